Source: an optimization exercise on an open RTL-to-GDS flow (aim: small area, a short achievable clock period and few clock cycles). Production flows keep margins and buffers that such runs may drop. At most, simulation tests tie the RTL to the original design; equivalence was not proved. The runs stand in the order in which they began. Some may have run side by side, so a run need not build on the results above it, and the first need not be the original design. Some runs may be left out. An edit can pass the tests and still lose a function that they never use. Function not checked in run 5: the RTL went through the layout flow alone. Power and IR drop assume default switching activity.

**flow/design.v**
```verilog
`timescale 1ns / 1ps
module ADD4_32(
  input [31:0] pc_before,
  output [31:0] pc_new
    );
	assign pc_new = pc_before + 4;
endmodule	
`timescale 1ns / 1ps
module ADDMulti4_32(
    input [31:0] A,
    input [31:0] B,
    output [31:0] out
    );
  assign out = A + (B << 2);
endmodule
`timescale 1ns / 1ps
module EXT(
  input [1:0]op_ext,              
  input [15:0] src_immed,         
  output [31:0] new_immed   			
    );
  assign new_immed[4:0] = (op_ext == 2'b00) ? src_immed[10:6] : src_immed[4:0];
  assign new_immed[15:5] = (op_ext == 2'b00) ? 11'b00000000000 : src_immed[15:5];
	assign new_immed[31:16] = (op_ext == 2'b10) ? (src_immed[15] ? 16'hffff : 16'h0000) : 16'h0000;
endmodule
`timescale 1ns / 1ps
module PCJUMP(
  	input [31:0] PC4,          
    input [25:0] in_addr,    
    output [31:0] out_addr    
    );
  	assign out_addr[31:28] = PC4[31:28];
    assign out_addr[27:2] = in_addr;
    assign out_addr[1:0] = 2'b00;
endmodule
`timescale 1ns / 1ps
module MUX2L_32(
	  input slc,
    input [31:0] in_0,
    input [31:0] in_1,
    output [31:0] out_0
    );
	assign out_0 = slc ? in_1 : in_0;
endmodule
`timescale 1ns / 1ps
module MUX4L_32(
  input [1:0] slc,
  input [31:0] in_0,
  input [31:0] in_1,
  input [31:0] in_2,
  input [31:0] in_3,
  output [31:0] out_0
    );
	assign out_0 = slc[0] ? (slc[1] ? in_3 : in_1) : (slc[1] ? in_2 : in_0);
endmodule
`timescale 1ns / 1ps
module MUX4L_5(
	 input [1:0] slc,
   input [4:0] in_0,
   input [4:0] in_1,
	 input [4:0] in_2,
	 input [4:0] in_3,
   output [4:0] out_0
    );
	assign out_0 = slc[0] ? (slc[1] ? in_3 : in_1) : (slc[1] ? in_2 : in_0);
endmodule
`timescale 1ns / 1ps
module ALU(
  input [3:0] op_ALU,            
  input [31:0] src_A,
  input [31:0] src_B,
    output reg zero,             
  output reg[31:0] result
    );
	always@(*)
	 begin
		case (op_ALU)
			4'b0000 :  result = src_A + src_B;
			4'b0001 :  result = src_A - src_B;
      4'b0010 :  result = ($signed(src_A) < $signed(src_B)) ? 1 : 0;    
			4'b0011 :  result = src_A >> src_B;
			4'b0100 :  result = src_A << src_B;
			4'b0101 :  result = src_A | src_B;
			4'b0110 :  result = src_A & src_B;
			4'b0111 :  result = src_A ^ src_B;
      4'b1000 :  result = src_B;											 
      4'b1001 :  result = src_A + 4;									 
      default: result = 32'd0;
		endcase
		if (result != 0)  zero = 0;
		else  zero = 1;
	 end
endmodule
`timescale 1ns / 1ps
module RF(
		input CLK,
	 	input w_RF,                   
  input [4:0] readReg_addrA,
  input [4:0] readReg_addrB,
  input [4:0] writeReg_addr,
  input [31:0] writeData,
  output [31:0] out_dataA,
  output [31:0] out_dataB
    );
 reg [31:0] register[1:31];  		 
	assign out_dataA = (readReg_addrA == 0) ? 32'd0 : register[readReg_addrA];
	assign out_dataB = (readReg_addrB == 0) ? 32'd0 : register[readReg_addrB];
  always@(posedge CLK)
	 begin
		if (w_RF && writeReg_addr != 0)  register[writeReg_addr] <= writeData;
	 end
endmodule
`timescale 1ns / 1ps
module PC(
    input CLK,
    input reset,
    input w_pc,                   
  input [31:0] in_addr,           
  output reg[31:0] out_addr       
    );
	always@(posedge CLK or posedge reset)
	 begin
		if (reset == 1)
      out_addr <= 0;
		else
		 begin
			if (w_pc)
        out_addr <= in_addr;
			else
        out_addr <= out_addr;
		 end
	 end
endmodule
`timescale 1ns / 1ps
module CU(
     input CLK,
     input reset,
  input [5:0] op_instruction,      
  input [5:0] func_instruction,    
    input zero,                    
    output reg w_pc,               
    output reg slc_ALUB,           
    output reg slc_ALUA,           
    output reg[1:0] slc_RFWriteData,   
    output reg w_RF,               
    output reg w_dataMem,          
  output reg[1:0] op_ext,          
  output reg[1:0] slc_pcSrc,       
  output reg[1:0] slc_RFWriteAddr, 
  output reg[3:0] op_ALU           
    );
    parameter [2:0]
        IF    		= 3'b000,
        ID    		= 3'b001,
        EX_MEM		= 3'b010,
        EX_NO_MEM = 3'b011,
        EX_NO_WB	=	3'b100,
        MEM_NO_WB	= 3'b101,
        MEM_WB   	= 3'b110,
        WB 				= 3'b111;
    parameter [5:0]
      add_func  = 6'b100000,
      sub_func 	= 6'b100001,
      and_func  = 6'b100100,
      or_func  	= 6'b100101,
      movn_func = 6'b001011,
      movz_func = 6'b001010,
      sll_func  = 6'b000000,
      slt_func  = 6'b101010,
      jr_func   = 6'b001000,
      addi_op   = 6'b001100,
      ori_op    = 6'b001101,
      sw_op  		= 6'b101011,
      lw_op     = 6'b100011,
      beq_op    = 6'b000100,
      j_op  		= 6'b000010,
      jal_op 		= 6'b000011;
    reg [2:0] status;
    reg [2:0] next_status;
    always@(posedge CLK or posedge reset)
     begin
        if (reset)
          status <= IF;
        else
          status <= next_status;
     end
    always@(*)
     begin
       next_status = status;
       case (status)
         IF: next_status = ID;
         ID:
           case (op_instruction)
             6'b000000: next_status = (func_instruction == jr_func) ? EX_NO_WB : EX_NO_MEM;
             sw_op, lw_op: next_status = EX_MEM;
             j_op: next_status = EX_NO_WB;
             jal_op, addi_op, beq_op, ori_op: next_status = EX_NO_MEM;
             default: next_status = ID;         
           endcase
         EX_MEM: next_status = (op_instruction == sw_op) ? MEM_NO_WB : MEM_WB;
         EX_NO_WB: next_status = IF;
         EX_NO_MEM: next_status = WB;
         MEM_NO_WB: next_status = IF;
         MEM_WB: next_status = WB;
         WB: next_status = IF;
       endcase
     end
    always@(*)
     begin
       slc_ALUA = 1;
       slc_ALUB = 1;
       op_ALU = 4'b0000;
       op_ext = 2'b10;
       slc_RFWriteData = 2'b00;
       slc_RFWriteAddr = 2'b01;
       case (op_instruction)
         6'b000000:
           begin
             slc_ALUB = 0;
             slc_RFWriteAddr = 2'b10;
             case (func_instruction)
               add_func : op_ALU = 4'b0000;
               sub_func : op_ALU = 4'b0001;
               and_func : op_ALU = 4'b0110;
               or_func  : op_ALU = 4'b0101;
               movn_func, movz_func:
                 begin
                   op_ALU = 4'b1000;
                   slc_RFWriteData = 2'b10;
                 end
               slt_func : op_ALU = 4'b0010;
               sll_func :
                 begin
                   slc_ALUB = 1;
                   op_ext = 2'b00;
                   op_ALU = 4'b0100;
                 end
               default: ;
             endcase
           end
         addi_op : op_ALU = 4'b0000;
         ori_op  :
           begin
             op_ext = 2'b01;
             op_ALU = 4'b0101;
           end
         lw_op   : slc_RFWriteData = 2'b01;
         sw_op   : ;
         beq_op  :
           begin
             slc_ALUB = 0;
             op_ALU = 4'b0001;
           end
         jal_op  :
           begin
             slc_ALUA = 0;
             op_ALU = 4'b1001;
             slc_RFWriteAddr = 2'b00;
           end
         default: ;
       endcase
     end
    always@(*)
     begin
       case (op_instruction)
         6'b000000: slc_pcSrc = (func_instruction == jr_func) ? 2'b10 : 2'b00;
         beq_op   : slc_pcSrc = zero ? 2'b01 : 2'b00;
         j_op, jal_op: slc_pcSrc = 2'b11;
         default  : slc_pcSrc = 2'b00;
       endcase
     end
    always@(*)
     begin
       w_pc = 0;
       w_RF = 0;
       w_dataMem = 0;
       case (status)
         EX_NO_WB: w_pc = 1;
         MEM_NO_WB:
           begin
             w_dataMem = 1;
             w_pc = 1;
           end
         WB:
           begin
             w_pc = 1;
             if (op_instruction == beq_op)
               w_RF = 0;
             else if (op_instruction == 6'b000000 && func_instruction == movn_func)
               w_RF = !zero;      
             else if (op_instruction == 6'b000000 && func_instruction == movz_func)
               w_RF = zero;       
             else
               w_RF = 1;
           end
         default: ;
       endcase
     end
  endmodule
`timescale 1ns / 1ps
module multicycle_CPU(
    input CLK,
    input reset,
    output [31:0] imem_addr,       
    input  [31:0] imem_rdata,      
    output [31:0] dmem_addr,       
    output [31:0] dmem_wdata,      
    output        dmem_we,         
    input  [31:0] dmem_rdata       
    );
  wire[31:0] out_data;  
  wire[31:0] out_ADDMulti4_32;
  wire[31:0] out_pcSrc;
  wire [4:0] out_RFWriteAddr;
  wire[31:0] result, out_RFWriteData;
  wire zero;
  wire w_pc, slc_ALUB, slc_ALUA, w_RF, w_dataMem;
  wire[1:0] op_ext, slc_pcSrc, slc_RFWriteAddr, slc_RFWriteData;
  wire[3:0] op_ALU;
  wire[31:0] pc_new;  
  wire[31:0] out_addr_pc;
  PC PC_case(.CLK(CLK), .reset(reset), .w_pc(w_pc), .in_addr(out_pcSrc),
             .out_addr(out_addr_pc) );
  wire[5:0] op, func;
  wire[4:0] rs, rt, rd, sa;
  assign imem_addr = out_addr_pc;
  assign {op, rs, rt, rd, sa, func} = imem_rdata;
  wire[31:0] out_dataA, out_dataB;
  RF RF_case (.CLK(CLK), .w_RF(w_RF), .readReg_addrA(rs),
              .readReg_addrB(rt),.writeReg_addr(out_RFWriteAddr),.writeData(out_RFWriteData),
              .out_dataA(out_dataA), .out_dataB(out_dataB));
  wire[31:0] new_immed;
  EXT EXT_case (.op_ext(op_ext), .src_immed({rd,sa,func}),
                .new_immed(new_immed));
  wire[31:0] out_addr;
  PCJUMP PCJUMP_case (.PC4(pc_new), .in_addr({rs,rt,rd,sa,func}),
                      .out_addr(out_addr));
  ADD4_32 ADD4_32_case (.pc_before(out_addr_pc),
                        .pc_new(pc_new));
  wire[31:0] out_slc_ALUA, out_slc_ALUB;
  MUX2L_32 MUX2L_32_ALUA (.slc(slc_ALUA), .in_0(pc_new), .in_1(out_dataA),
                          .out_0(out_slc_ALUA));
  MUX2L_32 MUX2L_32_ALUB (.slc(slc_ALUB), .in_0(out_dataB), .in_1(new_immed),
                          .out_0(out_slc_ALUB));
  MUX4L_32 MUX4L_32_RFWriteData (.slc(slc_RFWriteData), .in_0(result), .in_1(out_data),
                                 .in_2(out_dataA), .in_3(result),
                                 .out_0(out_RFWriteData));
  ALU ALU_case (.op_ALU(op_ALU), .src_A(out_slc_ALUA),
                .src_B(out_slc_ALUB),
                .zero(zero), .result(result));
  assign dmem_addr  = result;
  assign dmem_wdata = out_dataB;
  assign dmem_we    = w_dataMem;
  assign out_data   = dmem_rdata;
  ADDMulti4_32 ADDMulti4_32_case (.A(pc_new), .B(new_immed),
                                  .out(out_ADDMulti4_32));
  MUX4L_32 MUX4L_32_pcSrc (.slc(slc_pcSrc), .in_0(pc_new),
                           .in_1(out_ADDMulti4_32),
                           .in_2(out_dataA), .in_3(out_addr),
                           .out_0(out_pcSrc));
  MUX4L_5 MUX4L_5_RFWriteAddr (.slc(slc_RFWriteAddr), .in_0(5'h1F),
                               .in_1(rt), .in_2(rd),
                               .in_3(5'b00000),
                               .out_0(out_RFWriteAddr));
  CU CU_case (.CLK(CLK), .reset(reset), .op_instruction(op),
              .func_instruction(func), .zero(zero),
              .w_pc(w_pc), .slc_ALUB(slc_ALUB), .slc_ALUA(slc_ALUA),
              .slc_RFWriteData(slc_RFWriteData), .w_RF(w_RF),
              .w_dataMem(w_dataMem), .op_ext(op_ext), .slc_pcSrc(slc_pcSrc),
              .slc_RFWriteAddr(slc_RFWriteAddr), .op_ALU(op_ALU));
endmodule
```
**flow/constraint.sdc**
```tcl
create_clock -name core_clock -period 13.0 [get_ports {CLK}]
set_input_delay 2.6000 -clock core_clock [delete_from_list [all_inputs] [get_ports {CLK}]]
set_output_delay 2.6000 -clock core_clock [all_outputs]
set_load 0.01 [all_outputs]
```
**flow/config.mk**
```make
export PLATFORM = sky130hd
export DESIGN_NAME = multicycle_CPU
export DESIGN_NICKNAME = multicycle_CPU
export VERILOG_FILES = /design/flow/design.v
export SDC_FILE = /design/flow/constraint.sdc
export NUM_CORES = 4
export LEC_CHECK = 0
export CAP_MARGIN = 20
export CORE_MARGIN = 2
export CORE_UTILIZATION = 40
export SLEW_MARGIN = 20
```
**flow/run.sh**
```bash
#!/bin/bash
# synth_recipe.tcl (not shown) runs the flow's synth.tcl, then flattens the netlist and writes it again
# the make line also repeats each setting of config.mk as NAME=value (left out here)
make -C /OpenROAD-flow-scripts/flow DESIGN_CONFIG=/design/flow/config.mk WORK_HOME=/design/flow/orfs CLKGATE_MAP_FILE= SYNTH_SCRIPT=/design/flow/synth_recipe.tcl finish
```
==> results_dict.tcl, run 1 <==
set metrics [dict create \
    worstPathArrival_ns 10.10 \
    crit_slowest_cell "or4_1" \
    avgSynthCellArea_um2 13.1 \
    antenna_found_initial 11 \
    final_core_utilization_pct 47.6 \
    grtUsageTotal_pct 34.9 \
    wl_met3_um 30000 \
    synth_top_area_cell "edfxtp_1" \
    cts_setup_buffers 0 \
    placed_cells 6895 \
    drv_slew 0 \
    worst-setup-path-type "in2out" \
    dp_hpwl_um 197000 \
    power_density_mw_per_mm2 142 \
    synth_async_sr_flop_share_pct 3.41 \
    fp-row-count 142 \
    worstMarginPinSlew_ns 1.20 \
    yosysUniqueCellTypes 93 \
    wire_per_inst_um 38.3 \
    cts_root_buf "clkbuf_16" \
    dr.max_layer_used "met5" \
    regToRegSetupSlack_ns 3.09 \
    die_area_mm2 0.154 \
    ys_ff_latch 1027 \
    finalClockSkew_ns 0.0407 \
    crit_required_ns 10.40 \
    crit_buf_inv 4 \
    synth_common_cells "edfxtp_1, mux4_2, mux2i_1" \
    power.total_w 0.0101 \
    hold_viol_final 0 \
    cp-end-kind "output port" \
    synth_edf_count 992 \
    area_growth_pct 18.1 \
    wl_um 272000 \
    grt_pass1_wl_um 373000 \
    clk_pin_slew_worst_paths_ns 0.06 \
    final_cells 7102 \
    relSlewSlack_pct 18.9 \
    cts_made_buffers 107 \
    core-area_mm2 0.150 \
    synth_nets 4808 \
    drcViolationCount 0 \
    rsz0062_at_grt "false" \
    period_needed_ns 12.70 \
    dr_total_vias 47700 \
    finalNetCount 5188 \
    synth_area_mm2 0.0604 \
    synth_cells 4610 \
    crit_family "simple AND/OR/NAND/NOR gates" \
    io_buffer_count 162 \
    overflow 0 \
    die_w_um 393 \
    fmax_ghz 0.0787 \
    crit_chain "clkdlybuf4s50_1 -> or4_1 -> nor4_2 -> nand2_1 -> nand2b_1 -> a22o_1 -> inv_1 -> ha_1 -> nor2b_1 -> a211oi_1 -> o221a_2 -> nor3_1 -> or3_1 -> a311oi_1 -> o31a_1 -> xnor2_1 -> o2111ai_1 -> nor4b_1 -> inv_1 -> clkdlybuf4s50_1" \
    hold_path.class "reg2reg" \
    p_leak_nw 24.8 \
    final_layout_size_suffix_gt1_share_pct 23.4 \
    gp_congestion 1.07 \
    ir_drop_v 0.000108 \
    max_stage_delay_ns 0.80 \
    routed_via_density 6.71 \
    dr.pass1.iters 8 \
    synth_most_common_cell "edfxtp_1" \
    maxCapViolations 0 \
    outcome "timing/DRC/antenna clean" \
    wl_met2_um 121000 \
    grt_pass1_vias 45900 \
    fillCellCount 13200 \
    ant_nets 0 \
    clk_latency_ns 0.75 \
    wl_met1_um 97000 \
    ys.flop_type "edfxtp_1" \
    clock_sinks 1027 \
    synth_top_area_share_pct 49.3 \
    ys_seq_area_share_pct 50.8 \
    hold_buffers 0 \
    hold_ws_ns 0.576 \
    setup_viol 0 \
    start_util_pct 40.3 \
    die_y_um 393 \
    synth_area_leaders "edfxtp_1, mux4_2, mux2i_1" \
    cp-start-kind "input port" \
    period_share_pct 97.7 \
    cts_tree "built" \
    clock_path_buffers 3 \
    cp_max_fo 10 \
    boundaryPins 163 \
    htreeDepth 3 \
    yosys_warnings 4 \
    grt_max_degree 96 \
    drt_iter0_drc 6751 \
]
stage by stage:
step / setup WS (ns) / instance area [um2] / setup TNS, ns
detailed placement: 0.354 / 67900 / 0
floorplan: -0.748 / 60400 / -249.23
global placement: 0.243 / 67900 / 0
finish: 0.296 / 71300 / 0
CTS: 0.290 / 71200 / 0
global route: 0.0127 / 71300 / 0
placed cells by master (no fill, tap or decap), drive strengths merged, types with 81 or more instances in the layout:
cell,count
edfxtp,992
buf,454
mux4,371
mux2i,339
nor2,273
nand2,239
a21oi,235
inv,160
o21ai,155
clkdlybuf4s50,152
ha,131
clkbuf,127
nor3,96
a22oi,87
a221oi,81
cell type report:
class	instances	area (um2)	area share, %
clock buffers	126	2750	3.86
diodes	11	27.5	0.0386
clock inverters	68	598	0.839
inverters	157	589	0.826
flip-flops and latches	1027	30700	43.0
multi-input cells	3090	28100	39.4
repair buffers	607	6090	8.54
well taps	2016	2520	3.54
worst reg2reg max path, stage by stage, from the launching register on:
cell and delay (ns):
dfrtp_1 0.73, ha_1 0.31, nand2_1 0.25, or4_1 0.75
or3_1 0.41, xor2_1 0.94, mux2i_1 0.44, ha_1 0.44
nor3_1 0.27, nand2_1 0.07, or3_1 0.39, a311oi_1 0.42
o31a_1 0.22, xnor2_1 0.14, o2111ai_1 0.12, nor4b_1 0.72
inv_1 0.18, nor2_1 0.13, and4_1 0.69, nand3_1 0.24
xnor2_1 0.19, a211o_1 0.41, buf_12 0.22, nor3_2 0.50
buf_4 0.24, buf_12 0.16
logic make-up (layout without fill, tap and decap cells):
family	count (synthesis)	count (layout)	share of synthesized area (%)
AOI/OAI and AO/OA	1116	1116	13.1
xor gates and xnor gates	78	78	1.13
adders and majority gates	132	132	2.75
buffers and inverters	493	958	3.55
DFF	1027	1027	50.8
muxes	781	781	20.8
other	0	11	0
and+or+nand+nor	983	983	7.93
final timing paths:
kind,from,end,cells past startpoint
max in group asynchronous,reset,PC_case.out_addr[16]$_DFFE_PP0P_,3
max,imem_rdata[29],dmem_addr[28],20
min reg2reg,CU_case.status[2]$_DFF_PP0_,CU_case.status[2]$_DFF_PP0_,1
max reg2reg,PC_case.out_addr[2]$_DFFE_PP0P_,RF_case.register[21][30]$_DFFE_PP_,25
min in group asynchronous,reset,CU_case.status[2]$_DFF_PP0_,3
min,CU_case.status[2]$_DFF_PP0_,CU_case.status[2]$_DFF_PP0_,1
where the power goes:
group | internal (W) | switching, W | total [W]
Sequential | 0.00398 | 0.0000924 | 0.00407
Combinational | 0.000999 | 0.00202 | 0.00302
Clock | 0.00167 | 0.00135 | 0.00301
flip-flops by register name (all words and copies together) (netlist names):
signal	count
RF_case.register	992
CU_case.status	3
PC_case.out_addr	32
metal layers:
layer | vias to the layer above | global-route usage (%)
li1 | 19400 | -
met1 | 24200 | 42.9
met3 | 769 | 8.54
met5 | - | 0
met4 | 12 | 26.4
met2 | 3272 | 53.1
what timing repair did:
action,in CTS,in global routing
resized for setup,0,2
endpoints found under the hold margin,0,0
endpoints found under the setup margin,0,1
Testbench counts, summed over its fixed seeds: cycles 239,311.
==> inputs of run 2 (changes only) <==
--- a/flow/design.v
+++ b/flow/design.v
@@ -308,64 +308,118 @@
     output        dmem_we,         
     input  [31:0] dmem_rdata       
     );
-  wire[31:0] out_data;  
-  wire[31:0] out_ADDMulti4_32;
-  wire[31:0] out_pcSrc;
-  wire [4:0] out_RFWriteAddr;
-  wire[31:0] result, out_RFWriteData;
-  wire zero;
-  wire w_pc, slc_ALUB, slc_ALUA, w_RF, w_dataMem;
-  wire[1:0] op_ext, slc_pcSrc, slc_RFWriteAddr, slc_RFWriteData;
-  wire[3:0] op_ALU;
-  wire[31:0] pc_new;  
-  wire[31:0] out_addr_pc;
-  PC PC_case(.CLK(CLK), .reset(reset), .w_pc(w_pc), .in_addr(out_pcSrc),
-             .out_addr(out_addr_pc) );
-  wire[5:0] op, func;
-  wire[4:0] rs, rt, rd, sa;
-  assign imem_addr = out_addr_pc;
-  assign {op, rs, rt, rd, sa, func} = imem_rdata;
-  wire[31:0] out_dataA, out_dataB;
-  RF RF_case (.CLK(CLK), .w_RF(w_RF), .readReg_addrA(rs),
-              .readReg_addrB(rt),.writeReg_addr(out_RFWriteAddr),.writeData(out_RFWriteData),
-              .out_dataA(out_dataA), .out_dataB(out_dataB));
-  wire[31:0] new_immed;
-  EXT EXT_case (.op_ext(op_ext), .src_immed({rd,sa,func}),
-                .new_immed(new_immed));
-  wire[31:0] out_addr;
-  PCJUMP PCJUMP_case (.PC4(pc_new), .in_addr({rs,rt,rd,sa,func}),
-                      .out_addr(out_addr));
-  ADD4_32 ADD4_32_case (.pc_before(out_addr_pc),
-                        .pc_new(pc_new));
-  wire[31:0] out_slc_ALUA, out_slc_ALUB;
-  MUX2L_32 MUX2L_32_ALUA (.slc(slc_ALUA), .in_0(pc_new), .in_1(out_dataA),
-                          .out_0(out_slc_ALUA));
-  MUX2L_32 MUX2L_32_ALUB (.slc(slc_ALUB), .in_0(out_dataB), .in_1(new_immed),
-                          .out_0(out_slc_ALUB));
-  MUX4L_32 MUX4L_32_RFWriteData (.slc(slc_RFWriteData), .in_0(result), .in_1(out_data),
-                                 .in_2(out_dataA), .in_3(result),
-                                 .out_0(out_RFWriteData));
-  ALU ALU_case (.op_ALU(op_ALU), .src_A(out_slc_ALUA),
-                .src_B(out_slc_ALUB),
-                .zero(zero), .result(result));
-  assign dmem_addr  = result;
-  assign dmem_wdata = out_dataB;
-  assign dmem_we    = w_dataMem;
-  assign out_data   = dmem_rdata;
-  ADDMulti4_32 ADDMulti4_32_case (.A(pc_new), .B(new_immed),
-                                  .out(out_ADDMulti4_32));
-  MUX4L_32 MUX4L_32_pcSrc (.slc(slc_pcSrc), .in_0(pc_new),
-                           .in_1(out_ADDMulti4_32),
-                           .in_2(out_dataA), .in_3(out_addr),
-                           .out_0(out_pcSrc));
-  MUX4L_5 MUX4L_5_RFWriteAddr (.slc(slc_RFWriteAddr), .in_0(5'h1F),
-                               .in_1(rt), .in_2(rd),
-                               .in_3(5'b00000),
-                               .out_0(out_RFWriteAddr));
-  CU CU_case (.CLK(CLK), .reset(reset), .op_instruction(op),
-              .func_instruction(func), .zero(zero),
-              .w_pc(w_pc), .slc_ALUB(slc_ALUB), .slc_ALUA(slc_ALUA),
-              .slc_RFWriteData(slc_RFWriteData), .w_RF(w_RF),
-              .w_dataMem(w_dataMem), .op_ext(op_ext), .slc_pcSrc(slc_pcSrc),
-              .slc_RFWriteAddr(slc_RFWriteAddr), .op_ALU(op_ALU));
+  localparam [5:0]
+    F_ADD = 6'b100000, F_SUB = 6'b100001, F_AND = 6'b100100, F_OR = 6'b100101,
+    F_MOVN = 6'b001011, F_MOVZ = 6'b001010, F_SLL = 6'b000000, F_SLT = 6'b101010,
+    F_JR = 6'b001000,
+    O_ADDI = 6'b001100, O_ORI = 6'b001101, O_SW = 6'b101011, O_LW = 6'b100011,
+    O_BEQ = 6'b000100, O_J = 6'b000010, O_JAL = 6'b000011;
+  reg  [31:0] pc;
+  assign imem_addr = pc;
+  wire [31:0] fi  = imem_rdata;
+  wire [31:0] pc4 = pc + 32'd4;
+  wire        f_jmp = (fi[31:27] == 5'b00001);           
+  wire [31:0] f_jtarget = {pc4[31:28], fi[25:0], 2'b00};
+  reg         xv;         
+  reg  [31:0] ir;
+  reg  [31:0] xpc4;       
+  reg  [31:0] mres;       
+  reg  [31:0] mwd;        
+  reg  [4:0]  mdst;
+  reg         mwe;        
+  reg         mload;
+  reg         mst;
+  wire [5:0] op   = ir[31:26];
+  wire [4:0] rs   = ir[25:21];
+  wire [4:0] rt   = ir[20:16];
+  wire [4:0] rd   = ir[15:11];
+  wire [4:0] sa   = ir[10:6];
+  wire [5:0] func = ir[5:0];
+  wire [15:0] imm = ir[15:0];
+  wire is_r   = (op == 6'd0);
+  wire x_add  = is_r & (func == F_ADD);
+  wire x_sub  = is_r & (func == F_SUB);
+  wire x_and  = is_r & (func == F_AND);
+  wire x_or   = is_r & (func == F_OR);
+  wire x_slt  = is_r & (func == F_SLT);
+  wire x_sll  = is_r & (func == F_SLL);
+  wire x_movn = is_r & (func == F_MOVN);
+  wire x_movz = is_r & (func == F_MOVZ);
+  wire x_jr   = is_r & (func == F_JR);
+  wire x_addi = (op == O_ADDI);
+  wire x_ori  = (op == O_ORI);
+  wire x_lw   = (op == O_LW);
+  wire x_sw   = (op == O_SW);
+  wire x_beq  = (op == O_BEQ);
+  wire x_jal  = (op == O_JAL);
+  reg [31:0] rf [1:31];
+  wire [31:0] rf_a = (rs == 5'd0) ? 32'd0 : rf[rs];
+  wire [31:0] rf_b = (rt == 5'd0) ? 32'd0 : rf[rt];
+  wire fwd_a = mwe & (mdst == rs);
+  wire fwd_b = mwe & (mdst == rt);
+  wire [31:0] va = fwd_a ? mres : rf_a;
+  wire [31:0] vb = fwd_b ? mres : rf_b;
+  wire use_rs = ~(op == O_J | op == O_JAL);
+  wire use_rt = is_r | x_sw | x_beq;
+  wire stall  = xv & mload & ((use_rs & fwd_a) | (use_rt & fwd_b));
+  wire [31:0] imm_ext = {{16{imm[15] & ~x_ori}}, imm};
+  wire [31:0] opb  = is_r ? vb : imm_ext;
+  wire        dosub = x_sub | x_slt;
+  wire [31:0] sum  = va + (dosub ? ~opb : opb) + {31'd0, dosub};
+  wire        lt   = (va[31] ^ vb[31]) ? va[31] : sum[31];
+  wire [31:0] badd = xpc4 + (x_jal ? 32'd4 : {{14{imm[15]}}, imm, 2'b00});
+  wire        b_zero = (vb == 32'd0);
+  wire        eq   = (va == vb);
+  reg [31:0] res;
+  always @(*) begin
+    if (x_and)                res = va & vb;
+    else if (x_or | x_ori)    res = va | opb;
+    else if (x_slt)           res = {31'd0, lt};
+    else if (x_sll)           res = va << sa;
+    else if (x_movn | x_movz) res = va;
+    else if (x_jal)           res = badd;
+    else                      res = sum;
+  end
+  wire x_wr = x_add | x_sub | x_and | x_or | x_slt | x_sll |
+              (x_movn & ~b_zero) | (x_movz & b_zero) |
+              x_addi | x_ori | x_lw | x_jal;
+  wire [4:0] x_dst = x_jal ? 5'd31 : (is_r ? rd : rt);
+  wire go       = xv & ~stall;
+  wire redirect = go & ((x_beq & eq) | x_jr);
+  wire [31:0] x_target = x_jr ? va : badd;
+  always @(posedge CLK or posedge reset) begin
+    if (reset) begin
+      pc    <= 32'd0;
+      xv    <= 1'b0;
+      mwe   <= 1'b0;
+      mload <= 1'b0;
+      mst   <= 1'b0;
+    end else begin
+      if (redirect) begin
+        pc <= x_target;
+        xv <= 1'b0;
+      end else if (!stall) begin
+        pc <= f_jmp ? f_jtarget : pc4;
+        xv <= 1'b1;
+      end
+      mwe   <= go & x_wr & (x_dst != 5'd0);
+      mload <= go & x_lw;
+      mst   <= go & x_sw;
+    end
+  end
+  always @(posedge CLK) begin
+    if (!stall) begin
+      ir   <= fi;
+      xpc4 <= pc4;
+    end
+    mres <= res;
+    mwd  <= vb;
+    mdst <= x_dst;
+  end
+  assign dmem_addr  = mres;
+  assign dmem_wdata = mwd;
+  assign dmem_we    = mst;
+  always @(posedge CLK) begin
+    if (mwe) rf[mdst] <= mload ? dmem_rdata : mres;
+  end
 endmodule
==> run 2 against run 1 <==
  * Power grew 4.9%
  * Critical path depth shrank 4
  * Die area grew 1.5%
  * Final area is 2.7% lower
  * Via count shrank 11%
  * Critical endpoint is now pc[29]$_DFFE_PP0P_
==> results_dict.tcl, run 2 <==
set metrics [dict create \
    hold_buffers 0 \
    power_density_mw_per_mm2 153 \
    synth_area_mm2 0.0613 \
    synth_top_area_share_pct 51.7 \
    wl_um 227000 \
    fin_setup_tns_ns 0 \
    synth_most_common_cell "edfxtp_1" \
    final_layout_size_suffix_gt1_share_pct 22.0 \
    hold_path.class "reg2reg" \
    clk_latency_ns 0.78 \
    hold_viol_final 0 \
    relSlewSlack_pct 14.8 \
    placed_cells 6155 \
    grt_pass1_wl_um 316000 \
    overflow 0 \
    io_buffer_count 162 \
    die_area_mm2 0.156 \
    final_cells 6396 \
    avgSynthCellArea_um2 14.9 \
    dr_total_vias 42600 \
    ys.flop_type "edfxtp_1" \
    fp-row-count 143 \
    crit_required_ns 13.67 \
    worstPathArrival_ns 8.42 \
    synth_async_sr_flop_share_pct 3.07 \
    drt_iter0_drc 5886 \
    cp-start-kind "flip-flop" \
    cts_setup_buffers 0 \
    routed_via_density 6.66 \
    cts_tree "built" \
    dpl_cell_area_mm2 0.0653 \
    hp-start "ir[22]$_DFFE_PN_" \
    synth_common_cells "edfxtp_1, mux4_2, nor2_1" \
    yosysUniqueCellTypes 99 \
    cts_root_buf "clkbuf_16" \
    boundaryPins 163 \
    grt_pass1_vias 41400 \
    synth_cells 4114 \
    ir_drop_v 0.000121 \
    period_needed_ns 7.74 \
    synth_nets 4274 \
    synth-simple-area-share_pct 6.30 \
    dp_hpwl_um 143000 \
    period_share_pct 59.6 \
    gp_congestion 1.06 \
    drv_slew 0 \
    p_leak_nw 23.3 \
    synth_area_leaders "edfxtp_1, mux4_2, mux2i_1" \
    setup_ws_ns 5.26 \
    setup_viol 0 \
    top_register "rf" \
    synth_compound_area_share_pct 8.91 \
    htreeDepth 4 \
    finalClockSkew_ns 0.0369 \
    rsz0062_at_grt "false" \
    cp-end-kind "flip-flop" \
    clock_sinks 1171 \
    fmax_ghz 0.129 \
    worstHoldPathCells 2 \
    final_core_utilization_pct 45.6 \
    grtUsageTotal_pct 28.5 \
    final_common_cell "edfxtp_1" \
    synthAdderAreaFrac_pct 1.94 \
    die_w_um 396 \
    synth_edf_count 1056 \
    worst_r2r_endpoint "pc[29]$_DFFE_PP0P_" \
    worstMarginPinSlew_ns 1.26 \
    outcome "timing/DRC/antenna clean" \
    cp_max_fo 55 \
    mostFrequentLayoutCells "edfxtp_1, mux4_2, nand2_1" \
    dpl_worst_slack_ns 5.55 \
    worst-setup-path-type "reg2reg" \
    largest_reg_flops 992 \
    area_growth_pct 13.2 \
    grt_max_degree 100 \
    synth-xor-area-share_pct 1.74 \
    die_y_um 396 \
    ant_nets 0 \
    ys_ff_latch 1171 \
    dr.pass1.iters 6 \
    final_area_mm2 0.0694 \
    finalNetCount 4421 \
    regToRegSetupSlack_ns 5.26 \
    core-area_mm2 0.152 \
    synth_top_family_by_area "multiplexers" \
    wire_per_inst_um 35.4 \
    clock_path_buffers 3 \
    clk_pin_slew_worst_paths_ns 0.06 \
    post_cts_resized 0 \
    drcViolationCount 0 \
    ys_seq_area_share_pct 55.8 \
    start_util_pct 40.3 \
    cts_made_buffers 133 \
    antenna_found_initial 13 \
    synth_top_area_cell "edfxtp_1" \
    maxCapViolations 0 \
    yosys_warnings 1 \
    synthMuxAreaShare_pct 22.4 \
    reg2reg_depth 16 \
]
-- run 2: metal layers --
metal	vias to the layer above	part of all wire, %	track usage [%]
li1	17100	-	-
met1	22100	38	37.9
met2	2832	46	43.8
met3	577	11	6.58
met4	10	6.0	14.8
met5	-	0.037	0
-- run 2: worst max path at each step --
stage | endpoint | slack (ns) | cells past startpoint
6_report | pc[29]$_DFFE_PP0P_ | 5.26 | 16
3_5_place_dp | pc[29]$_DFFE_PP0P_ | 5.55 | 16
2_1_floorplan | mres[26]$_DFF_P_ | 7.64 | 22
3_3_place_gp | pc[29]$_DFFE_PP0P_ | 5.48 | 16
5_1_grt | pc[29]$_DFFE_PP0P_ | 5.08 | 16
4_1_cts | pc[29]$_DFFE_PP0P_ | 5.54 | 16
-- run 2: critical path, stage by stage, from the launching register on --
cell and delay [ns]:
dfxtp_4 0.72, buf_4 0.74, nand2_1 0.79, o221ai_1 0.71, a2111oi_0 0.27, a21oi_1 0.79, inv_1 0.19, ha_1 0.38
nor4b_1 0.52, nand4_1 0.15, o31ai_1 0.34, nor2b_2 0.21, buf_4 0.35, inv_1 0.55, nand2_1 0.53, o22ai_1 0.14
a31oi_1 0.17
-- run 2: report_power, final --
part	internal (W)	switching (W)	total [W]
Sequential	0.00457	0.000308	0.00488
Clock	0.00205	0.00157	0.00362
Combinational	0.000771	0.00133	0.00210
-- run 2: stage by stage --
step	power (W)	hold WS, ns
after floorplan	0.00600	0.447
after global placement	0.00698	0.528
after detailed placement	0.00699	0.534
after CTS	0.0106	0.550
after global routing	0.0109	0.586
final	0.0106	0.549
-- run 2: cells by family after synthesis --
group                      after synthesis
muxes                                  732
DFF                                   1171
AOI/OAI and AO/OA                      809
and+or+nand+nor                        838
buffers and inverters                  348
adders and majority gates               94
xor gates and xnor gates               122
-- run 2: area by class of cell --
cell class	instances	area, um2
antenna	4	10.0
clock buffer	175	3670
clock inverter	61	447
fill	13400	82700
inverter	61	230
multi-input combinational	2595	25600
sequential	1171	34200
tap	2030	2540
timing repair buffer	299	2700
Testbench counts for the RTL of run 2, summed over its fixed seeds: cycles 65,633.
==> inputs of run 3 (changes only) <==
--- a/flow/config.mk
+++ b/flow/config.mk
@@ -5,7 +5,9 @@
 export SDC_FILE = /design/flow/constraint.sdc
 export NUM_CORES = 4
 export LEC_CHECK = 0
+export ABC_CLOCK_PERIOD_IN_PS = 4000
 export CAP_MARGIN = 20
 export CORE_MARGIN = 2
-export CORE_UTILIZATION = 40
+export CORE_UTILIZATION = 65
+export SETUP_SLACK_MARGIN = 5
 export SLEW_MARGIN = 20
==> run 3 against run 2 <==
  * Still clean on timing, DRC and antenna
  * Combinational power is 5% higher
  * First-iteration DRC count is 58% higher
  * Final area is 1.8% lower
  * Cell count is 12% lower
  * Synthesized area stayed put
  * Non-clock buffer count stayed put
  * Via count is 10% higher
  * Core utilization is 27 points higher
  * Worst setup slack better by 0.019 ns
  * Clock-buffer cell count is 27 lower
  * Global-route usage is 23 points higher
  * Fmax is 0.25% higher
  * Critical path type unchanged
  * Largest power group unchanged
==> results_dict.tcl, run 3 <==
set metrics [dict create \
    outcome "timing/DRC/antenna clean" \
    power_density_mw_per_mm2 154 \
    use_met3_pct 21.9 \
    fin_setup_tns_ns 0 \
    period_needed_ns 7.72 \
    synth_top_area_cell "edfxtp_1" \
    mostFrequentLayoutCells "edfxtp_1, mux4_2, nand2_1" \
    top_register "rf" \
    cts_tree "built" \
    rsz0062_at_grt "false" \
    wl_um 250000 \
    dr.pass1.iters 12 \
    setup_ws_ns 5.28 \
    cp_max_fo 39 \
    synth_async_sr_flop_share_pct 3.07 \
    hold_path.class "reg2reg" \
    worst_r2r_endpoint "pc[29]$_DFFE_PP0P_" \
    cts_made_buffers 115 \
    setup.worst_path.end "pc[29]$_DFFE_PP0P_" \
    gr-usage-met1_pct 59.9 \
    synth_area_mm2 0.0613 \
    drt_iter0_drc 9312 \
    yosys_warnings 1 \
    final_common_cell "edfxtp_1" \
    area_growth_pct 11.2 \
    drv_slew 0 \
    ir_drop_v 0.000258 \
    relSlewSlack_pct 13.5 \
    wire_per_inst_um 44.6 \
    synth_cells 4114 \
    worstMarginPinSlew_ns 1.29 \
    ant_nets 0 \
    die_y_um 311 \
    top_usage_layer "met2" \
    ys.flop_type "edfxtp_1" \
    dp_hpwl_um 143000 \
    cts_root_buf "clkbuf_16" \
    cp-start-kind "flip-flop" \
    clk_latency_ns 0.75 \
    routed_via_density 8.39 \
    overflow 0 \
    synth_most_common_cell "edfxtp_1" \
    die_w_um 311 \
    gp_congestion 1.07 \
    maxCapViolations 0 \
    antenna_found_initial 22 \
    setup_viol 0 \
    synth_area_leaders "edfxtp_1, mux4_2, mux2i_1" \
    worstPathArrival_ns 8.39 \
    io_buffer_count 162 \
    hold_buffers 0 \
    ys_ff_latch 1171 \
    finalNetCount 4403 \
    final_layout_size_suffix_gt1_share_pct 21.9 \
    clock_sinks 1171 \
    boundaryPins 163 \
    power.total_w 0.0105 \
    drcViolationCount 0 \
    htreeDepth 3 \
    period_share_pct 59.4 \
    core-area_mm2 0.0935 \
    worst-setup-path-type "reg2reg" \
    fp-row-count 112 \
    crit_required_ns 13.67 \
    clock_path_buffers 3 \
    dr_total_vias 47000 \
    ys_seq_area_share_pct 55.8 \
    clk_pin_slew_worst_paths_ns 0.06 \
    reg2reg_depth 17 \
    avgSynthCellArea_um2 14.9 \
    grt_pass1_vias 46300 \
    cp-end-kind "flip-flop" \
    dpl_worst_slack_ns 5.50 \
    hold_viol_final 0 \
    finalClockSkew_ns 0.0414 \
    regToRegSetupSlack_ns 5.28 \
    synth_edf_count 1056 \
    grt_pass1_wl_um 348000 \
    grtUsageTotal_pct 51.5 \
    synth_nets 4274 \
    synth_top_area_share_pct 51.7 \
    largest_reg_flops 992 \
    synth_common_cells "edfxtp_1, mux4_2, nor2_1" \
    start_util_pct 65.6 \
    yosysUniqueCellTypes 99 \
    grt_max_degree 134 \
    fmax_ghz 0.129 \
    p_leak_nw 23.1 \
    die_area_mm2 0.0968 \
    met2_usage_pct 74.1 \
]
[run 3: cell counts after synthesis]
Identical to the previous run, type by type.
[run 3: how the worst min path moves through the flow]
stage                     slack [ns]                end  cells after the start               from
after floorplan                 0.45  xpc4[0]$_DFFE_PN_                      0  pc[0]$_DFFE_PP0P_
after detailed placement        0.52          flip-flop                      2   ir[25]$_DFFE_PN_
after global placement          0.54          flip-flop                      2   ir[25]$_DFFE_PN_
after CTS                       0.54          flip-flop                      2   ir[25]$_DFFE_PN_
final                           0.54          flip-flop                      2   ir[25]$_DFFE_PN_
after global routing            0.57          flip-flop                      2   ir[25]$_DFFE_PN_
[run 3: critical path: stages (launching register included)]
cell and delay, ns:
dfxtp_4 0.71, buf_4 0.62, buf_4 0.77, mux4_2 0.62, o22ai_1 0.19, or3_1 0.24, o221a_2 0.59, inv_1 0.29
ha_1 0.36, nor4_1 0.70, nand4_1 0.27, o31ai_1 0.25, nor2b_2 0.17, buf_4 0.36, inv_1 0.55, nand2_1 0.53
o22ai_1 0.16, a31oi_1 0.17
[run 3: cells by family after synthesis]
logic type	count (synthesis)	share of synthesized area (%)
flops	1171	55.8
simple gates	838	6.30
compound gates	809	8.91
mux	732	22.4
buf+inv	348	2.98
xor+xnor	122	1.74
fa+ha+maj	94	1.94
[run 3: stage by stage]
stage / instance area (um2) / util (%) / hold WS, ns / instances
floorplan: 61300 / - / 0.447 / 4114
global placement: 64300 / 68.8 / 0.535 / 5377
detailed placement: 64300 / 68.8 / 0.522 / 5378
CTS: 68100 / 72.9 / 0.541 / 5598
global route: 68200 / 72.9 / 0.565 / 5601
finish: 68200 / 72.9 / 0.544 / 5608
[run 3: cell type report]
cell class                 instances  area [um2]
fill                            5384       25300
clock buffer                     148        3100
clock inverter                    72         672
sequential                      1171       34200
tap                             1254        1570
multi-input combinational       2595       25600
inverter                          61         230
timing repair buffer             299        2720
antenna                            8        20.0
[run 3: power by group]
part	switching, W	total [W]	leakage (nW)	internal, W
sequential	0.000272	0.00484	10.7	0.00457
clock	0.00156	0.00344	1.83	0.00187
combinational	0.00143	0.00221	10.6	0.000775
[run 3: repair_timing]
item / 4_1_cts / 5_1_grt
resized for setup: 0 / 3
hold endpoints to repair: 0 / 0
setup endpoints to repair: 0 / 13
setup buffers: 0 / 1
[run 3: metal layers]
layer	part of all wire [%]	routed length, um
met1	29	73200
met2	43	107000
met3	17	42200
met4	11	27900
met5	0.074	186
==> inputs of run 4 (changes only) <==
--- a/flow/config.mk
+++ b/flow/config.mk
@@ -8,6 +8,6 @@
 export ABC_CLOCK_PERIOD_IN_PS = 4000
 export CAP_MARGIN = 20
 export CORE_MARGIN = 2
-export CORE_UTILIZATION = 65
+export CORE_UTILIZATION = 40
 export SETUP_SLACK_MARGIN = 5
 export SLEW_MARGIN = 20
==> run 4 against run 3 <==
  * Register-to-register slack lost 0.02 ns
  * Sequential share of layout area shrank 0.90 points
  * Core utilization shrank 27 points
  * Die area grew 62%
  * Hold slack gained 0.0055 ns
  * Sequential power grew 0.8%
  * Combinational power shrank 5%
  * First-iteration DRC count shrank 37%
  * Critical endpoint unchanged
  * Cell count grew 14%
  * Highest routed layer unchanged
  * Routed wire length shrank 9.5%
  * Clock skew shrank 0.0045 ns
  * Clock power grew 5%
==> results_dict.tcl, run 4 <==
set metrics [dict create \
    yosysUniqueCellTypes 99 \
    cp_max_fo 55 \
    synth_most_common_cell "edfxtp_1" \
    synth_area_mm2 0.0613 \
    core-area_mm2 0.152 \
    final_layout_size_suffix_gt1_share_pct 22.0 \
    antenna_found_initial 13 \
    hold_viol_final 0 \
    fp-row-count 143 \
    start_util_pct 40.3 \
    grt_pass1_wl_um 316000 \
    final_cells 6396 \
    synth_edf_count 1056 \
    htreeDepth 4 \
    final_common_cell "edfxtp_1" \
    cp-end-kind "flip-flop" \
    setup_viol 0 \
    post_cts_resized 0 \
    hold_buffers 0 \
    synth_async_sr_flop_share_pct 3.07 \
    cp-start-kind "flip-flop" \
    clk_pin_slew_worst_paths_ns 0.06 \
    drv_slew 0 \
    grt_pass1_vias 41400 \
    clock_path_buffers 3 \
    cts_root_buf "clkbuf_16" \
    pwr-share-clk_pct 34.1 \
    pwr-share-seq_pct 46.0 \
    wl_um 227000 \
    ys.flop_type "edfxtp_1" \
    die_y_um 396 \
    wire_per_inst_um 35.4 \
    top_register "rf" \
    largest_reg_flops 992 \
    internal_power_w 0.00740 \
    fin_setup_tns_ns 0 \
    cts_tree "built" \
    power.total_w 0.0106 \
    clock_sinks 1171 \
    synth_nets 4274 \
    outcome "timing/DRC/antenna clean" \
    die_w_um 396 \
    synth_area_leaders "edfxtp_1, mux4_2, mux2i_1" \
    period_share_pct 59.6 \
    ant_nets 0 \
    finalNetCount 4421 \
    ir_drop_v 0.000121 \
    relSlewSlack_pct 14.8 \
    switchingPower_w 0.00320 \
    synth_top_area_share_pct 51.7 \
    yosys_warnings 1 \
    mostFrequentLayoutCells "edfxtp_1, mux4_2, nand2_1" \
    boundaryPins 163 \
    ys_seq_area_share_pct 55.8 \
    grtUsageTotal_pct 28.5 \
    drt_iter0_drc 5886 \
    area_growth_pct 13.2 \
    synth_top_area_cell "edfxtp_1" \
    swShare_pct 30.2 \
    worstPathArrival_ns 8.42 \
    worstMarginPinSlew_ns 1.26 \
    finalClockSkew_ns 0.0369 \
    dr_total_vias 42600 \
    p_leak_nw 23.3 \
    overflow 0 \
    synth_common_cells "edfxtp_1, mux4_2, nor2_1" \
    dp_hpwl_um 143000 \
    clk_latency_ns 0.78 \
    comb_power_share_pct 19.8 \
    routed_via_density 6.66 \
    cts_setup_buffers 0 \
    synth_cells 4114 \
    rsz0062_at_grt "false" \
    dr.pass1.iters 6 \
    worst-setup-path-type "reg2reg" \
    ys_ff_latch 1171 \
    dpl_cell_area_mm2 0.0653 \
    cts_made_buffers 133 \
    crit_required_ns 13.67 \
    power_density_mw_per_mm2 153 \
    fmax_ghz 0.129 \
    avgSynthCellArea_um2 14.9 \
    io_buffer_count 162 \
    hold_path.class "reg2reg" \
    final_area_mm2 0.0694 \
    grt_max_degree 100 \
    hold_ws_ns 0.549 \
    maxCapViolations 0 \
    drcViolationCount 0 \
    period_needed_ns 7.74 \
    gp_congestion 1.06 \
    placed_cells 6155 \
    die_area_mm2 0.156 \
]
-- run 4: cell counts after synthesis --
Identical to the previous run, type by type.
-- run 4: kinds of logic after synthesis --
kind of cell | after synthesis | share of synthesized area [%]
AO/OA/AOI/OAI | 809 | 8.91
XOR/XNOR | 122 | 1.74
adder cells (fa/ha/maj) | 94 | 1.94
buffers and inverters | 348 | 2.98
flip-flops | 1171 | 55.8
multiplexers | 732 | 22.4
AND/OR/NAND/NOR | 838 | 6.30
-- run 4: layer usage --
metal / share of wire (%) / up-vias / global-route usage, %
met5: 0.037 / - / 0
met4: 6.0 / 10 / 14.8
met3: 11 / 577 / 6.58
met2: 46 / 2832 / 43.8
met1: 38 / 22100 / 37.9
li1: - / 17100 / -
-- run 4: power by group through the flow --
| stage | Combinational, W | Sequential, W | Clock [W] |
|---|---|---|---|
| after floorplan | 0.00123 | 0.00477 | 0 |
| after global placement | 0.00204 | 0.00494 | 0 |
| after detailed placement | 0.00205 | 0.00494 | 0 |
| after CTS | 0.00206 | 0.00486 | 0.00365 |
| after global routing | 0.00223 | 0.00488 | 0.00380 |
| final | 0.00210 | 0.00488 | 0.00362 |
-- run 4: path summary, 6_finish.rpt --
kind / start / endpoint / slack, ns / cells after the start
worst max-delay path: flip-flop / pc[29]$_DFFE_PP0P_ / 5.26 / 16
worst min-delay path: ir[22]$_DFFE_PN_ / flip-flop / 0.55 / 2
worst max register to register: flip-flop / pc[29]$_DFFE_PP0P_ / 5.26 / 16
worst min register to register: ir[22]$_DFFE_PN_ / flip-flop / 0.55 / 2
max in group asynchronous: reset / mload$_DFF_PP0_ / 10.31 / 3
min in group asynchronous: reset / pc[15]$_DFFE_PP0P_ / 2.27 / 3
-- run 4: critical path: stages (launching register included) --
cell       delay (ns)
dfxtp_4          0.72
buf_4            0.74
nand2_1          0.79
o221ai_1         0.71
a2111oi_0        0.27
a21oi_1          0.79
inv_1            0.19
ha_1             0.38
nor4b_1          0.52
nand4_1          0.15
o31ai_1          0.34
nor2b_2          0.21
buf_4            0.35
inv_1            0.55
nand2_1          0.53
o22ai_1          0.14
a31oi_1          0.17
-- run 4: final cells by class --
cell class              count  area, um2
diodes                      4       10.0
clock buffers             175       3670
clock inverters            61        447
fillers                 13400      82700
inverters                  61        230
multi-input cells        2595      25600
flip-flops and latches   1171      34200
well taps                2030       2540
repair buffers            299       2700
-- run 4: per-stage QoR --
step	setup slack [ns]	utilization (%)
after CTS	5.54	45.6
final	5.26	45.6
after global routing	5.08	45.6
after floorplan	7.64	-
after global placement	5.48	42.9
after detailed placement	5.55	42.9
==> inputs of run 5 (changes only) <==
--- a/flow/design.v
+++ b/flow/design.v
@@ -314,112 +314,165 @@
     F_JR = 6'b001000,
     O_ADDI = 6'b001100, O_ORI = 6'b001101, O_SW = 6'b101011, O_LW = 6'b100011,
     O_BEQ = 6'b000100, O_J = 6'b000010, O_JAL = 6'b000011;
-  reg  [31:0] pc;
-  assign imem_addr = pc;
-  wire [31:0] fi  = imem_rdata;
-  wire [31:0] pc4 = pc + 32'd4;
-  wire        f_jmp = (fi[31:27] == 5'b00001);           
-  wire [31:0] f_jtarget = {pc4[31:28], fi[25:0], 2'b00};
-  reg         xv;         
-  reg  [31:0] ir;
-  reg  [31:0] xpc4;       
-  reg  [31:0] mres;       
-  reg  [31:0] mwd;        
+  reg  [31:0] pc;                  
+  reg  [31:0] ras;                 
+  reg         ras_v;
+  reg         dv;                  
+  reg  [31:0] d_ir;
+  reg  [31:0] dpc;
+  reg         xv;                  
+  reg  [31:0] xa, xb;
+  reg  [15:0] ximm;
+  reg  [4:0]  xdst;
+  reg         xfa, xfb;            
+  reg         x_and, x_or, x_slt, x_sll, x_pass, x_sub, x_useimm, x_sext;
+  reg         x_movn, x_movz, x_beq, x_jr, x_lw, x_sw, x_wr, x_wm;
+  reg  [31:0] mres;                
+  reg  [31:0] mwd;
   reg  [4:0]  mdst;
-  reg         mwe;        
-  reg         mload;
-  reg         mst;
-  wire [5:0] op   = ir[31:26];
-  wire [4:0] rs   = ir[25:21];
-  wire [4:0] rt   = ir[20:16];
-  wire [4:0] rd   = ir[15:11];
-  wire [4:0] sa   = ir[10:6];
-  wire [5:0] func = ir[5:0];
-  wire [15:0] imm = ir[15:0];
-  wire is_r   = (op == 6'd0);
-  wire x_add  = is_r & (func == F_ADD);
-  wire x_sub  = is_r & (func == F_SUB);
-  wire x_and  = is_r & (func == F_AND);
-  wire x_or   = is_r & (func == F_OR);
-  wire x_slt  = is_r & (func == F_SLT);
-  wire x_sll  = is_r & (func == F_SLL);
-  wire x_movn = is_r & (func == F_MOVN);
-  wire x_movz = is_r & (func == F_MOVZ);
-  wire x_jr   = is_r & (func == F_JR);
-  wire x_addi = (op == O_ADDI);
-  wire x_ori  = (op == O_ORI);
-  wire x_lw   = (op == O_LW);
-  wire x_sw   = (op == O_SW);
-  wire x_beq  = (op == O_BEQ);
-  wire x_jal  = (op == O_JAL);
-  reg [31:0] rf [1:31];
-  wire [31:0] rf_a = (rs == 5'd0) ? 32'd0 : rf[rs];
-  wire [31:0] rf_b = (rt == 5'd0) ? 32'd0 : rf[rt];
-  wire fwd_a = mwe & (mdst == rs);
-  wire fwd_b = mwe & (mdst == rt);
-  wire [31:0] va = fwd_a ? mres : rf_a;
-  wire [31:0] vb = fwd_b ? mres : rf_b;
-  wire use_rs = ~(op == O_J | op == O_JAL);
-  wire use_rt = is_r | x_sw | x_beq;
-  wire stall  = xv & mload & ((use_rs & fwd_a) | (use_rt & fwd_b));
-  wire [31:0] imm_ext = {{16{imm[15] & ~x_ori}}, imm};
-  wire [31:0] opb  = is_r ? vb : imm_ext;
-  wire        dosub = x_sub | x_slt;
-  wire [31:0] sum  = va + (dosub ? ~opb : opb) + {31'd0, dosub};
-  wire        lt   = (va[31] ^ vb[31]) ? va[31] : sum[31];
-  wire [31:0] badd = xpc4 + (x_jal ? 32'd4 : {{14{imm[15]}}, imm, 2'b00});
-  wire        b_zero = (vb == 32'd0);
-  wire        eq   = (va == vb);
+  reg         mwe, mload, mst;
+  reg  [31:0] rf [1:31];
+  assign dmem_addr  = mres;
+  assign dmem_wdata = mwd;
+  assign dmem_we    = mst;
+  wire [31:0] m_wdata = mload ? dmem_rdata : mres;
+  always @(posedge CLK) begin
+    if (mwe) rf[mdst] <= m_wdata;
+  end
+  wire [31:0] a = (xfa & mwe) ? mres : xa;
+  wire [31:0] b = (xfb & mwe) ? mres : xb;
+  wire [31:0] ximm_ext = {{16{ximm[15] & x_sext}}, ximm};
+  wire [31:0] opb  = x_useimm ? ximm_ext : b;
+  wire [31:0] sum  = a + (x_sub ? ~opb : opb) + {31'd0, x_sub};
+  wire        lt   = (a[31] ^ b[31]) ? a[31] : sum[31];
+  wire        b_zero = (b == 32'd0);
+  wire        eq   = (a == b);
   reg [31:0] res;
   always @(*) begin
-    if (x_and)                res = va & vb;
-    else if (x_or | x_ori)    res = va | opb;
-    else if (x_slt)           res = {31'd0, lt};
-    else if (x_sll)           res = va << sa;
-    else if (x_movn | x_movz) res = va;
-    else if (x_jal)           res = badd;
-    else                      res = sum;
+    if (x_and)       res = a & b;
+    else if (x_or)   res = a | opb;
+    else if (x_slt)  res = {31'd0, lt};
+    else if (x_sll)  res = a << ximm[10:6];
+    else if (x_pass) res = a;
+    else             res = sum;
+  end
+  wire x_we = x_wr | (x_movn & ~b_zero) | (x_movz & b_zero);
+  wire [31:0] x_btarget = dpc + {{14{ximm[15]}}, ximm, 2'b00};
+  wire x_redirect = xv & ((x_beq & eq) | (x_jr & ~(dv & (a == dpc))));
+  wire [31:0] x_target = x_jr ? a : x_btarget;
+  wire [5:0] op   = d_ir[31:26];
+  wire [4:0] rs   = d_ir[25:21];
+  wire [4:0] rt   = d_ir[20:16];
+  wire [4:0] rd   = d_ir[15:11];
+  wire [5:0] func = d_ir[5:0];
+  wire [15:0] imm = d_ir[15:0];
+  wire is_r   = (op == 6'd0);
+  wire d_add  = is_r & (func == F_ADD);
+  wire d_sub  = is_r & (func == F_SUB);
+  wire d_and  = is_r & (func == F_AND);
+  wire d_or   = is_r & (func == F_OR);
+  wire d_slt  = is_r & (func == F_SLT);
+  wire d_sll  = is_r & (func == F_SLL);
+  wire d_movn = is_r & (func == F_MOVN);
+  wire d_movz = is_r & (func == F_MOVZ);
+  wire d_jr   = is_r & (func == F_JR);
+  wire d_addi = (op == O_ADDI);
+  wire d_ori  = (op == O_ORI);
+  wire d_lw   = (op == O_LW);
+  wire d_sw   = (op == O_SW);
+  wire d_beq  = (op == O_BEQ);
+  wire d_j    = (op == O_J);
+  wire d_jal  = (op == O_JAL);
+  wire d_pred = d_beq & (rs == rt);
+  wire [4:0] d_dst = d_jal ? 5'd31 : (is_r ? rd : rt);
+  wire d_wr  = (d_add | d_sub | d_and | d_or | d_slt | d_sll | d_addi | d_ori | d_lw | d_jal)
+               & (d_dst != 5'd0);
+  wire d_wm  = (d_wr | d_movn | d_movz) & (d_dst != 5'd0);
+  wire use_rs = ~(d_j | d_jal | d_pred);
+  wire use_rt = is_r | d_sw | (d_beq & ~d_pred);
+  reg [31:0] rf_a, rf_b;
+  integer k;
+  always @(*) begin
+    rf_a = 32'd0;
+    rf_b = 32'd0;
+    for (k = 1; k < 32; k = k + 1) begin
+      rf_a = rf_a | ({32{rs == k}} & rf[k]);
+      rf_b = rf_b | ({32{rt == k}} & rf[k]);
+    end
   end
-  wire x_wr = x_add | x_sub | x_and | x_or | x_slt | x_sll |
-              (x_movn & ~b_zero) | (x_movz & b_zero) |
-              x_addi | x_ori | x_lw | x_jal;
-  wire [4:0] x_dst = x_jal ? 5'd31 : (is_r ? rd : rt);
-  wire go       = xv & ~stall;
-  wire redirect = go & ((x_beq & eq) | x_jr);
-  wire [31:0] x_target = x_jr ? va : badd;
+  wire [31:0] da = (mwe & (mdst == rs)) ? m_wdata : rf_a;
+  wire [31:0] db = (mwe & (mdst == rt)) ? m_wdata : rf_b;
+  wire hit_a = xv & x_wm & (xdst == rs);
+  wire hit_b = xv & x_wm & (xdst == rt);
+  wire ld_stall = dv & xv & x_lw & ((use_rs & hit_a) | (use_rt & hit_b));
+  wire [31:0] d_sum = dpc + {(d_jal ? 30'd2 : ({{14{imm[15]}}, imm} + 30'd1)), 2'b00};
+  wire d_redirect = dv & d_pred & ~x_redirect;
+  assign imem_addr = pc;
+  wire [31:0] fi  = imem_rdata;
+  wire [31:0] pc4 = pc + 32'd4;
+  wire f_jmp = (fi[31:27] == 5'b00001);                       
+  wire f_jr  = (fi[31:26] == 6'd0) & (fi[5:0] == F_JR) & ras_v;
+  wire [31:0] f_next = f_jmp ? {pc4[31:28], fi[25:0], 2'b00} :
+                       f_jr  ? ras : pc4;
+  wire d_go = dv & ~x_redirect & ~ld_stall & ~d_pred;
   always @(posedge CLK or posedge reset) begin
     if (reset) begin
       pc    <= 32'd0;
+      ras_v <= 1'b0;
+      dv    <= 1'b0;
       xv    <= 1'b0;
       mwe   <= 1'b0;
       mload <= 1'b0;
       mst   <= 1'b0;
     end else begin
-      if (redirect) begin
+      if (x_redirect) begin
         pc <= x_target;
-        xv <= 1'b0;
-      end else if (!stall) begin
-        pc <= f_jmp ? f_jtarget : pc4;
-        xv <= 1'b1;
+        dv <= 1'b0;
+      end else if (d_redirect) begin
+        pc <= d_sum;
+        dv <= 1'b0;
+      end else if (ld_stall) begin
+        pc <= dpc;               
+        dv <= 1'b0;
+      end else begin
+        pc <= f_next;
+        dv <= 1'b1;
       end
-      mwe   <= go & x_wr & (x_dst != 5'd0);
-      mload <= go & x_lw;
-      mst   <= go & x_sw;
+      if (dv & d_jal) ras_v <= 1'b1;
+      xv    <= d_go;
+      mwe   <= xv & x_we;
+      mload <= xv & x_lw;
+      mst   <= xv & x_sw;
     end
   end
   always @(posedge CLK) begin
-    if (!stall) begin
-      ir   <= fi;
-      xpc4 <= pc4;
-    end
-    mres <= res;
-    mwd  <= vb;
-    mdst <= x_dst;
-  end
-  assign dmem_addr  = mres;
-  assign dmem_wdata = mwd;
-  assign dmem_we    = mst;
-  always @(posedge CLK) begin
-    if (mwe) rf[mdst] <= mload ? dmem_rdata : mres;
+    d_ir <= fi;
+    dpc  <= pc;
+    if (dv & d_jal) ras <= d_sum;
+    xa       <= d_jal ? d_sum : da;
+    xb       <= db;
+    ximm     <= imm;
+    xdst     <= d_dst;
+    xfa      <= hit_a & use_rs;
+    xfb      <= hit_b & use_rt;
+    x_and    <= d_and;
+    x_or     <= d_or | d_ori;
+    x_slt    <= d_slt;
+    x_sll    <= d_sll;
+    x_pass   <= d_movn | d_movz | d_jal;
+    x_sub    <= d_sub | d_slt;
+    x_useimm <= ~is_r;
+    x_sext   <= ~d_ori;
+    x_movn   <= d_movn & (d_dst != 5'd0);
+    x_movz   <= d_movz & (d_dst != 5'd0);
+    x_beq    <= d_beq;
+    x_jr     <= d_jr;
+    x_lw     <= d_lw & (d_dst != 5'd0);
+    x_sw     <= d_sw;
+    x_wr     <= d_wr;
+    x_wm     <= d_wm;
+    mres     <= res;
+    mwd      <= b;
+    mdst     <= xdst;
   end
 endmodule
==> flow/flow/run.sh (new file) <==
#!/bin/bash
# The standard layout (standard.sh: standard synthesis, then ORFS
# floorplan to finish), with timing repair aiming for a larger setup slack
# than the clock period asks for. Each step's output goes to a log here.
set -euo pipefail
MARGIN=9
bash standard.sh synth > synth.log 2>&1
bash standard.sh SETUP_SLACK_MARGIN=$MARGIN finish > layout.log 2>&1
==> flow/standard.sh (new file) <==
#!/bin/bash
# synth_recipe.tcl (not shown) runs the flow's synth.tcl, then flattens the netlist and writes it again
# the make line also repeats each setting of config.mk as NAME=value (left out here)
make -C /OpenROAD-flow-scripts/flow DESIGN_CONFIG=/design/flow/config.mk WORK_HOME=/design/flow/orfs CLKGATE_MAP_FILE= SYNTH_SCRIPT=/design/flow/synth_recipe.tcl "${@:-finish}"
--- a/flow/config.mk
+++ b/flow/config.mk
@@ -5,9 +5,7 @@
 export SDC_FILE = /design/flow/constraint.sdc
 export NUM_CORES = 4
 export LEC_CHECK = 0
-export ABC_CLOCK_PERIOD_IN_PS = 4000
 export CAP_MARGIN = 20
 export CORE_MARGIN = 2
 export CORE_UTILIZATION = 40
-export SETUP_SLACK_MARGIN = 5
 export SLEW_MARGIN = 20
removed: flow/run.sh
==> run 5 against run 4 <==
  * Sequential share of layout area is 0.44 points lower
  * Power up 20%
  * Worst setup slack improved by 3.6 ns
  * Cell count is 18% higher
  * Largest cell class unchanged
  * Clock-buffer cell count did not move
  * Fmax up 86%
  * Clock skew grew 0.040 ns
  * Hold slack worse by 0.16 ns
  * Clock power increased by 17%
  * Critical path depth grew 4
  * Via count grew 33%
  * Global-route usage increased by 12 points
  * Largest power group unchanged
  * Critical endpoint is now mres[30]$_DFF_P_
==> results_dict.tcl, run 5 <==
set metrics [dict create \
    outcome "timing/DRC/antenna clean" \
    final_layout_size_suffix_gt1_share_pct 21.8 \
    maxCapViolations 0 \
    worstPathArrival_ns 4.89 \
    finalNetCount 5554 \
    setup_viol 0 \
    antenna_found_initial 26 \
    clk_pin_slew_worst_paths_ns 0.06 \
    io_buffer_count 162 \
    dp_hpwl_um 187000 \
    max_stage_delay_ns 0.45 \
    hold_viol_final 0 \
    period_needed_ns 4.17 \
    crit_slowest_cell "dfrtp_2" \
    synth_area_mm2 0.0618 \
    cp-end-kind "flip-flop" \
    wire_per_inst_um 43.6 \
    rsz0062_at_grt "true" \
    start_util_pct 40.2 \
    final_core_utilization_pct 48.7 \
    relSlewSlack_pct 13.3 \
    cts_tree "built" \
    crit_family "compound AO/OA/AOI/OAI gates" \
    yosys_warnings 1 \
    p_leak_nw 25.8 \
    power_density_mw_per_mm2 169 \
    cp_max_fo 8 \
    mostFrequentLayoutCells "edfxtp_1, a22oi_1, buf_4" \
    synth_edf_count 1024 \
    worst-setup-path-type "reg2reg" \
    worstMarginPinSlew_ns 1.29 \
    area_growth_pct 21.2 \
    fin_setup_tns_ns 0 \
    cts_root_buf "clkbuf_16" \
    ir_drop_v 0.000122 \
    hold_ws_ns 0.386 \
    yosysUniqueCellTypes 87 \
    grtUsageTotal_pct 40.1 \
    crit_chain "nand2_4 -> buf_12 -> buf_12 -> buf_16 -> mux2_4 -> mux2i_4 -> xnor2_2 -> ha_2 -> o211a_1 -> o31ai_4 -> buf_6 -> a2111oi_4 -> a211oi_2 -> buf_4 -> o21ai_4 -> a221o_1 -> a211oi_2 -> a211oi_1 -> o41ai_1 -> a221o_1" \
    drv_slew 0 \
    ys.flop_type "edfxtp_1" \
    synth_cells 5033 \
    largest_reg_flops 992 \
    synth_top_area_share_pct 49.7 \
    hold_path.class "reg2reg" \
    period_share_pct 32.1 \
    ys_seq_area_share_pct 58.9 \
    drt_iter0_drc 12400 \
    overflow 0 \
    final_common_cell "edfxtp_1" \
    ys_ff_latch 1298 \
    clock_sinks 1298 \
    fmax_ghz 0.240 \
    die_area_mm2 0.158 \
    synth_async_sr_flop_share_pct 2.93 \
    grt_max_degree 59 \
    fp-row-count 144 \
    die_w_um 397 \
    synth_most_common_cell "edfxtp_1" \
    drcViolationCount 0 \
    dr_total_vias 56600 \
    crit_buf_inv 5 \
    crit_required_ns 13.72 \
    synth_common_cells "edfxtp_1, a22oi_1, nor2_1" \
    htreeDepth 4 \
    grt_pass1_wl_um 436000 \
    clock_path_buffers 3 \
    cts_made_buffers 140 \
    routed_via_density 7.50 \
    wl_um 329000 \
    synth_top_area_cell "edfxtp_1" \
    synth_area_leaders "edfxtp_1, dfxtp_1, a22oi_1" \
    dr.pass1.iters 14 \
    gp_congestion 1.02 \
    cp-start-kind "flip-flop" \
    top_register "rf" \
    ant_nets 0 \
    grt_pass1_vias 52000 \
    hold_buffers 0 \
    avgSynthCellArea_um2 12.3 \
    finalClockSkew_ns 0.0768 \
    boundaryPins 163 \
    synth_nets 5227 \
    clk_latency_ns 0.84 \
    die_y_um 397 \
    core-area_mm2 0.154 \
]
## run 5: cell count changes after synthesis, sizes merged, moves of 76 or more
cell    delta
a221oi   +208
a22o     +200
a22oi    +442
buf       -76
clkbuf   +137
dfxtp    +157
mux4     -475
nand2    -104
nand3     +87
nand4    +123
nor2      +78
## run 5: layout make-up
type / instances / area [um2]
Antenna cell: 21 / 52.6
Clock buffer: 175 / 3760
Clock inverter: 82 / 1010
Fill cell: 13400 / 78900
Inverter: 84 / 327
Multi-Input combinational cell: 3306 / 26000
Sequential cell: 1298 / 36600
Tap cell: 2044 / 2560
Timing Repair Buffer: 530 / 4650
## run 5: kinds of logic (layout without fill, tap and decap cells)
kind of cell    count (synthesis)  in the layout  share of synthesized area (%)
mux                           222            222                           4.25
other cells                     0             21                              0
flops                        1298           1298                           58.9
xor+xnor                      190            190                           2.69
simple gates                 1080           1081                           8.64
buf+inv                       430            871                           2.74
compound gates               1685           1685                           20.1
fa+ha+maj                     128            128                           2.63
## run 5: routing by layer
layer | global-route usage, % | up-vias | part of all wire (%)
met5 | 0.0908 | - | 0.041
met4 | 31.7 | 14 | 10
met3 | 17.8 | 1947 | 17
met2 | 57.6 | 6445 | 41
met1 | 46.6 | 27100 | 32
li1 | - | 21100 | -
## run 5: worst register-to-register path, cell delays in order, from the launching register on
cell       delay (ns)
dfrtp_2          0.45
nand2_4          0.09
buf_12           0.14
buf_12           0.12
buf_16           0.15
mux2_4           0.37
mux2i_4          0.21
xnor2_2          0.10
ha_2             0.36
o211a_1          0.18
o31ai_4          0.08
buf_6            0.14
a2111oi_4        0.31
a211oi_2         0.06
buf_4            0.17
o21ai_4          0.17
a221o_1          0.27
a211oi_2         0.11
a211oi_1         0.20
o41ai_1          0.11
a221o_1          0.33
## run 5: timing repair
item                                    in CTS  in global routing
gates resized for setup                    698                161
pin swaps                                   54                 65
gates cloned                                13                  4
endpoints found under the setup margin     192                103
buffers inserted                           131                 62
## run 5: path summary, 6_finish.rpt
path                            slack [ns]             from  cells after the start               end
max in group asynchronous             9.85            reset                      2   pc[5]$_DFF_PP0_
worst min register to register        0.39  d_ir[8]$_DFF_P_                      0   ximm[8]$_DFF_P_
min in group asynchronous             2.38            reset                      2  pc[21]$_DFF_PP0_
worst max register to register        8.83    mwe$_DFF_PP0_                     20  mres[30]$_DFF_P_
worst max-delay path                  8.83    mwe$_DFF_PP0_                     20  mres[30]$_DFF_P_
worst min-delay path                  0.39  d_ir[8]$_DFF_P_                      0   ximm[8]$_DFF_P_
## run 5: where the power goes
part	leakage (nW)	internal [W]	switching [W]
Sequential	11.6	0.00510	0.000311
Clock	2.31	0.00238	0.00184
Combinational	11.8	0.00102	0.00205
## run 5: per-stage QoR
| step | cells | setup WS (ns) | instance area (um2) | power (W) |
|---|---|---|---|---|
| floorplan | 5033 | 8.78 | 62000 | 0.00673 |
| global placement | 7049 | 7.53 | 66600 | 0.00802 |
| detailed placement | 7049 | 7.44 | 66600 | 0.00803 |
| CTS | 7450 | 8.82 | 73600 | 0.0124 |
| global route | 7520 | 8.71 | 74900 | 0.0129 |
| finish | 7540 | 8.83 | 75000 | 0.0127 |
==> inputs of run 6 (changes only) <==
--- a/flow/design.v
+++ b/flow/design.v
@@ -321,12 +321,13 @@
   reg  [31:0] d_ir;
   reg  [31:0] dpc;
   reg         xv;                  
-  reg  [31:0] xa, xb;
-  reg  [15:0] ximm;
+  reg  [31:0] xa;                  
+  reg  [31:0] xb;                  
+  reg  [31:0] xc;                  
   reg  [4:0]  xdst;
-  reg         xfa, xfb;            
-  reg         x_and, x_or, x_slt, x_sll, x_pass, x_sub, x_useimm, x_sext;
-  reg         x_movn, x_movz, x_beq, x_jr, x_lw, x_sw, x_wr, x_wm;
+  reg         xfa, xfb, xfc;       
+  reg         x_and, x_or, x_slt, x_sll, x_pass, x_sub;
+  reg         x_movn, x_movz, x_beq, x_jr, x_lw, x_sw, x_wr, x_wm, x_hold;
   reg  [31:0] mres;                
   reg  [31:0] mwd;
   reg  [4:0]  mdst;
@@ -339,31 +340,30 @@
   always @(posedge CLK) begin
     if (mwe) rf[mdst] <= m_wdata;
   end
-  wire [31:0] a = (xfa & mwe) ? mres : xa;
-  wire [31:0] b = (xfb & mwe) ? mres : xb;
-  wire [31:0] ximm_ext = {{16{ximm[15] & x_sext}}, ximm};
-  wire [31:0] opb  = x_useimm ? ximm_ext : b;
-  wire [31:0] sum  = a + (x_sub ? ~opb : opb) + {31'd0, x_sub};
+  wire [31:0] a = xfa ? mres : xa;
+  wire [31:0] b = xfb ? mres : xb;
+  wire [31:0] c = xfc ? mres : xc;
+  wire [31:0] sum  = a + (x_sub ? ~b : b) + {31'd0, x_sub};
   wire        lt   = (a[31] ^ b[31]) ? a[31] : sum[31];
   wire        b_zero = (b == 32'd0);
   wire        eq   = (a == b);
   reg [31:0] res;
   always @(*) begin
     if (x_and)       res = a & b;
-    else if (x_or)   res = a | opb;
+    else if (x_or)   res = a | b;
     else if (x_slt)  res = {31'd0, lt};
-    else if (x_sll)  res = a << ximm[10:6];
+    else if (x_sll)  res = a << b[4:0];
     else if (x_pass) res = a;
     else             res = sum;
   end
   wire x_we = x_wr | (x_movn & ~b_zero) | (x_movz & b_zero);
-  wire [31:0] x_btarget = dpc + {{14{ximm[15]}}, ximm, 2'b00};
   wire x_redirect = xv & ((x_beq & eq) | (x_jr & ~(dv & (a == dpc))));
-  wire [31:0] x_target = x_jr ? a : x_btarget;
+  wire [31:0] x_target = x_jr ? a : xc;
   wire [5:0] op   = d_ir[31:26];
   wire [4:0] rs   = d_ir[25:21];
   wire [4:0] rt   = d_ir[20:16];
   wire [4:0] rd   = d_ir[15:11];
+  wire [4:0] sa   = d_ir[10:6];
   wire [5:0] func = d_ir[5:0];
   wire [15:0] imm = d_ir[15:0];
   wire is_r   = (op == 6'd0);
@@ -385,11 +385,12 @@
   wire d_jal  = (op == O_JAL);
   wire d_pred = d_beq & (rs == rt);
   wire [4:0] d_dst = d_jal ? 5'd31 : (is_r ? rd : rt);
-  wire d_wr  = (d_add | d_sub | d_and | d_or | d_slt | d_sll | d_addi | d_ori | d_lw | d_jal)
-               & (d_dst != 5'd0);
-  wire d_wm  = (d_wr | d_movn | d_movz) & (d_dst != 5'd0);
+  wire d_nz  = (d_dst != 5'd0);
+  wire d_wr  = (d_add | d_sub | d_and | d_or | d_slt | d_sll | d_addi | d_ori | d_lw | d_jal) & d_nz;
+  wire d_cw  = (d_movn | d_movz) & d_nz;             
   wire use_rs = ~(d_j | d_jal | d_pred);
-  wire use_rt = is_r | d_sw | (d_beq & ~d_pred);
+  wire use_rb = (is_r & ~d_sll) | (d_beq & ~d_pred);   
+  wire use_rc = d_sw;                                 
   reg [31:0] rf_a, rf_b;
   integer k;
   always @(*) begin
@@ -404,9 +405,11 @@
   wire [31:0] db = (mwe & (mdst == rt)) ? m_wdata : rf_b;
   wire hit_a = xv & x_wm & (xdst == rs);
   wire hit_b = xv & x_wm & (xdst == rt);
-  wire ld_stall = dv & xv & x_lw & ((use_rs & hit_a) | (use_rt & hit_b));
+  wire ld_stall = dv & xv & x_hold & ((use_rs & hit_a) | ((use_rb | use_rc) & hit_b));
   wire [31:0] d_sum = dpc + {(d_jal ? 30'd2 : ({{14{imm[15]}}, imm} + 30'd1)), 2'b00};
   wire d_redirect = dv & d_pred & ~x_redirect;
+  wire [31:0] d_opb = d_sll ? {27'd0, sa} : (is_r | d_beq) ? db :
+                      d_ori ? {16'd0, imm} : {{16{imm[15]}}, imm};
   assign imem_addr = pc;
   wire [31:0] fi  = imem_rdata;
   wire [31:0] pc4 = pc + 32'd4;
@@ -450,29 +453,29 @@
     dpc  <= pc;
     if (dv & d_jal) ras <= d_sum;
     xa       <= d_jal ? d_sum : da;
-    xb       <= db;
-    ximm     <= imm;
+    xb       <= d_opb;
+    xc       <= d_beq ? d_sum : db;
     xdst     <= d_dst;
     xfa      <= hit_a & use_rs;
-    xfb      <= hit_b & use_rt;
+    xfb      <= hit_b & use_rb;
+    xfc      <= hit_b & use_rc;
     x_and    <= d_and;
     x_or     <= d_or | d_ori;
     x_slt    <= d_slt;
     x_sll    <= d_sll;
     x_pass   <= d_movn | d_movz | d_jal;
     x_sub    <= d_sub | d_slt;
-    x_useimm <= ~is_r;
-    x_sext   <= ~d_ori;
-    x_movn   <= d_movn & (d_dst != 5'd0);
-    x_movz   <= d_movz & (d_dst != 5'd0);
+    x_movn   <= d_movn & d_nz;
+    x_movz   <= d_movz & d_nz;
     x_beq    <= d_beq;
     x_jr     <= d_jr;
-    x_lw     <= d_lw & (d_dst != 5'd0);
+    x_lw     <= d_lw & d_nz;
     x_sw     <= d_sw;
     x_wr     <= d_wr;
-    x_wm     <= d_wm;
+    x_wm     <= d_wr | d_cw;
+    x_hold   <= (d_lw & d_nz) | d_cw;
     mres     <= res;
-    mwd      <= b;
+    mwd      <= c;
     mdst     <= xdst;
   end
 endmodule
==> run 6 against run 5 <==
  * Power shrank 2.5%
  * Global-route usage shrank 1.1 points
  * Die area shrank 0.71%
  * Sequential share of layout area grew 0.87 points
  * Clock skew shrank 0.042 ns
  * Via count shrank 1.5%
  * Core utilization grew 0.11 points
  * Combinational power shrank 8.1%
  * Critical path type unchanged
  * Largest power group unchanged
  * Highest routed layer unchanged
==> results_dict.tcl, run 6 <==
set metrics [dict create \
    drcViolationCount 0 \
    io_buffer_count 162 \
    clk_latency_ns 0.82 \
    synth_common_cells "edfxtp_1, a22oi_1, nor2_1" \
    dr.pass1.iters 14 \
    antenna_found_initial 21 \
    fin_setup_tns_ns 0 \
    placed_cells 7024 \
    final_cells 7513 \
    fp-row-count 143 \
    ys.flop_type "edfxtp_1" \
    period_needed_ns 4.22 \
    start_util_pct 40.4 \
    hold_ws_ns 0.383 \
    drv_slew 0 \
    synth_nets 5202 \
    overflow 0 \
    worstMarginPinSlew_ns 1.17 \
    pwr-share-clk_pct 33.6 \
    outcome "timing/DRC/antenna clean" \
    grt_max_degree 65 \
    finalNetCount 5537 \
    area_growth_pct 21.0 \
    hold_viol_final 0 \
    finalClockSkew_ns 0.0347 \
    rsz0062_at_grt "true" \
    mostFrequentLayoutCells "edfxtp_1, a22oi_1, buf_4" \
    ir_drop_v 0.000151 \
    relSlewSlack_pct 22.0 \
    die_area_mm2 0.157 \
    synth_area_mm2 0.0614 \
    clock_path_buffers 3 \
    fmax_ghz 0.237 \
    max_stage_delay_ns 0.86 \
    grt_pass1_vias 50900 \
    switchingPower_w 0.00401 \
    power.total_w 0.0124 \
    clk_pin_slew_worst_paths_ns 0.07 \
    die_y_um 396 \
    dpl_cell_area_mm2 0.0664 \
    power_density_mw_per_mm2 167 \
    final_area_mm2 0.0743 \
    drt_iter0_drc 12300 \
    cpMostUsedCell "a21oi_1" \
    die_w_um 396 \
    cp_max_fo 21 \
    crit_slowest_cell "nor2_4" \
    dr_total_vias 55700 \
    maxCapViolations 0 \
    synth_async_sr_flop_share_pct 2.89 \
    setup_viol 0 \
    synth_edf_count 1024 \
    p_leak_nw 25.4 \
    top_register "rf" \
    avgSynthCellArea_um2 12.3 \
    worstPathArrival_ns 4.90 \
    crit_family "simple AND/OR/NAND/NOR gates" \
    grtUsageTotal_pct 39.0 \
    synth_cells 5005 \
    worst-setup-path-type "reg2reg" \
    wl_um 321000 \
    internal_power_w 0.00837 \
    yosysUniqueCellTypes 87 \
    cts_root_buf "clkbuf_16" \
    swShare_pct 32.4 \
    boundaryPins 163 \
    ys_seq_area_share_pct 59.9 \
    cp-end-kind "flip-flop" \
    gp_congestion 0.995 \
    comb_power_share_pct 22.7 \
    fillCellCount 13300 \
    synth_most_common_cell "edfxtp_1" \
    wire_per_inst_um 42.8 \
    clock_sinks 1314 \
    core-area_mm2 0.152 \
    largest_reg_flops 992 \
    final_layout_size_suffix_gt1_share_pct 20.9 \
    cts_tree "built" \
    htreeDepth 4 \
    crit_buf_inv 1 \
    synth_top_area_cell "edfxtp_1" \
    crit_required_ns 13.69 \
    pwr-share-seq_pct 43.7 \
    ant_nets 0 \
    synth_top_area_share_pct 50.1 \
    dp_hpwl_um 183000 \
    ys_ff_latch 1314 \
    yosys_warnings 1 \
    hold_buffers 0 \
    final_common_cell "edfxtp_1" \
    cts_made_buffers 143 \
    routed_via_density 7.41 \
    hold_path.class "reg2reg" \
    period_share_pct 32.4 \
    cp-start-kind "flip-flop" \
    grt_pass1_wl_um 422000 \
    crit_chain "nand3b_1 -> nor2_4 -> buf_4 -> a22o_1 -> a221oi_1 -> nand4_1 -> nor3_1 -> a21oi_1 -> nand2_1 -> a21oi_1" \
    synth_area_leaders "edfxtp_1, dfxtp_1, a22oi_1" \
]
run 6: worst paths after layout:
path	start	endpoint	slack, ns	cells after the start
setup / recovery	d_ir[18]$_DFF_P_	xb[11]$_SDFF_PP0_	8.78	10
hold / removal	xdst[2]$_DFF_P_	mdst[2]$_DFF_P_	0.38	0
setup reg to reg	d_ir[18]$_DFF_P_	xb[11]$_SDFF_PP0_	8.78	10
hold reg to reg	xdst[2]$_DFF_P_	mdst[2]$_DFF_P_	0.38	0
max in group asynchronous	reset	pc[25]$_DFF_PP0_	10.13	3
min in group asynchronous	reset	mst$_DFF_PP0_	2.30	3
run 6: logic make-up after synthesis:
group           count (synthesis)  synth area share, %
flops                        1314                 59.9
simple gates                 1088                 8.57
buf+inv                       457                 2.89
mux                           231                 4.00
compound gates               1609                 19.5
xor+xnor                      175                 2.50
fa+ha+maj                     131                 2.69
run 6: final cells by class:
cell class	count	area, um2	share of cell area [%]
multi-input combinational	3240	24900	33.5
clock inverter	81	827	1.11
sequential	1314	36900	49.7
tap	2030	2540	3.42
timing repair buffer	534	4740	6.38
clock buffer	182	3890	5.24
antenna	25	62.6	0.0842
inverter	107	408	0.549
run 6: power groups by stage:
stage	logic, W	registers (W)	clock network, W
after floorplan	0.00121	0.00538	0
after global placement	0.00224	0.00560	0
after detailed placement	0.00225	0.00559	0
after CTS	0.00255	0.00539	0.00414
after global routing	0.00290	0.00541	0.00431
final	0.00282	0.00541	0.00416
run 6: per-stage QoR:
step                      util, %  setup WS (ns)
after floorplan                 -           8.94
after global placement       43.6           7.54
after detailed placement     43.6           7.53
after CTS                    47.7           8.96
after global routing         48.8           8.89
final                        48.8           8.78
run 6: routing by layer:
metal / vias to the layer above / GRT usage (%) / wire (um)
met3: 1871 / 16.7 / 55300
met1: 26800 / 47.1 / 105000
met4: 34 / 28.0 / 31700
met2: 6224 / 55.4 / 129000
li1: 20800 / - / -
met5: - / 1.79 / 593
run 6: what timing repair did:
action / 4_1_cts / 5_1_grt
pin swaps: 20 / 41
setup endpoints to repair: 208 / 132
cloned: 6 / 12
gates resized for setup: 542 / 165
buffers inserted: 92 / 90
Testbench counts for the RTL of run 6, summed over its fixed seeds: cycles 64,690.
==> inputs of run 7 (changes only) <==
--- a/flow/config.mk
+++ b/flow/config.mk
@@ -8,4 +8,6 @@
 export CAP_MARGIN = 20
 export CORE_MARGIN = 2
 export CORE_UTILIZATION = 40
+export CTS_CLUSTER_DIAMETER = 100
+export CTS_CLUSTER_SIZE = 20
 export SLEW_MARGIN = 20
==> run 7 against run 6 <==
  * Die area is the same
  * Non-clock buffer count grew 4
  * Final area shrank 3.5%
  * Sequential share of layout area increased by 1.8 points
  * Register-to-register slack got worse by 0.05 ns
  * Clock power decreased by 37%
==> results_dict.tcl, run 7 <==
set metrics [dict create \
    outcome "timing/DRC/antenna clean" \
    period_needed_ns 4.26 \
    start_util_pct 40.4 \
    clock_path_buffers 3 \
    drcViolationCount 0 \
    mostFrequentLayoutCells "edfxtp_1, a22oi_1, buf_4" \
    final_area_mm2 0.0717 \
    fmax_ghz 0.235 \
    ys_seq_area_share_pct 59.9 \
    hold_viol_final 0 \
    grt_max_degree 65 \
    crit_slowest_cell "nor2_4" \
    hold_path.class "reg2reg" \
    period_share_pct 32.8 \
    crit_required_ns 13.64 \
    gp_congestion 0.995 \
    synth_async_sr_flop_share_pct 2.89 \
    wl_met1_um 106000 \
    reg2reg_depth 10 \
    multi_input_area_mm2 0.0248 \
    dp_hpwl_um 183000 \
    dpl_worst_slack_ns 7.53 \
    hold_buffers 0 \
    synth_edf_count 1024 \
    largest_reg_flops 992 \
    setup_ws_ns 8.74 \
    seq_area_mm2 0.0369 \
    fp-row-count 143 \
    wire_per_inst_um 43.3 \
    ir_drop_v 0.000112 \
    clk_pin_slew_worst_paths_ns 0.09 \
    final_common_cell "edfxtp_1" \
    worst_r2r_endpoint "xb[0]$_DFF_P_" \
    top_register "rf" \
    dpl_cell_area_mm2 0.0664 \
    boundaryPins 163 \
    worstPathArrival_ns 4.90 \
    wl_um 319000 \
    synth_most_common_cell "edfxtp_1" \
    cts_root_buf "clkbuf_16" \
    drv_slew 0 \
    cts_tree "built" \
    ys.flop_type "edfxtp_1" \
    cp_max_fo 21 \
    wl_met3_um 52400 \
    final_layout_size_suffix_gt1_share_pct 18.3 \
    grtUsageTotal_pct 38.8 \
    area_growth_pct 16.8 \
    power_density_mw_per_mm2 151 \
    setup_viol 0 \
    avgSynthCellArea_um2 12.3 \
    synth_top_area_cell "edfxtp_1" \
    htreeDepth 3 \
    maxCapViolations 0 \
    clock_sinks 1314 \
    antenna_found_initial 15 \
    overflow 0 \
    synth_cells 5005 \
    ant_nets 0 \
    synth_top_area_share_pct 50.1 \
    synth_nets 5202 \
    cts_made_buffers 78 \
    fin_setup_tns_ns 0 \
    die_area_mm2 0.157 \
    regToRegSetupSlack_ns 8.74 \
    core-area_mm2 0.152 \
    grt_pass1_wl_um 420000 \
    drt_iter0_drc 12100 \
    finalNetCount 5476 \
    cp-start-kind "flip-flop" \
    relSlewSlack_pct 19.0 \
    dr.max_layer_used "met5" \
    worst-setup-path-type "reg2reg" \
    dr.pass1.iters 14 \
    io_buffer_count 162 \
    power.total_w 0.0108 \
    max_stage_delay_ns 0.87 \
    crit_chain "nand3b_1 -> nor2_4 -> buf_4 -> a22o_1 -> a221oi_1 -> nand4_1 -> nor3_1 -> a21oi_1 -> mux2i_1 -> o21ai_0" \
    ys_ff_latch 1314 \
    grt_pass1_vias 50200 \
    yosys_warnings 1 \
    dr_total_vias 55000 \
    yosysUniqueCellTypes 87 \
    r2r-start "d_ir[19]$_DFF_P_" \
    fillCellCount 13500 \
    clk_latency_ns 0.78 \
    cp-end-kind "flip-flop" \
    rsz0062_at_grt "true" \
    finalClockSkew_ns 0.0567 \
    wl_met2_um 128000 \
    worstMarginPinSlew_ns 1.21 \
    routed_via_density 7.47 \
    synth_common_cells "edfxtp_1, a22oi_1, nor2_1" \
    setup.worst_path.end "xb[0]$_DFF_P_" \
    die_y_um 396 \
    synth_area_leaders "edfxtp_1, dfxtp_1, a22oi_1" \
    die_w_um 396 \
    crit_path_start "d_ir[19]$_DFF_P_" \
    synth_area_mm2 0.0614 \
    p_leak_nw 24.2 \
]
==> run 7: critical path, delay by kind of cell (launching register included) <==
| kind | cells | cell delay, ns |
|---|---|---|
| and+or+nand+nor | 4 | 1.55 |
| AOI/OAI and AO/OA | 4 | 1.13 |
| DFF | 1 | 0.64 |
| muxes | 1 | 0.16 |
| buffers and inverters | 1 | 0.66 |
==> run 7: per-stage QoR <==
stage          instances  hold slack (ns)  util [%]
3_5_place_dp        7024            0.388      43.6
2_1_floorplan       5005            0.375         -
5_1_grt             7339            0.404      47.1
4_1_cts             7232            0.398      46.1
6_report            7360            0.398      47.1
3_3_place_gp        7024            0.384      43.6
==> run 7: final cells by class <==
class                           instances  share of cell area [%]
Multi-Input combinational cell       3240                    34.6
Clock inverter                         15                   0.321
Tap cell                             2030                    3.54
Antenna cell                           22                  0.0768
Sequential cell                      1314                    51.5
Timing Repair Buffer                  538                    6.58
Inverter                              107                   0.565
Clock buffer                           94                    2.81
==> run 7: cells by family (layout without fill, tap and decap cells) <==
| group | after synthesis | count (layout) | share of synthesized area (%) |
|---|---|---|---|
| compound gates | 1609 | 1609 | 19.5 |
| fa+ha+maj | 131 | 131 | 2.69 |
| flops | 1314 | 1314 | 59.9 |
| xor+xnor | 175 | 175 | 2.50 |
| simple gates | 1088 | 1094 | 8.57 |
| mux | 231 | 231 | 4.00 |
| buf+inv | 457 | 754 | 2.89 |
| other cells | 0 | 22 | 0 |
==> run 7: layer usage <==
| metal | up-vias | global-route usage [%] |
|---|---|---|
| met5 | - | 0.308 |
| met4 | 28 | 27.6 |
| met3 | 1761 | 15.8 |
| met2 | 6108 | 55.3 |
| met1 | 26500 | 47.4 |
| li1 | 20600 | - |
==> run 7: how the worst min path moves through the flow <==
| stage | cells after the start | slack, ns | end | from |
|---|---|---|---|---|
| detailed placement | 0 | 0.39 | mdst[2]$_DFF_P_ | xdst[2]$_DFF_P_ |
| CTS | 0 | 0.40 | mdst[2]$_DFF_P_ | xdst[2]$_DFF_P_ |
| floorplan | 0 | 0.37 | mdst[0]$_DFF_P_ | xdst[0]$_DFF_P_ |
| global route | 0 | 0.40 | mdst[3]$_DFF_P_ | xdst[3]$_DFF_P_ |
| finish | 0 | 0.40 | mdst[2]$_DFF_P_ | xdst[2]$_DFF_P_ |
| global placement | 0 | 0.38 | mdst[2]$_DFF_P_ | xdst[2]$_DFF_P_ |
==> run 7: power breakdown <==
part	internal (W)	leakage, nW	switching, W	total, W
registers	0.00516	11.8	0.000240	0.00540
clock network	0.00112	1.08	0.00150	0.00263
logic	0.000879	11.4	0.00192	0.00280
==> run 7: timing repair <==
action,CTS,global route
pin swaps,20,47
buffers inserted,91,97
setup endpoints to repair,208,119
cloned,8,8
endpoints found under the hold margin,0,0
gates resized for setup,422,158
==> inputs of run 8 (changes only) <==
--- a/flow/design.v
+++ b/flow/design.v
@@ -320,6 +320,7 @@
   reg         dv;                  
   reg  [31:0] d_ir;
   reg  [31:0] dpc;
+  reg  [31:1] d_rs_oh, d_rt_oh;    
   reg         xv;                  
   reg  [31:0] xa;                  
   reg  [31:0] xb;                  
@@ -397,8 +398,8 @@
     rf_a = 32'd0;
     rf_b = 32'd0;
     for (k = 1; k < 32; k = k + 1) begin
-      rf_a = rf_a | ({32{rs == k}} & rf[k]);
-      rf_b = rf_b | ({32{rt == k}} & rf[k]);
+      rf_a = rf_a | ({32{d_rs_oh[k]}} & rf[k]);
+      rf_b = rf_b | ({32{d_rt_oh[k]}} & rf[k]);
     end
   end
   wire [31:0] da = (mwe & (mdst == rs)) ? m_wdata : rf_a;
@@ -415,6 +416,14 @@
   wire [31:0] pc4 = pc + 32'd4;
   wire f_jmp = (fi[31:27] == 5'b00001);                       
   wire f_jr  = (fi[31:26] == 6'd0) & (fi[5:0] == F_JR) & ras_v;
+  reg  [31:1] f_rs_oh, f_rt_oh;
+  integer j;
+  always @(*) begin
+    for (j = 1; j < 32; j = j + 1) begin
+      f_rs_oh[j] = (fi[25:21] == j);
+      f_rt_oh[j] = (fi[20:16] == j);
+    end
+  end
   wire [31:0] f_next = f_jmp ? {pc4[31:28], fi[25:0], 2'b00} :
                        f_jr  ? ras : pc4;
   wire d_go = dv & ~x_redirect & ~ld_stall & ~d_pred;
@@ -450,6 +459,8 @@
   end
   always @(posedge CLK) begin
     d_ir <= fi;
+    d_rs_oh <= f_rs_oh;
+    d_rt_oh <= f_rt_oh;
     dpc  <= pc;
     if (dv & d_jal) ras <= d_sum;
     xa       <= d_jal ? d_sum : da;
==> run 8 against run 7 <==
  * Clock power up 3%
  * Global-route usage fell by 1.7 points
  * Combinational power about the same
  * Highest routed layer unchanged
==> results_dict.tcl, run 8 <==
set metrics [dict create \
    outcome "timing/DRC/antenna clean" \
    seq_area_mm2 0.0383 \
    routed_via_density 7.32 \
    hold_viol_final 0 \
    synth-simple-area-share_pct 8.21 \
    finalClockSkew_ns 0.0457 \
    cp_max_fo 4 \
    synthMuxAreaShare_pct 3.75 \
    boundaryPins 163 \
    ir_drop_v 0.0000947 \
    clock_path_buffers 3 \
    grt_max_degree 65 \
    ys_seq_area_share_pct 60.4 \
    start_util_pct 40.3 \
    core-area_mm2 0.156 \
    finalNetCount 5497 \
    dp_hpwl_um 179000 \
    crit_buf_inv 1 \
    multi_input_area_mm2 0.0244 \
    synth_compound_area_share_pct 19.6 \
    synth_top_family_by_area "compound AO/OA/AOI/OAI gates" \
    drt_iter0_drc 11500 \
    hold_buffers 0 \
    crit_required_ns 10.40 \
    synth_async_sr_flop_share_pct 2.76 \
    period_needed_ns 4.01 \
    drcViolationCount 0 \
    cts_root_buf "clkbuf_16" \
    synth_edf_count 1024 \
    ys_ff_latch 1376 \
    synthAdderAreaFrac_pct 2.63 \
    hold_path.class "reg2reg" \
    io_buffer_count 162 \
    grt_pass1_wl_um 416000 \
    final_layout_size_suffix_gt1_share_pct 16.4 \
    worstPathArrival_ns 1.41 \
    cp-end-kind "output port" \
    rsz0062_at_grt "true" \
    final_common_cell "edfxtp_1" \
    overflow 0 \
    setup_viol 0 \
    setup_ws_ns 8.99 \
    cts_made_buffers 80 \
    synth_area_leaders "edfxtp_1, dfxtp_1, a22oi_1" \
    power_density_mw_per_mm2 154 \
    synth-xor-area-share_pct 2.51 \
    synth_cells 5104 \
    drv_slew 0 \
    dpl_worst_slack_ns 7.47 \
    grtUsageTotal_pct 37.1 \
    maxCapViolations 0 \
    synth_top_area_share_pct 48.9 \
    synth_most_common_cell "edfxtp_1" \
    die_w_um 401 \
    cp-start-kind "flip-flop" \
    antenna_found_initial 18 \
    yosys_warnings 1 \
    crit_slowest_cell "dfrtp_2" \
    worst-setup-path-type "reg2out" \
    synth_nets 5301 \
    synth_common_cells "edfxtp_1, a22oi_1, dfxtp_1" \
    fillCellCount 13900 \
    wire_per_inst_um 42.0 \
    synth_area_mm2 0.0629 \
    mostFrequentLayoutCells "edfxtp_1, a22oi_1, a221oi_1" \
    grt_pass1_vias 50200 \
    htreeDepth 3 \
    gp_congestion 0.993 \
    dr_total_vias 54200 \
    die_area_mm2 0.160 \
    area_growth_pct 14.6 \
    crit_chain "buf_6" \
    clk_pin_slew_worst_paths_ns 0.09 \
    largest_reg_flops 992 \
    cts_tree "built" \
    wl_um 311000 \
    ys.flop_type "edfxtp_1" \
    die_y_um 401 \
    period_share_pct 30.9 \
    fp-row-count 145 \
    p_leak_nw 24.4 \
    worstMarginPinSlew_ns 1.31 \
    fin_setup_tns_ns 0 \
    top_register "rf" \
    yosysUniqueCellTypes 95 \
    avgSynthCellArea_um2 12.3 \
    clk_latency_ns 0.76 \
    relSlewSlack_pct 11.8 \
    clock_sinks 1376 \
    dr.pass1.iters 12 \
    crit_family "flip-flops" \
    ant_nets 0 \
    max_stage_delay_ns 0.52 \
    synth_top_area_cell "edfxtp_1" \
    fmax_ghz 0.249 \
]
run 8: changes by cell type in the layout (fill, tap and decap cells not counted), moves of 24 or more:
cell      delta
a22oi_1    -112
buf_4       -70
dfxtp_2     +63
nor2_4      -60
a22o_1      +52
a221oi_1    +45
o21ai_0     +45
nor3_1      +37
nand2_1     +34
nand3_1     -31
nor2_1      +30
mux2i_1     -24
run 8: layout make-up:
| cell class | instances | area share (%) |
|---|---|---|
| multi-input combinational | 3261 | 33.9 |
| timing repair buffer | 457 | 5.62 |
| antenna | 10 | 0.0347 |
| inverter | 124 | 0.649 |
| clock inverter | 8 | 0.189 |
| tap | 2058 | 3.57 |
| sequential | 1376 | 53.1 |
| clock buffer | 111 | 2.97 |
run 8: repair_timing:
item	CTS	global route
setup buffers	113	19
gates cloned	6	3
resized for setup	456	99
pin swaps	23	33
setup endpoints to repair	203	91
run 8: metrics by stage:
stage	total power, W	hold WS, ns	utilization, %	instance area (um2)	cells
floorplan	0.00684	0.375	-	63000	5104
global placement	0.00806	0.381	43.1	67300	7135
detailed placement	0.00806	0.385	43.1	67300	7135
CTS	0.0109	0.403	45.7	71400	7373
global route	0.0114	0.412	46.1	72100	7398
finish	0.0111	0.407	46.1	72100	7405
run 8: logic make-up (layout without fill, tap and decap cells):
logic type	Yosys count	after routing
AO/OA/AOI/OAI	1660	1660
buffers and inverters	468	700
XOR/XNOR	180	180
AND/OR/NAND/NOR	1079	1080
multiplexers	210	210
flip-flops	1376	1376
other	0	10
adder cells (fa/ha/maj)	131	131
run 8: worst paths after layout:
| check | start | end | slack [ns] | cells past startpoint |
|---|---|---|---|---|
| min | xdst[0]$_DFF_P_ | mdst[0]$_DFF_P_ | 0.41 | 0 |
| min reg2reg | xdst[0]$_DFF_P_ | mdst[0]$_DFF_P_ | 0.41 | 0 |
| min in group asynchronous | reset | ras_v$_DFFE_PP0P_ | 2.36 | 3 |
| max reg2reg | d_ir[2]$_DFF_P_ | ras[30]$_DFFE_PP_ | 9.01 | 15 |
| max in group asynchronous | reset | pc[19]$_DFF_PP0_ | 10.10 | 3 |
| max | pc[19]$_DFF_PP0_ | imem_addr[19] | 8.99 | 1 |
run 8: report_power, final:
| group | switching, W | internal (W) | leakage [nW] |
|---|---|---|---|
| Sequential | 0.000269 | 0.00536 | 12.3 |
| Combinational | 0.00187 | 0.000903 | 11.0 |
| Clock | 0.00153 | 0.00117 | 1.10 |
| Total | 0.00367 | 0.00743 | 24.4 |
run 8: layer usage:
metal / track usage (%) / up-vias / wire, um
met5: 0 / - / 131
li1: - / 20700 / -
met2: 53.5 / 5643 / 127000
met4: 24.0 / 20 / 27300
met1: 46.1 / 26300 / 106000
met3: 14.7 / 1519 / 50800
Testbench counts for the RTL of run 8, summed over its fixed seeds: cycles 64,690.
==> inputs of run 9 (changes only) <==
--- a/flow/design.v
+++ b/flow/design.v
@@ -320,14 +320,13 @@
   reg         dv;                  
   reg  [31:0] d_ir;
   reg  [31:0] dpc;
-  reg  [31:1] d_rs_oh, d_rt_oh;    
   reg         xv;                  
   reg  [31:0] xa;                  
   reg  [31:0] xb;                  
   reg  [31:0] xc;                  
   reg  [4:0]  xdst;
   reg         xfa, xfb, xfc;       
-  reg         x_and, x_or, x_slt, x_sll, x_pass, x_sub;
+  reg         x_and, x_or, x_slt, x_sll, x_pass, x_sub, x_arith;
   reg         x_movn, x_movz, x_beq, x_jr, x_lw, x_sw, x_wr, x_wm, x_hold;
   reg  [31:0] mres;                
   reg  [31:0] mwd;
@@ -348,15 +347,15 @@
   wire        lt   = (a[31] ^ b[31]) ? a[31] : sum[31];
   wire        b_zero = (b == 32'd0);
   wire        eq   = (a == b);
-  reg [31:0] res;
+  reg [31:0] other;
   always @(*) begin
-    if (x_and)       res = a & b;
-    else if (x_or)   res = a | b;
-    else if (x_slt)  res = {31'd0, lt};
-    else if (x_sll)  res = a << b[4:0];
-    else if (x_pass) res = a;
-    else             res = sum;
+    if (x_and)       other = a & b;
+    else if (x_or)   other = a | b;
+    else if (x_sll)  other = a << b[4:0];
+    else if (x_pass) other = a;
+    else             other = 32'd0;
   end
+  wire [31:0] res = ({32{x_arith}} & sum) | other | {31'd0, x_slt & lt};
   wire x_we = x_wr | (x_movn & ~b_zero) | (x_movz & b_zero);
   wire x_redirect = xv & ((x_beq & eq) | (x_jr & ~(dv & (a == dpc))));
   wire [31:0] x_target = x_jr ? a : xc;
@@ -398,8 +397,8 @@
     rf_a = 32'd0;
     rf_b = 32'd0;
     for (k = 1; k < 32; k = k + 1) begin
-      rf_a = rf_a | ({32{d_rs_oh[k]}} & rf[k]);
-      rf_b = rf_b | ({32{d_rt_oh[k]}} & rf[k]);
+      rf_a = rf_a | ({32{rs == k}} & rf[k]);
+      rf_b = rf_b | ({32{rt == k}} & rf[k]);
     end
   end
   wire [31:0] da = (mwe & (mdst == rs)) ? m_wdata : rf_a;
@@ -416,14 +415,6 @@
   wire [31:0] pc4 = pc + 32'd4;
   wire f_jmp = (fi[31:27] == 5'b00001);                       
   wire f_jr  = (fi[31:26] == 6'd0) & (fi[5:0] == F_JR) & ras_v;
-  reg  [31:1] f_rs_oh, f_rt_oh;
-  integer j;
-  always @(*) begin
-    for (j = 1; j < 32; j = j + 1) begin
-      f_rs_oh[j] = (fi[25:21] == j);
-      f_rt_oh[j] = (fi[20:16] == j);
-    end
-  end
   wire [31:0] f_next = f_jmp ? {pc4[31:28], fi[25:0], 2'b00} :
                        f_jr  ? ras : pc4;
   wire d_go = dv & ~x_redirect & ~ld_stall & ~d_pred;
@@ -459,8 +450,6 @@
   end
   always @(posedge CLK) begin
     d_ir <= fi;
-    d_rs_oh <= f_rs_oh;
-    d_rt_oh <= f_rt_oh;
     dpc  <= pc;
     if (dv & d_jal) ras <= d_sum;
     xa       <= d_jal ? d_sum : da;
@@ -476,6 +465,7 @@
     x_sll    <= d_sll;
     x_pass   <= d_movn | d_movz | d_jal;
     x_sub    <= d_sub | d_slt;
+    x_arith  <= ~(d_and | d_or | d_ori | d_slt | d_sll | d_movn | d_movz | d_jal);
     x_movn   <= d_movn & d_nz;
     x_movz   <= d_movz & d_nz;
     x_beq    <= d_beq;
--- a/flow/config.mk
+++ b/flow/config.mk
@@ -7,7 +7,7 @@
 export LEC_CHECK = 0
 export CAP_MARGIN = 20
 export CORE_MARGIN = 2
-export CORE_UTILIZATION = 40
+export CORE_UTILIZATION = 60
 export CTS_CLUSTER_DIAMETER = 100
 export CTS_CLUSTER_SIZE = 20
 export SLEW_MARGIN = 20
==> run 9 against run 8 <==
  * Register-to-register slack got worse by 0.20 ns
  * Fmax fell by 4.1%
  * Routed wire length fell by 5.4%
  * Synthesized area fell by 2.3%
  * Synthesized cell count fell by 1.5%
  * Critical path depth rose by 9
  * Power fell by 3.1%
  * Non-clock buffer count rose by 61
  * Clock-buffer cell count fell by 13
  * First-iteration DRC count rose by 18%
  * Hold slack improved by 0.0030 ns
  * Sequential share of layout area fell by 0.70 points
==> results_dict.tcl, run 9 <==
set metrics [dict create \
    start_util_pct 60.4 \
    ir_drop_v 0.000139 \
    core-area_mm2 0.102 \
    maxCapViolations 0 \
    wl_um 294000 \
    period_share_pct 32.2 \
    finalNetCount 5469 \
    synth_top_area_cell "edfxtp_1" \
    hold_ws_ns 0.409 \
    ant_nets 0 \
    antenna_found_initial 19 \
    worst-setup-path-type "reg2reg" \
    ys.flop_type "edfxtp_1" \
    dp_hpwl_um 164000 \
    fmax_ghz 0.239 \
    power_density_mw_per_mm2 152 \
    clk_latency_ns 0.74 \
    synth_common_cells "edfxtp_1, a22oi_1, nor2_1" \
    ys_ff_latch 1315 \
    boundaryPins 163 \
    hold_path.class "reg2reg" \
    cts_made_buffers 77 \
    worstPathArrival_ns 4.81 \
    largest_reg_flops 992 \
    p_leak_nw 24.0 \
    area_growth_pct 14.8 \
    cp-end-kind "flip-flop" \
    clock_sinks 1315 \
    synth_async_sr_flop_share_pct 2.89 \
    routed_via_density 8.26 \
    crit_required_ns 13.62 \
    cts_tree "built" \
    avgSynthCellArea_um2 12.2 \
    final_area_mm2 0.0705 \
    final_layout_size_suffix_gt1_share_pct 17.8 \
    synth_most_common_cell "edfxtp_1" \
    clk_pin_slew_worst_paths_ns 0.10 \
    synth_edf_count 1024 \
    multi_input_area_mm2 0.0247 \
    die_y_um 324 \
    gp_congestion 1.04 \
    yosysUniqueCellTypes 82 \
    synth_nets 5222 \
    cts_root_buf "clkbuf_16" \
    dpl_cell_area_mm2 0.0654 \
    fillCellCount 7417 \
    top_register "rf" \
    outcome "timing/DRC/antenna clean" \
    setup_viol 0 \
    synth_top_area_share_pct 50.0 \
    synth_area_leaders "edfxtp_1, dfxtp_1, a22oi_1" \
    wire_per_inst_um 44.1 \
    final_common_cell "edfxtp_1" \
    grt_max_degree 67 \
    die_w_um 324 \
    ys_seq_area_share_pct 59.8 \
    hold_buffers 0 \
    dr.pass1.iters 13 \
    dr_total_vias 55200 \
    synth_area_mm2 0.0615 \
    drcViolationCount 0 \
    fp-row-count 117 \
    relSlewSlack_pct 6.68 \
    period_needed_ns 4.19 \
    grtUsageTotal_pct 54.4 \
    seq_area_mm2 0.0370 \
    clock_path_buffers 3 \
    worstMarginPinSlew_ns 1.39 \
    io_buffer_count 162 \
    drt_iter0_drc 13600 \
    die_area_mm2 0.105 \
    drv_slew 0 \
    yosys_warnings 1 \
    htreeDepth 3 \
    synth_cells 5025 \
    grt_pass1_vias 49400 \
    grt_pass1_wl_um 391000 \
    rsz0062_at_grt "true" \
    fin_setup_tns_ns 0 \
    cp-start-kind "flip-flop" \
    finalClockSkew_ns 0.0342 \
    cp_max_fo 23 \
    hold_viol_final 0 \
    overflow 0 \
    mostFrequentLayoutCells "edfxtp_1, a22oi_1, buf_4" \
]
## run 9: changes by cell type in the layout (fill, tap and decap cells not counted), sizes merged, moves of 15 or more
cell    delta
inv       -24
a21oi     +22
nor2      +55
nand3     +27
dfxtp     -61
nor3      -34
o22ai     +32
buf       +50
o21ai     -74
o211ai    -24
a22o      -56
mux2i     +15
a22oi    +119
a221oi    -57
## run 9: cells by family after synthesis
kind of cell / synth area share (%)
and+or+nand+nor: 8.57
adders and majority gates: 2.69
AOI/OAI and AO/OA: 19.4
xor gates and xnor gates: 2.54
DFF: 59.8
muxes: 4.15
buffers and inverters: 2.89
## run 9: layout make-up
cell class	count	share of cell area, %
flip-flops and latches	1315	52.4
multi-input cells	3259	35.1
repair buffers	518	6.43
clock buffers	98	2.89
well taps	1368	2.43
inverters	101	0.550
clock inverters	10	0.215
diodes	12	0.0426
## run 9: worst paths after layout
path	from	to	slack, ns	cells past startpoint
min	xdst[1]$_DFF_P_	mdst[1]$_DFF_P_	0.41	0
max in group asynchronous	reset	pc[18]$_DFF_PP0_	10.03	2
max reg2reg	d_ir[17]$_DFF_P_	xc[12]$_DFF_P_	8.81	10
max	d_ir[17]$_DFF_P_	xc[12]$_DFF_P_	8.81	10
min in group asynchronous	reset	pc[2]$_DFF_PP0_	2.34	2
min reg2reg	xdst[1]$_DFF_P_	mdst[1]$_DFF_P_	0.41	0
## run 9: through the flow
step                      cells  total power (W)  utilization, %  worst slack, ns
after global routing       6669           0.0109            69.3             8.82
after CTS                  6559           0.0104            67.7             8.84
after detailed placement   6355          0.00776            64.2             7.87
final                      6681           0.0108            69.3             8.81
after floorplan            5025          0.00659               -             8.85
after global placement     6354          0.00774            64.2             7.82
## run 9: layer usage
metal	vias up	part of all wire (%)	GRT usage [%]
li1	20500	-	-
met1	26000	31	65.3
met2	6580	39	74.7
met3	2069	19	26.7
met4	30	11	41.6
met5	-	0.16	0.880
## run 9: what timing repair did
item / in CTS / in global routing
pin swaps: 20 / 50
buffers inserted: 93 / 104
gates resized for setup: 369 / 195
endpoints found under the hold margin: 0 / 0
endpoints found under the setup margin: 208 / 135
cloned: 3 / 6
## run 9: critical path: stages, from the launching register on
cell and delay [ns]:
dfxtp_1 0.64, nand2b_2 0.51, nor2_4 0.22, buf_4 0.39, a22o_1 0.31, a221oi_1 0.27, nand4_1 0.14, nor3_1 1.07
a21oi_1 0.27, nand2_1 0.14, nand2_1 0.08
## run 9: power by group
part | internal, W | switching [W]
Clock | 0.00112 | 0.00145
Combinational | 0.000863 | 0.00189
Sequential | 0.00517 | 0.000255
Testbench counts for the RTL of run 9, summed over its fixed seeds: cycles 64,690.
==> inputs of run 10 (changes only) <==
--- a/flow/design.v
+++ b/flow/design.v
@@ -320,6 +320,7 @@
   reg         dv;                  
   reg  [31:0] d_ir;
   reg  [31:0] dpc;
+  reg  [31:1] d_rs_oh, d_rt_oh;    
   reg         xv;                  
   reg  [31:0] xa;                  
   reg  [31:0] xb;                  
@@ -397,8 +398,8 @@
     rf_a = 32'd0;
     rf_b = 32'd0;
     for (k = 1; k < 32; k = k + 1) begin
-      rf_a = rf_a | ({32{rs == k}} & rf[k]);
-      rf_b = rf_b | ({32{rt == k}} & rf[k]);
+      rf_a = rf_a | ({32{d_rs_oh[k]}} & rf[k]);
+      rf_b = rf_b | ({32{d_rt_oh[k]}} & rf[k]);
     end
   end
   wire [31:0] da = (mwe & (mdst == rs)) ? m_wdata : rf_a;
@@ -415,6 +416,14 @@
   wire [31:0] pc4 = pc + 32'd4;
   wire f_jmp = (fi[31:27] == 5'b00001);                       
   wire f_jr  = (fi[31:26] == 6'd0) & (fi[5:0] == F_JR) & ras_v;
+  reg  [31:1] f_rs_oh, f_rt_oh;
+  integer j;
+  always @(*) begin
+    for (j = 1; j < 32; j = j + 1) begin
+      f_rs_oh[j] = (fi[25:21] == j);
+      f_rt_oh[j] = (fi[20:16] == j);
+    end
+  end
   wire [31:0] f_next = f_jmp ? {pc4[31:28], fi[25:0], 2'b00} :
                        f_jr  ? ras : pc4;
   wire d_go = dv & ~x_redirect & ~ld_stall & ~d_pred;
@@ -450,6 +459,8 @@
   end
   always @(posedge CLK) begin
     d_ir <= fi;
+    d_rs_oh <= f_rs_oh;
+    d_rt_oh <= f_rt_oh;
     dpc  <= pc;
     if (dv & d_jal) ras <= d_sum;
     xa       <= d_jal ? d_sum : da;
--- a/flow/config.mk
+++ b/flow/config.mk
@@ -7,7 +7,7 @@
 export LEC_CHECK = 0
 export CAP_MARGIN = 20
 export CORE_MARGIN = 2
-export CORE_UTILIZATION = 60
+export CORE_UTILIZATION = 40
 export CTS_CLUSTER_DIAMETER = 100
 export CTS_CLUSTER_SIZE = 20
 export SLEW_MARGIN = 20
==> run 10 against run 9 <==
  * Synthesized cell count is 2.1% higher
  * Sequential cell count increased by 62
  * Die area up 54%
  * Global-route usage decreased by 18 points
  * Register-to-register slack better by 0.27 ns
  * Clock-buffer cell count is 14 higher
  * Final area increased by 1.2%
  * Fmax grew 4.8%
  * Cell count grew 10%
  * Sequential share of layout area is 1.2 points higher
==> results_dict.tcl, run 10 <==
set metrics [dict create \
    die_w_um 402 \
    die_area_mm2 0.161 \
    crit_slowest_cell "dfxtp_4" \
    cp-end-kind "output port" \
    synth_area_leaders "edfxtp_1, dfxtp_1, a22oi_1" \
    synth_area_mm2 0.0633 \
    grt_pass1_vias 50300 \
    fmax_ghz 0.250 \
    mostFrequentLayoutCells "edfxtp_1, a22oi_1, a221oi_1" \
    ys.flop_type "edfxtp_1" \
    io_buffer_count 162 \
    dp_hpwl_um 176000 \
    dpl_cell_area_mm2 0.0677 \
    hold_path.class "reg2reg" \
    maxCapViolations 0 \
    reg2reg_depth 14 \
    finalNetCount 5469 \
    clk_pin_slew_worst_paths_ns 0.10 \
    synth_nets 5326 \
    met2_usage_pct 53.5 \
    cp-start-kind "flip-flop" \
    worst_r2r_endpoint "mres[29]$_DFF_P_" \
    max_stage_delay_ns 0.39 \
    worst-setup-path-type "reg2out" \
    final_common_cell "edfxtp_1" \
    ys_seq_area_share_pct 60.0 \
    cts_tree "built" \
    use_met3_pct 13.9 \
    rsz0062_at_grt "true" \
    clock_path_buffers 3 \
    crit_required_ns 10.40 \
    clock_sinks 1377 \
    ir_drop_v 0.000105 \
    worstHoldPathCells 0 \
    gp_congestion 1.03 \
    grtUsageTotal_pct 36.5 \
    wl_um 307000 \
    fp-row-count 145 \
    synth_common_cells "edfxtp_1, a22oi_1, dfxtp_1" \
    period_needed_ns 4.00 \
    worstMarginPinSlew_ns 1.29 \
    synth_edf_count 1024 \
    start_util_pct 40.4 \
    wire_per_inst_um 41.6 \
    regToRegSetupSlack_ns 9.08 \
    ant_nets 0 \
    seq_area_mm2 0.0383 \
    hold_buffers 0 \
    boundaryPins 163 \
    relSlewSlack_pct 13.2 \
    area_growth_pct 12.8 \
    dr.pass1.iters 10 \
    worstPathArrival_ns 1.40 \
    ys_ff_latch 1377 \
    core-area_mm2 0.157 \
    crit_buf_inv 1 \
    worstHoldEndpoint "mdst[0]$_DFF_P_" \
    power_density_mw_per_mm2 155 \
    cts_root_buf "clkbuf_16" \
    grt_pass1_wl_um 411000 \
    synth_cells 5129 \
    grt_max_degree 66 \
    cts_made_buffers 79 \
    routed_via_density 7.32 \
    yosysUniqueCellTypes 85 \
    final_area_mm2 0.0714 \
    crit_chain "clkdlybuf4s15_1" \
    finalClockSkew_ns 0.0499 \
    r2r-start "xfa$_DFF_P_" \
    setup_viol 0 \
    yosys_warnings 1 \
    avgSynthCellArea_um2 12.3 \
    fillCellCount 14300 \
    overflow 0 \
    synth_most_common_cell "edfxtp_1" \
    p_leak_nw 24.2 \
    synth_top_area_cell "edfxtp_1" \
    synth_async_sr_flop_share_pct 2.76 \
    top_usage_layer "met2" \
    hold_viol_final 0 \
    gr-usage-met1_pct 43.5 \
    dr_total_vias 54000 \
    final_layout_size_suffix_gt1_share_pct 14.9 \
    fin_setup_tns_ns 0 \
    hp-start "xdst[0]$_DFF_P_" \
    drcViolationCount 0 \
    cp_max_fo 2 \
    largest_reg_flops 992 \
    crit_family "flip-flops" \
    drt_iter0_drc 10900 \
    multi_input_area_mm2 0.0244 \
    die_y_um 402 \
    period_share_pct 30.7 \
    outcome "timing/DRC/antenna clean" \
    synth_top_area_share_pct 48.6 \
    clk_latency_ns 0.77 \
    antenna_found_initial 11 \
    drv_slew 0 \
    htreeDepth 3 \
    top_register "rf" \
]
==> run 10: changes by cell type after synthesis, sizes merged, moves of 25 or more <==
cell / change
dfxtp: +62
a22oi: -93
nor2: -79
a221oi: +53
nor3: +44
a22o: +51
nand3: -27
a21oi: -25
==> run 10: how the worst max path moves through the flow <==
stage	endpoint	startpoint	cells past startpoint	slack (ns)
after CTS	pc[16]$_DFF_PP0_	imem_rdata[1]	10	8.98
after global placement	pc[2]$_DFF_PP0_	imem_rdata[28]	9	7.42
after global routing	xa[31]$_DFF_P_	d_ir[28]$_DFF_P_	16	8.95
final	dmem_addr[22]	mres[22]$_DFF_P_	1	9.00
after floorplan	pc[31]$_DFF_PP0_	imem_rdata[28]	9	8.52
after detailed placement	pc[2]$_DFF_PP0_	imem_rdata[28]	9	7.40
==> run 10: cell type report <==
cell class | instances | share of cell area (%)
multi-input cells | 3274 | 34.1
diodes | 5 | 0.0175
clock inverters | 10 | 0.270
inverters | 124 | 0.652
well taps | 2058 | 3.61
clock buffers | 112 | 2.94
repair buffers | 416 | 4.77
flip-flops and latches | 1377 | 53.6
==> run 10: what timing repair did <==
item | CTS | global route
resized for setup | 430 | 70
buffers inserted | 76 | 19
pin swaps | 14 | 14
gates cloned | 1 | 2
setup endpoints to repair | 213 | 90
==> run 10: cell families after synthesis <==
group                      Yosys count  share of synthesized area (%)
muxes                              242                           4.17
buffers and inverters              479                           2.95
xor gates and xnor gates           178                           2.46
AOI/OAI and AO/OA                 1643                           19.5
DFF                               1377                           60.0
adders and majority gates          131                           2.61
and+or+nand+nor                   1079                           8.26
==> run 10: metrics by stage <==
step | total power, W | utilization, % | hold WS (ns) | std cells | worst slack [ns]
finish | 0.0110 | 45.5 | 0.404 | 7376 | 9.00
detailed placement | 0.00809 | 43.2 | 0.387 | 7151 | 7.40
global placement | 0.00808 | 43.2 | 0.393 | 7151 | 7.42
floorplan | 0.00683 | - | 0.375 | 5129 | 8.52
CTS | 0.0109 | 45.3 | 0.400 | 7350 | 8.98
global route | 0.0113 | 45.5 | 0.409 | 7371 | 8.95
==> run 10: metal layers <==
metal	vias to the layer above	share of wire, %
met4	14	9.7
li1	20800	-
met3	1572	15
met1	26300	33
met2	5341	42
met5	-	0.038
==> run 10: report_power, final <==
group          leakage [nW]  total, W  internal [W]  switching (W)
registers              12.3   0.00561       0.00535       0.000258
logic                  10.8   0.00273      0.000846        0.00188
clock network          1.10   0.00269       0.00117        0.00152
Testbench counts for the RTL of run 10, summed over its fixed seeds: cycles 64,690.
==> inputs of run 11 (changes only) <==
--- a/flow/config.mk
+++ b/flow/config.mk
@@ -7,7 +7,7 @@
 export LEC_CHECK = 0
 export CAP_MARGIN = 20
 export CORE_MARGIN = 2
-export CORE_UTILIZATION = 40
+export CORE_UTILIZATION = 60
 export CTS_CLUSTER_DIAMETER = 100
 export CTS_CLUSTER_SIZE = 20
 export SLEW_MARGIN = 20
==> run 11 against run 10 <==
  * The layout now fails its checks (capacitance limit, slew limit)
  * Final area is 1.0% lower
  * Largest power group unchanged
  * Register-to-register slack hardly changed
  * Worst setup slack worse by 0.042 ns
  * Combinational power is 1% lower
  * Highest routed layer unchanged
  * Hold slack worse by 0.0074 ns
  * Sequential share of layout area is 0.54 points higher
  * Cell count is 8.7% lower
  * Synthesized cell count stayed put
==> results_dict.tcl, run 11 <==
set metrics [dict create \
    grtUsageTotal_pct 53.9 \
    reg2reg_depth 13 \
    wire_per_inst_um 44.4 \
    avgSynthCellArea_um2 12.3 \
    finalClockSkew_ns 0.0477 \
    gp_congestion 1.00 \
    synth_top_area_share_pct 48.6 \
    fin_setup_tns_ns 0 \
    ys_ff_latch 1377 \
    cts_made_buffers 79 \
    dr.pass1.iters 13 \
    clk_latency_ns 0.75 \
    htreeDepth 3 \
    p_leak_nw 24.3 \
    crit_chain "buf_2 -> nor4bb_4 -> nand3_2 -> or3_4 -> buf_6 -> buf_6 -> a211oi_2 -> a21oi_1 -> a211oi_1 -> o22a_1" \
    r2r-start "xfa$_DFF_P_" \
    largest_reg_flops 992 \
    cp_max_fo 5 \
    boundaryPins 163 \
    hold_path.class "reg2reg" \
    crit_required_ns 13.66 \
    wl_um 299000 \
    crit_path_start "imem_rdata[2]" \
    period_needed_ns 4.04 \
    clock_path_buffers 3 \
    dr_total_vias 55600 \
    ant_nets 0 \
    cp-start-kind "input port" \
    area_growth_pct 11.6 \
    cts_root_buf "clkbuf_16" \
    synth_top_area_cell "edfxtp_1" \
    setup_viol 0 \
    hold_viol_final 0 \
    io_buffer_count 162 \
    core-area_mm2 0.105 \
    die_w_um 329 \
    final_layout_size_suffix_gt1_share_pct 15.0 \
    max_stage_delay_ns 0.41 \
    worst-setup-path-type "in2reg" \
    worstMarginPinSlew_ns 1.54 \
    maxCapViolations 1 \
    setup.worst_path.end "pc[16]$_DFF_PP0_" \
    yosysUniqueCellTypes 85 \
    final_common_cell "edfxtp_1" \
    mostFrequentLayoutCells "edfxtp_1, a22oi_1, a221oi_1" \
    internal_power_w 0.00734 \
    switchingPower_w 0.00366 \
    antenna_found_initial 23 \
    ir_drop_v 0.000156 \
    yosys_warnings 1 \
    drv_slew 3 \
    drcViolationCount 0 \
    finalNetCount 5485 \
    grt_pass1_vias 51000 \
    cts_tree "built" \
    grt_max_degree 66 \
    synth_cells 5129 \
    synth_area_leaders "edfxtp_1, dfxtp_1, a22oi_1" \
    die_area_mm2 0.108 \
    drt_iter0_drc 12800 \
    outcome "finished with violations" \
    overflow 0 \
    synth_async_sr_flop_share_pct 2.76 \
    cp-end-kind "flip-flop" \
    fp-row-count 119 \
    comb_power_share_pct 24.4 \
    swShare_pct 33.3 \
    worst_r2r_endpoint "pc[27]$_DFF_PP0_" \
    ys.flop_type "edfxtp_1" \
    clk_pin_slew_worst_paths_ns 0.08 \
    cpMostUsedCell "buf_6" \
    synth_most_common_cell "edfxtp_1" \
    start_util_pct 60.3 \
    hold_buffers 0 \
    worstPathArrival_ns 4.70 \
    synth_edf_count 1024 \
    relSlewSlack_pct -3.78 \
    power_density_mw_per_mm2 156 \
    rsz0062_at_grt "true" \
    synth_area_mm2 0.0633 \
    fmax_ghz 0.248 \
    die_y_um 329 \
    dpl_cell_area_mm2 0.0670 \
    power.total_w 0.0110 \
    period_share_pct 31.1 \
    crit_slowest_cell "or3_4" \
    final_area_mm2 0.0707 \
    clock_sinks 1377 \
    pwr-share-clk_pct 24.2 \
    synth_common_cells "edfxtp_1, a22oi_1, dfxtp_1" \
    fillCellCount 7835 \
    regToRegSetupSlack_ns 9.07 \
    failed_checks "capacitance limit, slew limit" \
    grt_pass1_wl_um 401000 \
    ys_seq_area_share_pct 60.0 \
    dp_hpwl_um 170000 \
    pwr-share-seq_pct 51.3 \
    routed_via_density 8.25 \
    top_register "rf" \
    synth_nets 5326 \
]
-- run 11: worst max-delay path: cells and delay by family --
| family | cells | cell delay, ns |
|---|---|---|
| AND/OR/NAND/NOR | 3 | 0.99 |
| AO/OA/AOI/OAI | 4 | 0.71 |
| buffers and inverters | 3 | 0.39 |
-- run 11: layout make-up --
cell class,count,area [um2],area share [%]
clock inverter,10,164,0.232
antenna,16,40.0,0.0567
inverter,124,465,0.659
tap,1391,1740,2.46
timing repair buffer,432,3520,4.98
clock buffer,109,2110,2.99
sequential,1377,38300,54.2
multi-input combinational,3274,24300,34.5
-- run 11: power groups by stage --
stage | Clock (W) | Combinational (W) | Sequential [W]
final | 0.00266 | 0.00269 | 0.00565
after global routing | 0.00278 | 0.00276 | 0.00564
after CTS | 0.00263 | 0.00250 | 0.00562
after detailed placement | 0 | 0.00226 | 0.00579
after global placement | 0 | 0.00223 | 0.00579
after floorplan | 0 | 0.00124 | 0.00559
-- run 11: kinds of logic (layout without fill, tap and decap cells) --
group                    after synthesis  count (layout)  synth area share, %
other                                  0              16                    0
AND/OR/NAND/NOR                     1079            1079                 8.26
buffers and inverters                479             675                 2.95
AO/OA/AOI/OAI                       1643            1644                 19.5
multiplexers                         242             242                 4.17
XOR/XNOR                             178             178                 2.46
adder cells (fa/ha/maj)              131             131                 2.61
flip-flops                          1377            1377                 60.0
-- run 11: timing repair --
action	4_1_cts	5_1_grt
endpoints found under the hold margin	0	0
gates cloned	2	1
endpoints found under the setup margin	196	127
pin swaps	17	21
gates resized for setup	390	101
setup buffers	73	21
-- run 11: how the worst min path moves through the flow --
| stage | from | cells after the start | end |
|---|---|---|---|
| 3_3_place_gp | pc[1]$_DFFE_PP0P_ | 0 | dpc[1]$_DFF_P_ |
| 4_1_cts | xdst[3]$_DFF_P_ | 0 | mdst[3]$_DFF_P_ |
| 2_1_floorplan | xdst[0]$_DFF_P_ | 0 | mdst[0]$_DFF_P_ |
| 6_report | xdst[3]$_DFF_P_ | 0 | mdst[3]$_DFF_P_ |
| 5_1_grt | xdst[3]$_DFF_P_ | 0 | mdst[3]$_DFF_P_ |
| 3_5_place_dp | pc[1]$_DFFE_PP0P_ | 0 | dpc[1]$_DFF_P_ |
-- run 11: metal layers --
metal  wire, um  GRT usage [%]  vias up
met5        500           2.22        -
met4      33000           42.6       29
met3      54600           27.0     2040
met2     117000           73.0     6448
met1      94100           64.4    26200
li1           -              -    20800
-- run 11: through the flow --
| stage | util, % | worst slack [ns] | hold slack, ns | instances |
|---|---|---|---|---|
| after detailed placement | 63.8 | 7.62 | 0.381 | 6497 |
| after CTS | 67.0 | 8.91 | 0.397 | 6691 |
| after global placement | 63.8 | 7.66 | 0.379 | 6497 |
| final | 67.3 | 8.96 | 0.397 | 6733 |
| after floorplan | - | 8.52 | 0.375 | 5129 |
| after global routing | 67.3 | 8.91 | 0.400 | 6717 |

-- port drivers added, routing unchanged --
Ports are ideal in the flow. The routed layouts listed here were re-timed in OpenROAD.
Step 1: set_driving_cell puts a clkbuf_16 on CLK and a buf_2 on each other input, an assumption about the parent block.
Step 2, shift: input delay + t, output delay - t, t = (earliest + latest rising clock arrival at the registers) / 2. This alone moves slack from input paths to output paths.
Three values: ideal ports, drivers, drivers and shift; two values: the first two.
run | t (ns) | setup slack, ns | clock arrival spread, ns | worst register clock-pin slew, ns | pins driven straight from the clock port
run 1 | 0.809 | 0.296 / 0.217 / 0.217 | 0.041 / 0.041 | 0.07 / 0.07 | 1
run 2 | 0.839 | 5.257 / 5.257 / 5.257 | 0.037 / 0.037 | 0.07 / 0.07 | 1
run 3 | 0.801 | 5.276 / 5.276 / 5.276 | 0.042 / 0.042 | 0.07 / 0.07 | 1
run 4 | 0.839 | 5.257 / 5.257 / 5.257 | 0.037 / 0.037 | 0.07 / 0.07 | 1
run 5 | 0.877 | 8.833 / 8.833 / 8.062 | 0.076 / 0.077 | 0.08 / 0.08 | 1
run 6 | 0.885 | 8.784 / 8.784 / 8.117 | 0.035 / 0.035 | 0.07 / 0.07 | 1
run 7 | 0.831 | 8.738 / 8.738 / 8.151 | 0.060 / 0.060 | 0.10 / 0.10 | 1
run 8 | 0.818 | 8.986 / 8.902 / 8.235 | 0.047 / 0.047 | 0.10 / 0.10 | 1
run 9 | 0.796 | 8.813 / 8.813 / 8.181 | 0.034 / 0.034 | 0.10 / 0.10 | 1
run 10 | 0.824 | 9.003 / 8.920 / 8.259 | 0.054 / 0.054 | 0.10 / 0.10 | 1
run 11 | 0.795 | 8.961 / 8.948 / 8.204 | 0.047 / 0.048 | 0.10 / 0.10 | 1
For run 5, which loses most, drivers alone change the setup slack by 0.000 ns; drivers and shift together by -0.771 ns.
